Source: an optimization exercise on an open RTL-to-GDS flow (aim: small area). Production flows keep margins and buffers that such runs may drop.
Where RTL was checked, it was by simulation tests only, not by an equivalence proof against the original.
The runs stand in the order in which they began. Some may have run side by side, so a run need not build on the results above it, and the first need not be the original design.
Some runs may be left out. An edit can pass the tests and still lose a function that they never use.
No functional check of the RTL was part of run 1.
No activity file was given, so power comes from the tool's default toggle rates.

===== design/flow/design.v =====
`timescale 1ns / 1ps
module synchronizer #
(
  parameter SIZE = 1,
  parameter DEPTH = 2
)
(
  input                   clk,
  input      [SIZE - 1:0] in,
  output reg [SIZE - 1:0] out
);
  reg  [SIZE - 1:0] sync [DEPTH - 2:0];
  genvar i;
  always @ (posedge clk)
    out <= sync[DEPTH - 2];
  always @ (posedge clk)
    sync[0] <= in;
  generate
    for (i = 0; i < (DEPTH - 2); i = i + 1)
    begin : flops
      always @ (posedge clk)
        sync[i + 1] <= sync[i];
    end
  endgenerate
endmodule
`timescale 1ns / 1ps
module spinn_receiver
(
  input                         clk,
  input                         rst,
  input                         enable,
  output reg                    err,
  input                   [6:0] data_2of7,
  output reg                    ack,
  output reg  [72 - 1:0] pkt_data,
  output reg                    pkt_vld,
  input                         pkt_rdy,
  output wire [2:0]             dbg_state
);
  localparam STATE_BITS = 3;
  localparam REST_ST    = 0;
  localparam IDLE_ST    = REST_ST + 1;
  localparam TRAN_ST    = IDLE_ST + 1;
  localparam WTRD_ST    = TRAN_ST + 1;
  localparam ERR0_ST    = WTRD_ST + 1;
  localparam EOP0_ST    = ERR0_ST + 1;
  localparam PARK_ST    = EOP0_ST + 1;              
  reg  [STATE_BITS - 1:0] state;
  reg                     busy;   
  reg                     nsb;    
  reg                     dat;    
  reg                     eop;    
  reg                     bad;    
  reg               [6:0] old_data_2of7;
  reg               [3:0] symbol;
  reg                     long_pkt;
  reg               [4:0] symbol_cnt;
  reg                     exp_eop;
  reg               [4:0] err_cnt;
  reg   [72 - 1:0] pkt_buf;
  reg   [72 - 1:0] nxt_data;
  reg                     nxt_vld;
  function [3:0] decode_2of7 ;
    input [6:0] data;
    input [6:0] old_data;
    case (data ^ old_data)
      7'b0010001: decode_2of7 = 0;     
      7'b0010010: decode_2of7 = 1;     
      7'b0010100: decode_2of7 = 2;     
      7'b0011000: decode_2of7 = 3;     
      7'b0100001: decode_2of7 = 4;     
      7'b0100010: decode_2of7 = 5;     
      7'b0100100: decode_2of7 = 6;     
      7'b0101000: decode_2of7 = 7;     
      7'b1000001: decode_2of7 = 8;     
      7'b1000010: decode_2of7 = 9;     
      7'b1000100: decode_2of7 = 10;    
      7'b1001000: decode_2of7 = 11;    
      7'b0000011: decode_2of7 = 12;    
      7'b0000110: decode_2of7 = 13;    
      7'b0001100: decode_2of7 = 14;    
      7'b0001001: decode_2of7 = 15;    
      default:    decode_2of7 = 4'hx;  
    endcase
  endfunction
  always @(posedge clk or posedge rst)
    if (rst)
    begin
        old_data_2of7 <= 7'd0;   
        ack           <= 1'b0;
    end
    else
        case (state)
            PARK_ST : 
                begin
                    old_data_2of7 <= old_data_2of7;   
                    ack           <= ack;             
                end
            REST_ST:    
                begin
                    old_data_2of7 <= data_2of7;   
	                ack           <= 1'b1;        
                end
            IDLE_ST: if (nsb)  
                begin
                    old_data_2of7 <= data_2of7;       
	                ack           <= ~ack;            
                end
             else
                begin
                    old_data_2of7 <= old_data_2of7;   
                    ack           <= ack;             
                end
            TRAN_ST: if (dat || bad)
                begin
                    old_data_2of7 <= data_2of7;   
                    ack           <= ~ack;        
                end
             else
                begin
                    old_data_2of7 <= old_data_2of7;   
                    ack           <= ack;             
	            end
	       EOP0_ST: if (!busy)  
                begin
                    old_data_2of7 <= data_2of7;       
                    ack           <= ~ack;            
                end
                else
                begin
                    old_data_2of7 <= old_data_2of7;   
                    ack           <= ack;             
                end
            WTRD_ST: if (!busy)  
                begin
                    old_data_2of7 <= data_2of7;       
                    ack           <= ~ack;            
                end
                else
                begin
                    old_data_2of7 <= old_data_2of7;   
                    ack           <= ack;             
                end
            ERR0_ST: if (nsb || (err_cnt == 0))  
                begin
                    old_data_2of7 <= data_2of7;       
                    ack           <= ~ack;            
                end
                else
                begin
                    old_data_2of7 <= old_data_2of7;   
                    ack           <= ack;             
                end
            default: 
                begin
                    old_data_2of7 <= old_data_2of7;   
                    ack           <= ack;             
                end
        endcase 
  always @(posedge clk or posedge rst)
    if (rst)
      pkt_vld <= 1'b0;   
    else
      if (nxt_vld || busy)
        pkt_vld <= 1'b1;
      else
        pkt_vld <= 1'b0;
  always @(posedge clk or posedge rst)
    if (rst)
      pkt_data <= 72'd0;   
    else
      case (state)
	EOP0_ST: if (exp_eop && !busy)
		   pkt_data <= nxt_data;
                 else
		   pkt_data <= pkt_data;   
	WTRD_ST: if (!busy)
		   pkt_data <= nxt_data;
                 else
		   pkt_data <= pkt_data;   
	default:   pkt_data <= pkt_data;   
      endcase 
  always @(*)
    if (long_pkt)
      nxt_data[40 +: 32] = pkt_buf[40 +: 32];   
    else
      nxt_data[40 +: 32] = 32'd0;               
  always @(*)
    if (long_pkt)
      nxt_data[0 +: 40] = pkt_buf[0 +: 40];
    else
      nxt_data[0 +: 40] = pkt_buf[32 +: 40];   
  always @(*)
    case (state)
    	EOP0_ST: if (exp_eop && !busy)
                   nxt_vld <= 1'b1;
                 else
                   nxt_vld <= 1'b0;
    	WTRD_ST: if (!busy)
    	           nxt_vld <= 1'b1;
                 else
    	           nxt_vld <= 1'b0;
    	default:   nxt_vld <= 1'b0;
    endcase 
  always @(posedge clk or posedge rst)
    if (rst)
      pkt_buf <= 72'd0;   
    else
      if (((state == IDLE_ST) || (state == TRAN_ST)) && dat)
        pkt_buf <= {symbol, pkt_buf[72 - 1:4]};
  always @(posedge clk or posedge rst)
    if (rst)
      symbol_cnt <= 5'd0;   
    else
      case (state)
	IDLE_ST: if (dat)
                   symbol_cnt <= 5'd1;   
                 else
                   symbol_cnt <= 5'd0;   
	TRAN_ST: if (dat)
		   symbol_cnt <= symbol_cnt + 1;   
                 else
		   symbol_cnt <= symbol_cnt;       
	default:   symbol_cnt <= symbol_cnt;       
      endcase 
  always @(posedge clk or posedge rst)
    if (rst)
      long_pkt <= 1'b0;   
    else
      case (state)
	IDLE_ST: if (dat)
                   long_pkt <= symbol[1];
        default:   long_pkt <= long_pkt;    
      endcase 
  always @(*)
    symbol = decode_2of7(data_2of7, old_data_2of7);
  always @(*)
    busy = pkt_vld && !pkt_rdy;
  always @(*)
    case (data_2of7 ^ old_data_2of7)
      7'b0010001: begin dat = 1; eop = 0; nsb = 1; bad = 0; end   
      7'b0010010: begin dat = 1; eop = 0; nsb = 1; bad = 0; end   
      7'b0010100: begin dat = 1; eop = 0; nsb = 1; bad = 0; end   
      7'b0011000: begin dat = 1; eop = 0; nsb = 1; bad = 0; end   
      7'b0100001: begin dat = 1; eop = 0; nsb = 1; bad = 0; end   
      7'b0100010: begin dat = 1; eop = 0; nsb = 1; bad = 0; end   
      7'b0100100: begin dat = 1; eop = 0; nsb = 1; bad = 0; end   
      7'b0101000: begin dat = 1; eop = 0; nsb = 1; bad = 0; end   
      7'b1000001: begin dat = 1; eop = 0; nsb = 1; bad = 0; end   
      7'b1000010: begin dat = 1; eop = 0; nsb = 1; bad = 0; end   
      7'b1000100: begin dat = 1; eop = 0; nsb = 1; bad = 0; end   
      7'b1001000: begin dat = 1; eop = 0; nsb = 1; bad = 0; end   
      7'b0000011: begin dat = 1; eop = 0; nsb = 1; bad = 0; end   
      7'b0000110: begin dat = 1; eop = 0; nsb = 1; bad = 0; end   
      7'b0001100: begin dat = 1; eop = 0; nsb = 1; bad = 0; end   
      7'b0001001: begin dat = 1; eop = 0; nsb = 1; bad = 0; end   
      7'b1100000: begin dat = 0; eop = 1; nsb = 1; bad = 0; end   
      0, 1, 2, 4,	  	   	  	  
      8, 16, 32,                                     
      64:         begin dat = 0; eop = 0; nsb = 0; bad = 0; end
      default:    begin dat = 0; eop = 0; nsb = 1; bad = 1; end
    endcase
  always @ (*)
    exp_eop = (!long_pkt && (symbol_cnt == 10)) || (symbol_cnt == 18);
  always @(posedge clk or posedge rst)
    if (rst)
      err <= 1'b0;
    else
      if (state == ERR0_ST)
        err <= 1'b1;
      else
        err <= 1'b0;   
  always @(posedge clk or posedge rst)
    if (rst)
      err_cnt <= 5'd31;
    else
      case (state)
	ERR0_ST: if (err_cnt != 0)
		   err_cnt <= err_cnt - 1;
                 else
		   err_cnt <= 5'd31;
	default:   err_cnt <= 5'd31;     
      endcase 
  always @(posedge clk or posedge rst)
    if (rst)
      state <= REST_ST;
    else
      case (state)
	REST_ST: if (enable)
	             state <= IDLE_ST;
             else
                 state <= PARK_ST;
    PARK_ST : if (enable)
                 state <= IDLE_ST;
              else
                 state <= PARK_ST;
	IDLE_ST: casex ({dat, bad})
                   2'b1x:   state <= TRAN_ST;   
                   2'bx1:   state <= ERR0_ST;   
                   default: state <= IDLE_ST;   
                 endcase
	TRAN_ST: casex ({bad, eop})
		           2'b1x:   
                     state <= ERR0_ST;
	               2'bx1:   
                     state <= EOP0_ST;
                   default:   
                     state <= TRAN_ST;
                 endcase
	EOP0_ST: casex ({exp_eop, busy})
		           2'b01:   
                     state <= EOP0_ST;
	               2'b11:   
                     state <= WTRD_ST;
                   default:   
                     if (enable)
                        state <= IDLE_ST;
                     else
                        state <= PARK_ST;
                 endcase
        WTRD_ST:  if (!busy)
                      if (enable)
                          state <= IDLE_ST;   
                      else 
                          state <= PARK_ST;
                 else
                   state <= WTRD_ST;   
        ERR0_ST:  if (eop)
                      if (enable)
                          state <= IDLE_ST;
                      else 
                          state <= PARK_ST;
                  else
                      state <= ERR0_ST;   
        default: state <= state;   
      endcase
  assign dbg_state = state;
endmodule
`timescale 1ns / 1ps
module spinn_driver
(
  input                        clk,
  input                        rst,
  input      [72 - 1:0] pkt_data,
  input                        pkt_vld,
  output reg                   pkt_rdy,
  output reg             [6:0] data_2of7,
  input                        ack,
  output wire [1:0]            dbg_state
);
  localparam STATE_BITS = 2;
  localparam IDLE_ST    = 0;
  localparam TRAN_ST    = IDLE_ST + 1;
  localparam EOP_ST     = TRAN_ST + 1;
  reg  [STATE_BITS - 1:0] state;
  reg                     eop;
  reg                     old_ack;
  reg   [72 - 5:0] pkt_buf;  
  reg                     long_pkt;
  reg               [4:0] symbol_cnt;
  function [6:0] encode_2of7 ;
    input [4:0] din;
    input [6:0] code_2of7;
    casex (din)
      5'b00000 : encode_2of7 = code_2of7 ^ 7'b0010001;  
      5'b00001 : encode_2of7 = code_2of7 ^ 7'b0010010;  
      5'b00010 : encode_2of7 = code_2of7 ^ 7'b0010100;  
      5'b00011 : encode_2of7 = code_2of7 ^ 7'b0011000;  
      5'b00100 : encode_2of7 = code_2of7 ^ 7'b0100001;  
      5'b00101 : encode_2of7 = code_2of7 ^ 7'b0100010;  
      5'b00110 : encode_2of7 = code_2of7 ^ 7'b0100100;  
      5'b00111 : encode_2of7 = code_2of7 ^ 7'b0101000;  
      5'b01000 : encode_2of7 = code_2of7 ^ 7'b1000001;  
      5'b01001 : encode_2of7 = code_2of7 ^ 7'b1000010;  
      5'b01010 : encode_2of7 = code_2of7 ^ 7'b1000100;  
      5'b01011 : encode_2of7 = code_2of7 ^ 7'b1001000;  
      5'b01100 : encode_2of7 = code_2of7 ^ 7'b0000011;  
      5'b01101 : encode_2of7 = code_2of7 ^ 7'b0000110;  
      5'b01110 : encode_2of7 = code_2of7 ^ 7'b0001100;  
      5'b01111 : encode_2of7 = code_2of7 ^ 7'b0001001;  
      5'b1xxxx : encode_2of7 = code_2of7 ^ 7'b1100000;  
      default  : encode_2of7 = 7'bxxxxxxx;
    endcase
  endfunction
  always @(posedge clk or posedge rst)
    if (rst)
    begin
      data_2of7 <= 7'd0;
      old_ack   <= 1'b0;   
    end
    else
      case (state)
        IDLE_ST: if (pkt_vld)
                 begin
                   data_2of7 <= encode_2of7({1'b0, pkt_data[3:0]},
                                             data_2of7
                                           );   
	           old_ack <= ack;              
	         end
                 else
                 begin
                   data_2of7 <= data_2of7;      
	           old_ack   <= old_ack;        
	         end
	TRAN_ST: if (old_ack != ack)
	         begin
                   if (eop)
                     data_2of7 <= encode_2of7({1'b1, pkt_buf[3:0]},
                                                 data_2of7
                                               );   
	           else
                     data_2of7 <= encode_2of7({1'b0, pkt_buf[3:0]},
                                                 data_2of7
                                               );   
	           old_ack <= ack;   
	         end
                 else
                 begin
                   data_2of7 <= data_2of7;   
	           old_ack   <= old_ack;     
	         end
        default: begin
                   data_2of7 <= data_2of7;   
	           old_ack   <= old_ack;     
	         end
      endcase 
  always @(posedge clk or posedge rst)
    if (rst)
      pkt_rdy <= 1'b1;
    else
      case (state)
        IDLE_ST: if (pkt_vld)
	           pkt_rdy <= 1'b0;
                 else
	           pkt_rdy <= 1'b1;
	EOP_ST:  if (old_ack != ack)
	           pkt_rdy <= 1'b1;      
                 else
	           pkt_rdy <= 1'b0;
        default:   pkt_rdy <= pkt_rdy;   
      endcase 
  always @(posedge clk or posedge rst)
    if (rst)
      pkt_buf <= {(72 - 4) {1'b0}};   
    else
      case (state)
        IDLE_ST: if (pkt_vld)
	           pkt_buf <= pkt_data[72 - 1:4];  
                 else
                   pkt_buf <= pkt_buf;                    
	TRAN_ST: if (old_ack != ack)
	           pkt_buf <= pkt_buf >> 4;   
                 else
                   pkt_buf <= pkt_buf;        
        default:   pkt_buf <= pkt_buf;        
      endcase 
  always @(posedge clk or posedge rst)
    if (rst)
      symbol_cnt <= 5'd0;   
    else
      case (state)
        IDLE_ST: if (pkt_vld)
                   symbol_cnt <= 5'd1;   
                 else
                   symbol_cnt <= 5'd0;
	TRAN_ST: if (old_ack != ack)
                   symbol_cnt <= symbol_cnt + 1;
                 else
                   symbol_cnt <= symbol_cnt;   
        default:   symbol_cnt <= symbol_cnt;   
      endcase 
  always @(posedge clk or posedge rst)
    if (rst)
      long_pkt <= 1'b0;   
    else
      case (state)
        IDLE_ST: if (pkt_vld)
                   long_pkt <= pkt_data[1];   
                 else
                   long_pkt <= long_pkt;      
        default:   long_pkt <= long_pkt;      
      endcase 
  always @ (*)
    eop = (!long_pkt && (symbol_cnt == 10)) || (symbol_cnt == 18);
  always @(posedge clk or posedge rst)
    if (rst)
      state <= IDLE_ST;
    else
      case (state)
        IDLE_ST: if (pkt_vld)
                   state <= TRAN_ST;
                 else
                   state <= IDLE_ST;   
	TRAN_ST: if ((old_ack != ack) && eop)
                   state <= EOP_ST;
                 else
                   state <= TRAN_ST;   
	EOP_ST:  if (old_ack != ack)
                   state <= IDLE_ST;
                 else
                   state <= EOP_ST;    
        default:   state <= state;     
      endcase 
  assign dbg_state = state;
endmodule
`timescale 1ns / 1ps
module in_mapper #
	(
		parameter AER_WIDTH = 32
	)
    (
        input  wire        			rst,
        input  wire        			clk,
        input  wire                 enable,
        output reg         			dump_mode,
        output reg                  offload,
        output reg                  link_timeout,
        input wire                  offload_on,
        input wire                  offload_off,
        input  wire [31:0]          tx_data_mask,
        input  wire                 link_timeout_dis,
        input  wire [AER_WIDTH-1:0] iaer_data,
        input  wire        			iaer_vld,
        output             			iaer_rdy,
        output      [71:0] 			ipkt_data,
        output             			ipkt_vld,
        input  wire        			ipkt_rdy
    );
    localparam FIFO_DEPTH  = 3;
    localparam FIFO_WIDTH  = 40;
    reg              [7:0] link_timeout_cnt;
    always @(posedge clk or posedge rst) begin
        if (rst) begin
            link_timeout_cnt <= 8'd128;
            link_timeout     <= 1'b0;
        end else begin
            link_timeout <= 1'b0;
            if (ipkt_rdy | link_timeout_dis) begin
                link_timeout_cnt <= 8'd128;   
            end else if (link_timeout_cnt != 8'd0) begin
                link_timeout_cnt <= link_timeout_cnt - 1;
            end else begin
                link_timeout_cnt <= link_timeout_cnt;   
                link_timeout <= 1'b1;
            end
        end
    end
    always @(posedge clk or posedge rst) begin
        if (rst) 
            offload <= 1'b1;
        else begin
            if (offload_off) 
                offload <= 1'b0;
            else if (offload_on) 
                offload <= 1'b1;
            end
        end
    always @(posedge clk or posedge rst) begin
        if (rst) 
            dump_mode <= 1'b1;
        else 
            dump_mode <= offload | link_timeout;
        end
    wire [38:0]  pkt_bits;
    wire         parity;
    assign pkt_bits = {{(32-AER_WIDTH){1'b0}}, (iaer_data & tx_data_mask), 7'd0};
    assign parity   = ~(^pkt_bits);
    reg [FIFO_WIDTH-1:0] data_fifo[0:FIFO_DEPTH-1];
    integer fifo_len;
    wire write;
    wire read;
    wire fifo_full;
    wire fifo_empty;
    integer i;
    assign write = ~fifo_full  & iaer_vld & enable;
    assign read  = ~fifo_empty & ipkt_rdy;
    always @(posedge clk or posedge rst) begin
        if (rst) begin
            fifo_len <= 0;
        end else begin
            case ({write, read})
                2'b01 :
                    begin
                        fifo_len <= fifo_len - 1;
                        for (i=0; i<FIFO_DEPTH-1; i=i+1)
                            data_fifo[i] <= data_fifo[i+1];
                    end
                2'b10 :
                    begin
                        fifo_len <= fifo_len + 1;
                        data_fifo[fifo_len] <= {pkt_bits, parity};
                    end
                2'b11 :
                    begin
                        for (i=0; i<FIFO_DEPTH-1; i=i+1)
                            data_fifo[i] <= data_fifo[i+1];
                        data_fifo[fifo_len-1] <= {pkt_bits, parity};
                    end
            endcase
        end
    end
    assign fifo_full  = (fifo_len == FIFO_DEPTH);
    assign fifo_empty = (fifo_len == 0);
    assign iaer_rdy   = (~fifo_full | dump_mode) & enable;
    assign ipkt_vld   = ~fifo_empty & ~dump_mode;
    assign ipkt_data  = {32'h0, data_fifo[0]};
endmodule
`timescale 1ns / 1ps
module out_mapper #
	(
		parameter AER_WIDTH = 32
	)
    (
        input              			rst,
        input           			clk,
        output reg         			parity_err,
        input  wire                 keys_enable,
        input  wire [31:0]          start_key,
        input  wire [31:0]          stop_key, 
        output reg                  cmd_start,
        output reg                  cmd_stop,
        input  wire [31:0]          rx_data_mask,
        input  wire [71:0] 			opkt_data,
        input  wire        			opkt_vld,
        output             			opkt_rdy,
        output      [AER_WIDTH-1:0] oaer_data,
        output             			oaer_vld,
        input  wire        			oaer_rdy
    );
    localparam FIFO_DEPTH  = 3;
    localparam FIFO_WIDTH  = 32;
    wire mc_pkt;
    wire parity_chk;
    wire fifo_full;
    wire fifo_empty;    
    assign mc_pkt = ~opkt_data[7] & ~opkt_data[6];
    assign parity_chk = ^opkt_data;
    always @(posedge clk or posedge rst) begin
        if (rst)
            parity_err <= 1'b0;
        else
            if (~fifo_full & opkt_vld & mc_pkt)
                parity_err <= ~parity_chk;
    end
    reg [FIFO_WIDTH-1:0] data_fifo[0:FIFO_DEPTH-1];
    integer fifo_len;
    wire write;
    wire read;
    wire cmd_vld, cmd_flag;    
    assign cmd_flag = (opkt_data[39:8] == start_key) | (opkt_data[39:8] == stop_key);
    assign cmd_vld = cmd_flag & opkt_vld & mc_pkt & parity_chk;     
    always @(posedge clk or posedge rst) begin
        if (rst) 
            begin
            cmd_start <= 0;
            cmd_stop  <= 0;
            end 
        else begin
            cmd_start <= (opkt_data[39:8] == start_key) & cmd_vld & keys_enable;
            cmd_stop  <= (opkt_data[39:8] == stop_key) & cmd_vld & keys_enable;
            end
        end
    integer i;
    assign write   = ~cmd_flag & ~fifo_full & opkt_vld & mc_pkt & parity_chk;
    assign read    = ~fifo_empty & oaer_rdy;
    always @(posedge clk or posedge rst) begin
        if (rst) begin
            fifo_len <= 0;
        end else begin
            case ({write, read})
                2'b01 :
                    begin
                        fifo_len <= fifo_len - 1;
                        for (i=0; i<FIFO_DEPTH-1; i=i+1)
                            data_fifo[i] <= data_fifo[i+1];
                    end
                2'b10 :
                    begin
                        fifo_len <= fifo_len + 1;
                        data_fifo[fifo_len] <= (rx_data_mask & opkt_data[39:8]);
                    end
                2'b11 :
                    begin
                        for (i=0; i<FIFO_DEPTH-1; i=i+1)
                            data_fifo[i] <= data_fifo[i+1];
                        data_fifo[fifo_len-1] <= (rx_data_mask & opkt_data[39:8]);
                    end
            endcase
        end
    end
    assign fifo_full  = (fifo_len == FIFO_DEPTH);
    assign fifo_empty = (fifo_len == 0);
    assign opkt_rdy   = ~fifo_full;
    assign oaer_vld   = ~fifo_empty;
    assign oaer_data  = data_fifo[0];
endmodule
`timescale 1ns / 1ps
module spinn_neu_if #
    (
    	parameter C_PSPNNLNK_WIDTH = 32,
    	parameter C_HAS_TX         = "true",
    	parameter C_HAS_RX         = "true"
    )
    (
        input wire         rst,
        input wire         clk_32,
        input wire         enable,
        output wire        dump_mode,
        output wire        parity_err,
        output wire        rx_err,
        output wire        offload,
        output wire        link_timeout,
        input  wire        link_timeout_dis,
        input  wire  [6:0] data_2of7_from_spinnaker,
        output wire        ack_to_spinnaker,
        output wire  [6:0] data_2of7_to_spinnaker,
        input  wire        ack_from_spinnaker,
        input  wire [31:0] iaer_addr,
        input  wire        iaer_vld,
        output wire        iaer_rdy,
        output wire [31:0] oaer_addr,
        output wire        oaer_vld,
        input  wire        oaer_rdy,
        input  wire        keys_enable,
        input  wire [31:0] start_key,
        input  wire [31:0] stop_key, 
        output wire        cmd_start,
        output wire        cmd_stop,
        input  wire [31:0] tx_data_mask,
        input  wire [31:0] rx_data_mask,
        input wire         offload_off,
        input wire         offload_on,
        output wire  [2:0] dbg_rxstate,
        output wire  [1:0] dbg_txstate,
        output wire        dbg_ipkt_vld,
        output wire        dbg_ipkt_rdy,
        output wire        dbg_opkt_vld,
        output wire        dbg_opkt_rdy
    );
    wire        clk_sync;
    wire        clk_mod;
    wire [31:0] i_iaer_addr;
    wire        i_iaer_rdy;
    wire        i_iaer_vld;
    wire        i_ispinn_ack;
    wire  [6:0] i_ispinn_data;
    wire  [6:0] s_ispinn_data;
    wire [31:0] i_oaer_addr;
    wire        i_oaer_rdy;
    wire        i_oaer_vld;
    wire        i_ospinn_ack;
    wire  [6:0] i_ospinn_data;
    wire        s_ospinn_ack;
    wire [71:0] i_ipkt_data;
    wire        i_ipkt_vld;
    wire        i_ipkt_rdy;
    wire [71:0] i_opkt_data;
    wire        i_opkt_vld;
    wire        i_opkt_rdy;
    wire        i_cmd_start;
    wire        i_cmd_stop;
    wire        i_offload_on;
    wire        i_offload_off;
    assign clk_sync = clk_32;
    assign clk_mod  = clk_32;
    assign i_ispinn_data    = data_2of7_from_spinnaker;
    assign ack_to_spinnaker = i_ispinn_ack;
    assign data_2of7_to_spinnaker = i_ospinn_data;
    assign i_ospinn_ack           = ack_from_spinnaker;
    assign i_iaer_addr = iaer_addr;
    assign i_iaer_vld  = iaer_vld;
    assign iaer_rdy    = i_iaer_rdy;
    assign oaer_addr   = i_oaer_addr;
    assign oaer_vld    = i_oaer_vld;
    assign i_oaer_rdy  = oaer_rdy;
generate
    if(C_HAS_RX == "true") 
    begin
    synchronizer
    #(
        .SIZE  (7),
        .DEPTH (2)
    ) sdat
    (
        .clk (clk_sync),
        .in  (i_ispinn_data),
        .out (s_ispinn_data)
    );
    spinn_receiver sr
    (
        .rst       (rst),
        .clk       (clk_mod),
        .enable    (enable),
        .err       (rx_err),
        .data_2of7 (s_ispinn_data),
        .ack       (i_ispinn_ack),
        .pkt_data  (i_opkt_data),
        .pkt_vld   (i_opkt_vld),
        .pkt_rdy   (i_opkt_rdy),
        .dbg_state (dbg_rxstate)
    );
    out_mapper     #(
        .AER_WIDTH     (C_PSPNNLNK_WIDTH)
    ) om
    (
        .rst           (rst),
        .clk           (clk_mod),
        .parity_err    (parity_err),
        .keys_enable   (keys_enable),       
        .start_key     (start_key),
        .stop_key      (stop_key),
        .cmd_start     (i_cmd_start),
        .cmd_stop      (i_cmd_stop),
        .rx_data_mask  (rx_data_mask),
        .opkt_data     (i_opkt_data),
        .opkt_vld      (i_opkt_vld),
        .opkt_rdy      (i_opkt_rdy),
        .oaer_data     (i_oaer_addr),
        .oaer_vld      (i_oaer_vld),
        .oaer_rdy      (i_oaer_rdy)
    );
    end  
endgenerate   
generate
    if(C_HAS_TX == "true")
    begin    
    synchronizer
    #(
        .SIZE  (1),
        .DEPTH (2)
    ) ssack
    (
        .clk (clk_sync),
        .in  (i_ospinn_ack),
        .out (s_ospinn_ack)
    );
    in_mapper     #(
        .AER_WIDTH (C_PSPNNLNK_WIDTH)
    ) im
    (
        .rst              (rst),
        .clk              (clk_mod),
        .enable           (enable),
        .dump_mode        (dump_mode),
        .offload          (offload),        
        .link_timeout     (link_timeout),
        .offload_on       (i_offload_on),
        .offload_off      (i_offload_off),  
        .tx_data_mask     (tx_data_mask),
        .link_timeout_dis (link_timeout_dis),
        .iaer_data        (i_iaer_addr),
        .iaer_vld         (i_iaer_vld),
        .iaer_rdy         (i_iaer_rdy),
        .ipkt_data        (i_ipkt_data),
        .ipkt_vld         (i_ipkt_vld),
        .ipkt_rdy         (i_ipkt_rdy)
    );
    spinn_driver sd
    (
        .rst       (rst),
        .clk       (clk_mod),
        .pkt_data  (i_ipkt_data),
        .pkt_vld   (i_ipkt_vld),
        .pkt_rdy   (i_ipkt_rdy),
        .data_2of7 (i_ospinn_data),
        .ack       (s_ospinn_ack),
        .dbg_state (dbg_txstate)
    );
    end
endgenerate
    assign dbg_ipkt_vld = i_ipkt_vld;
    assign dbg_ipkt_rdy = i_ipkt_rdy;
    assign dbg_opkt_vld = i_opkt_vld;
    assign dbg_opkt_rdy = i_opkt_rdy;
    assign i_offload_off = ((C_HAS_RX == "true") & i_cmd_start) | ((C_HAS_TX == "true") & offload_off);
    assign i_offload_on  = ((C_HAS_RX == "true") & i_cmd_stop)  | ((C_HAS_TX == "true") & offload_on );
    assign cmd_start     = (C_HAS_RX == "true") & i_cmd_start;
    assign cmd_stop      = (C_HAS_RX == "true") & i_cmd_stop;
endmodule

===== design/flow/run.sh =====
#!/bin/bash
# synth_recipe.tcl (not shown) runs the flow's synth.tcl, then flattens the netlist and writes it again
# the make line also repeats each setting of config.mk as NAME=value (left out here)
make -C /OpenROAD-flow-scripts/flow DESIGN_CONFIG=/design/flow/config.mk WORK_HOME=/design/flow/orfs CLKGATE_MAP_FILE= SYNTH_SCRIPT=/design/flow/synth_recipe.tcl finish

===== design/flow/constraint.sdc =====
create_clock -name core_clock -period 10.0 [get_ports {clk_32}]
set_input_delay 2.0000 -clock core_clock [delete_from_list [all_inputs] [get_ports {clk_32}]]
set_output_delay 2.0000 -clock core_clock [all_outputs]
set_load 0.01 [all_outputs]

===== design/flow/config.mk =====
export PLATFORM = sky130hd
export DESIGN_NAME = spinn_neu_if
export DESIGN_NICKNAME = spinn_neu_if
export VERILOG_FILES = /design/flow/design.v
export SDC_FILE = /design/flow/constraint.sdc
export NUM_CORES = 4
export LEC_CHECK = 0
export CAP_MARGIN = 20
export CORE_MARGIN = 2
export CORE_UTILIZATION = 40
export SLEW_MARGIN = 20

==> reports/qor.json, run 1 <==
{
  "status": {
    "outcome": "timing/DRC/antenna clean"
  },
  "global_routing": {
    "antenna_violations_before_repair": 3,
    "grt.met1_usage_pct": 26.50,
    "gr-usage-all-layers_pct": 19.00,
    "gr-max-usage-layer": "met2",
    "grt_pass1_wl_um": 100900,
    "grt_util_met2_pct": 30.57,
    "groute.layer.met3.usage_pct": 3.410,
    "first_global_vias": 17940,
    "grt.overflow.total": 0,
    "grt_start_max_net_pins": 148
  },
  "worst_setup_path": {
    "crit_path_max_fanout": 25,
    "worstPathArrival_ps": 6210,
    "worst_reg2reg_endpoint": "genblk1.om.fifo_len[19]",
    "worstSetupPathType": "in2reg",
    "timing.critical_path.required_ps": 10470,
    "r2r_start": "genblk1.sr.pkt_data[12]",
    "timing.critical_path.from_type": "input port",
    "crit_path_end_kind": "register",
    "ff2ff_path_depth": 17,
    "r2r_setup_slack_ps": 5040
  },
  "worst_hold_path": {
    "hold-path-cell-count": 0,
    "hold_start": "genblk1.sdat.sync[0][1]",
    "worstHoldEndpoint": "genblk1.sdat.out[1]",
    "timing.hold.worst.class": "reg2reg"
  },
  "timing": {
    "fin_crit_ps": 5745,
    "fin_skew_ps": 29.33,
    "worst_pin_slew_ps": 1010,
    "final-setup-viol-count": 0,
    "max_freq_ghz": 0.1741,
    "timing_max_transition_violations_final": 0,
    "timing.final.crit_share_pct": 57.45,
    "fin_setup_tns_ps": 0,
    "grt_setup_unrepaired": "no",
    "timing_hold_violations_final": 0,
    "max_slew_margin_pct": 32.67
  },
  "floorplanning": {
    "floorplan.die.height_um": 256.5,
    "start_util_pct": 40.44,
    "boundaryPins": 235,
    "placeable_core_area_sq_mm": 0.06308,
    "floorplan.die_area_sq_mm": 0.06582,
    "rows": 92,
    "die_w_um": 256.5
  },
  "placement": {
    "placed_instances": 3286,
    "gp_congestion": 0.8259,
    "place.port_buffers": 234,
    "place_area_sq_mm": 0.02859,
    "detailed_place_hpwl_um": 43330
  },
  "pwr": {
    "leakage_nw": 12.64,
    "power.density_mw_per_mm2": 217.4,
    "report.power.total_mw": 6.650,
    "vdd_drop_max_uv": 136.1
  },
  "logic_synthesis": {
    "largest_area_contributor_in_the_synthesized_netlist": "sky130_fd_sc_hd__dfrtp_1",
    "yosysUniqueCellTypes": 73,
    "synth_fp_nets": 2525,
    "post_synth_main_area_contributors": "sky130_fd_sc_hd__dfrtp_1 28%, sky130_fd_sc_hd__edfxtp_1 23%, sky130_fd_sc_hd__mux2i_1 4.9%",
    "synth_sequential_area_ratio_pct": 53.48,
    "synth_warnings": 10,
    "synth_top_area_share_pct": 28.35,
    "syn_inst": 2316,
    "yosys_register_bits": 509,
    "post_synth_instance_area_sq_mm": 0.02551,
    "syn-mean-instance-area_sq_um": 11.02,
    "most_frequently_used_cell_type_in_the_post_synthesis_netlist": "sky130_fd_sc_hd__dfrtp_1",
    "yosys-top-cells-count": "289 x sky130_fd_sc_hd__dfrtp_1, 228 x sky130_fd_sc_hd__nand2_1, 195 x sky130_fd_sc_hd__edfxtp_1",
    "synth_enable_flop_cells": 195,
    "synthArstFlopShare_pct": 58.55,
    "synthFlopType": "sky130_fd_sc_hd__dfrtp_1"
  },
  "clocking": {
    "cts_buf_count": 56,
    "cts_resized": 0,
    "cts_buffer_depth": 3,
    "cts_hold_repair.buffers": 0,
    "clock_tree_from_tritoncts": "yes",
    "cts-htree-levels": 2,
    "clk_transition_reported_paths_ps": 60,
    "ctsRootBufferMaster": "sky130_fd_sc_hd__clkbuf_16",
    "clkLatencyLatePin_ps": 620,
    "post_cts_buffers": 0,
    "numClockSinks": 509
  },
  "cells_and_area": {
    "final_util_pct": 48.48,
    "finish.cell_count_without_fillers": 3394,
    "final_cell_area_sq_mm": 0.03058,
    "syn2layout_area_growth_pct": 19.88,
    "post_route_cells_drive_above_1_share_pct": 9.658,
    "fin_nets": 2709
  },
  "routing": {
    "drt-wirelength-per-cell_um": 18.58,
    "vias_per_cell": 5.312,
    "dr.first_iter.drc_count": 1245,
    "detail_route.wirelength_um": 63050,
    "num_vias": 18030,
    "drc": 0,
    "drt_first_pass_iters": 5,
    "ant_nets": 0
  },
  "flow_run": {
    "drv.max_cap_violation_count": 0
  }
}
power by group:
| group | internal [mW] | switching [mW] | total, mW |
|---|---|---|---|
| combinational | 0.728 | 0.954 | 1.68 |
| clock | 1.30 | 0.856 | 2.15 |
| sequential | 2.51 | 0.301 | 2.82 |
| total | 4.54 | 2.11 | 6.65 |
final cells by class:
| class | count | area [sq um] |
|---|---|---|
| multi-input cells | 1632 | 11190 |
| clock buffers | 84 | 1692 |
| clock inverters | 21 | 244.0 |
| repair buffers | 260 | 2594 |
| flip-flops and latches | 509 | 13650 |
| diodes | 1 | 2.502 |
| fillers | 5757 | 32500 |
| well taps | 846 | 1059 |
| inverters | 41 | 157.7 |
how the worst max path moves through the flow:
stage                                      start                          end  slack, ps
after global routing               start_key[25]  genblk1.om.data_fifo[1][13]       4060
after detailed placement           start_key[25]   genblk1.om.data_fifo[1][1]       3770
final                              start_key[25]  genblk1.om.data_fifo[1][18]       4250
after floorplan                    start_key[10]   genblk1.om.data_fifo[0][0]       3610
after CTS                 genblk2.im.fifo_len[2]                     iaer_rdy       4320
after global placement             start_key[25]  genblk1.om.data_fifo[1][17]       3750
critical path: stages:
cell	delay [ps]
sky130_fd_sc_hd__clkdlybuf4s50_1	420
sky130_fd_sc_hd__xor2_1	160
sky130_fd_sc_hd__nor4_1	740
sky130_fd_sc_hd__nand4_1	230
sky130_fd_sc_hd__nor2_1	210
sky130_fd_sc_hd__nor2_1	100
sky130_fd_sc_hd__and3_1	230
sky130_fd_sc_hd__ha_1	520
sky130_fd_sc_hd__inv_1	390
sky130_fd_sc_hd__nor2_1	140
sky130_fd_sc_hd__a21oi_2	480
sky130_fd_sc_hd__buf_4	380
sky130_fd_sc_hd__a22o_1	180
cells by family after synthesis:
| kind of cell | count (synthesis) | synth area share [%] |
|---|---|---|
| mux | 215 | 8.877 |
| fa+ha+maj | 33 | 1.609 |
| simple gates | 683 | 13.17 |
| flops | 509 | 53.48 |
| buf+inv | 175 | 3.006 |
| xor+xnor | 258 | 8.887 |
| compound gates | 443 | 10.97 |
registers in the layout (all words and copies together), names as in the netlist, 2 cells and up:
name                         cells
genblk1.om.data_fifo            96
genblk1.om.fifo_len             32
genblk1.sdat.out                 7
genblk1.sdat.sync                7
genblk1.sr.err_cnt               5
genblk1.sr.old_data_2of7         7
genblk1.sr.pkt_buf              72
genblk1.sr.pkt_data             72
genblk1.sr.state                 3
genblk1.sr.symbol_cnt            5
genblk2.im.data_fifo            99
genblk2.im.fifo_len             32
genblk2.im.link_timeout_cnt      8
genblk2.sd.data_2of7             7
genblk2.sd.pkt_buf              36
genblk2.sd.state                 2
genblk2.sd.symbol_cnt            5
per-layer routing:
metal  part of all wire [%]  up-vias
met5                  0.022        -
met4                    2.2        2
met3                    4.9       88
met2                     47      442
met1                     46     8850
li1                       -     8647
cells in the final DEF (no fill, tap or decap), types with 63 or more instances in the layout:
master                            count
sky130_fd_sc_hd__nor2_1             109
sky130_fd_sc_hd__o21ai_0            159
sky130_fd_sc_hd__edfxtp_1           195
sky130_fd_sc_hd__mux2_2              89
sky130_fd_sc_hd__mux2i_1            125
sky130_fd_sc_hd__and2_1              63
sky130_fd_sc_hd__clkdlybuf4s50_1    234
sky130_fd_sc_hd__dfrtp_1            288
sky130_fd_sc_hd__a21oi_1            107
sky130_fd_sc_hd__xnor2_1            130
sky130_fd_sc_hd__xor2_1             127
sky130_fd_sc_hd__a22o_1              72
sky130_fd_sc_hd__nand2_1            228
sky130_fd_sc_hd__nand3_1             72
per-stage QoR:
| step | hold WS [ps] | setup WS (ps) |
|---|---|---|
| final | 326.1 | 4255 |
| after global routing | 328.9 | 4064 |
| after CTS | 327.4 | 4318 |
| after detailed placement | 312.8 | 3766 |
| after global placement | 314.3 | 3754 |
| after floorplan | 309.6 | 3615 |
==> run 2: changes to the inputs <==
==> design/flow/design.v (replaced) <==
`timescale 1ns / 1ps
module synchronizer #
(
  parameter SIZE = 1
)
(
  input                   clk,
  input      [SIZE - 1:0] in,
  output reg [SIZE - 1:0] out
);
  reg [SIZE - 1:0] sync;
  always @(posedge clk) begin
    sync <= in;
    out  <= sync;
  end
endmodule
`timescale 1ns / 1ps
module spinn_receiver
(
  input             clk,
  input             rst,
  input             enable,
  output reg        err,
  input       [6:0] data_2of7,
  output reg        ack,
  output reg [31:0] pkt_key,
  output reg        pkt_mc,
  output reg        pkt_par,
  output reg        pkt_vld,
  input             pkt_rdy,
  output      [2:0] dbg_state
);
  localparam REST_ST = 3'd0;
  localparam IDLE_ST = 3'd1;
  localparam TRAN_ST = 3'd2;
  localparam WTRD_ST = 3'd3;
  localparam ERR0_ST = 3'd4;
  localparam EOP0_ST = 3'd5;
  localparam PARK_ST = 3'd6;
  reg  [2:0] state;
  reg  [6:0] old_data_2of7;
  reg  [4:0] cnt;
  reg        long_pkt;
  reg [31:0] key;
  reg        mc2, mc10;      
  reg        par_a, par_b;   
  wire [6:0] d = data_2of7 ^ old_data_2of7;
  reg dat, eop, nsb;
  always @(*) begin
    dat = 1'b0;
    eop = 1'b0;
    nsb = 1'b1;
    case (d)
      7'b0010001, 7'b0010010, 7'b0010100, 7'b0011000,
      7'b0100001, 7'b0100010, 7'b0100100, 7'b0101000,
      7'b1000001, 7'b1000010, 7'b1000100, 7'b1001000,
      7'b0000011, 7'b0000110, 7'b0001100, 7'b0001001: dat = 1'b1;
      7'b1100000:                                     eop = 1'b1;
      7'd0, 7'd1, 7'd2, 7'd4, 7'd8, 7'd16, 7'd32, 7'd64: nsb = 1'b0;
      default: ;
    endcase
  end
  wire bad = nsb & ~dat & ~eop;
  wire       g3 = ~(d[4] | d[5] | d[6]);
  wire [3:0] symbol;
  assign symbol[3] = d[6] | g3;
  assign symbol[2] = d[5] | g3;
  assign symbol[1] = d[3] | (~g3 & d[2]);
  assign symbol[0] = g3 ? ((d[1] & d[2]) | (d[0] & d[3])) : (d[1] | d[3]);
  wire       sym_par = ^symbol;
  wire       sym_mc  = ~symbol[3] & ~symbol[2];
  wire busy    = pkt_vld & ~pkt_rdy;
  wire exp_eop = (~long_pkt & (cnt == 5'd10)) | (cnt == 5'd18);
  wire short18 = ~long_pkt & (cnt == 5'd18);
  wire st_idle = (state == IDLE_ST);
  wire st_tran = (state == TRAN_ST);
  wire st_err  = (state == ERR0_ST);
  wire st_eop  = (state == EOP0_ST);
  wire st_wtrd = (state == WTRD_ST);
  wire take = ((st_eop & exp_eop) | st_wtrd) & ~busy;
  wire adv = (st_idle & nsb) | (st_tran & (dat | bad)) |
             ((st_eop | st_wtrd) & ~busy) | (st_err & (nsb | (cnt == 5'd31)));
  always @(posedge clk or posedge rst)
    if (rst)
      ack <= 1'b0;
    else if (state == REST_ST)
      ack <= 1'b1;
    else if (adv)
      ack <= ~ack;
  always @(posedge clk)
    if ((state == REST_ST) | adv)
      old_data_2of7 <= data_2of7;
  wire [4:0] cnt_inc = cnt + 5'd1;
  always @(posedge clk)
    if (st_idle)
      cnt <= {4'd0, dat};
    else if (st_tran) begin
      if (dat)
        cnt <= cnt_inc;
      else if (bad)
        cnt <= 5'd0;
    end else if (st_err)
      cnt <= cnt_inc;
  wire       sym_in = dat & (st_idle | st_tran);
  wire [4:0] cnew   = st_idle ? 5'd1 : cnt_inc;
  wire [4:0] kidx   = cnew - 5'd3;
  wire       kwr    = sym_in & (cnew >= 5'd3) & (cnew <= 5'd18) &
                      (~long_pkt | (cnew <= 5'd10));
  always @(posedge clk)
    if (st_idle & dat)
      long_pkt <= symbol[1];
  genvar i;
  generate
    for (i = 0; i < 8; i = i + 1) begin : nib
      always @(posedge clk)
        if (kwr & (kidx[2:0] == i))
          key[4*i +: 4] <= symbol;
    end
  endgenerate
  always @(posedge clk)
    if (sym_in) begin
      if (cnew == 5'd2)  mc2  <= sym_mc;
      if (cnew == 5'd10) mc10 <= sym_mc;
      par_a <= (cnew == 5'd1) ? sym_par : (par_a ^ sym_par);
      par_b <= (cnew == 5'd9) ? sym_par : (par_b ^ sym_par);
    end
  always @(posedge clk)
    if (take) begin
      pkt_key <= key;
      pkt_mc  <= short18 ? mc10  : mc2;
      pkt_par <= short18 ? par_b : par_a;
    end
  always @(posedge clk or posedge rst)
    if (rst)
      pkt_vld <= 1'b0;
    else
      pkt_vld <= take | busy;
  always @(posedge clk or posedge rst)
    if (rst)
      err <= 1'b0;
    else
      err <= st_err;
  always @(posedge clk or posedge rst)
    if (rst)
      state <= REST_ST;
    else
      case (state)
        REST_ST, PARK_ST:
          state <= enable ? IDLE_ST : PARK_ST;
        IDLE_ST:
          if (dat)
            state <= TRAN_ST;
          else if (bad)
            state <= ERR0_ST;
        TRAN_ST:
          if (bad)
            state <= ERR0_ST;
          else if (eop)
            state <= EOP0_ST;
        EOP0_ST:
          if (busy)
            state <= exp_eop ? WTRD_ST : EOP0_ST;
          else
            state <= enable ? IDLE_ST : PARK_ST;
        WTRD_ST:
          if (~busy)
            state <= enable ? IDLE_ST : PARK_ST;
        ERR0_ST:
          if (eop)
            state <= enable ? IDLE_ST : PARK_ST;
        default: ;
      endcase
  assign dbg_state = state;
endmodule
`timescale 1ns / 1ps
module spinn_driver
(
  input             clk,
  input             rst,
  input      [31:0] pkt_data,
  input             pkt_par,
  input             pkt_vld,
  output reg        pkt_rdy,
  output reg  [6:0] data_2of7,
  input             ack,
  output      [1:0] dbg_state
);
  localparam IDLE_ST = 2'd0;
  localparam TRAN_ST = 2'd1;
  localparam EOP_ST  = 2'd2;
  function [6:0] code_2of7;
    input [3:0] n;
    case (n)
      4'd0:  code_2of7 = 7'b0010001;
      4'd1:  code_2of7 = 7'b0010010;
      4'd2:  code_2of7 = 7'b0010100;
      4'd3:  code_2of7 = 7'b0011000;
      4'd4:  code_2of7 = 7'b0100001;
      4'd5:  code_2of7 = 7'b0100010;
      4'd6:  code_2of7 = 7'b0100100;
      4'd7:  code_2of7 = 7'b0101000;
      4'd8:  code_2of7 = 7'b1000001;
      4'd9:  code_2of7 = 7'b1000010;
      4'd10: code_2of7 = 7'b1000100;
      4'd11: code_2of7 = 7'b1001000;
      4'd12: code_2of7 = 7'b0000011;
      4'd13: code_2of7 = 7'b0000110;
      4'd14: code_2of7 = 7'b0001100;
      default: code_2of7 = 7'b0001001;
    endcase
  endfunction
  reg  [1:0] state;
  reg        old_ack;
  reg [31:0] buf_data;
  reg  [3:0] cnt;
  wire toggle = old_ack ^ ack;
  wire eop    = (cnt == 4'd10);
  wire first  = (cnt == 4'd1);
  wire st_idle = (state == IDLE_ST);
  wire st_tran = (state == TRAN_ST);
  wire st_eop  = (state == EOP_ST);
  wire       send_first = st_idle & pkt_vld;
  wire       send_next  = st_tran & toggle;
  wire [3:0] nib = send_first ? {3'b000, pkt_par} :
                   first      ? 4'd0 : buf_data[3:0];
  wire [6:0] sym = (send_next & eop) ? 7'b1100000 : code_2of7(nib);
  always @(posedge clk or posedge rst)
    if (rst)
      data_2of7 <= 7'd0;
    else if (send_first | send_next)
      data_2of7 <= data_2of7 ^ sym;
  always @(posedge clk)
    if (send_first | send_next)
      old_ack <= ack;
  always @(posedge clk)
    if (send_first)
      buf_data <= pkt_data;
    else if (send_next & ~first)
      buf_data <= {buf_data[31:28], buf_data[31:4]};
  always @(posedge clk)
    if (send_first)
      cnt <= 4'd1;
    else if (send_next)
      cnt <= cnt + 4'd1;
  always @(posedge clk or posedge rst)
    if (rst)
      pkt_rdy <= 1'b1;
    else if (st_idle)
      pkt_rdy <= ~pkt_vld;
    else if (st_eop)
      pkt_rdy <= toggle;
  always @(posedge clk or posedge rst)
    if (rst)
      state <= IDLE_ST;
    else
      case (state)
        IDLE_ST: if (pkt_vld)           state <= TRAN_ST;
        TRAN_ST: if (toggle & eop)      state <= EOP_ST;
        EOP_ST:  if (toggle)            state <= IDLE_ST;
        default: ;
      endcase
  assign dbg_state = state;
endmodule
`timescale 1ns / 1ps
module fifo3
(
  input             clk,
  input             rst,
  input             wr,
  input             rd,
  input      [31:0] din,
  output     [31:0] dout,
  output            empty,
  output            full
);
  reg  [1:0] len;
  reg [31:0] f0, f1, f2;
  always @(posedge clk or posedge rst)
    if (rst)
      len <= 2'd0;
    else
      len <= len + {1'b0, wr} - {1'b0, rd};
  always @(posedge clk) begin
    if ((len == 2'd0) | ((len == 2'd1) & rd))
      f0 <= din;
    else if (rd)
      f0 <= f1;
    if ((len[1] == 1'b0) | ((len == 2'd2) & rd))
      f1 <= din;
    else if (rd)
      f1 <= f2;
    if (len != 2'd3)
      f2 <= din;
  end
  assign dout  = f0;
  assign empty = (len == 2'd0);
  assign full  = (len == 2'd3);
endmodule
module in_mapper
(
  input             rst,
  input             clk,
  input             enable,
  output reg        dump_mode,
  output reg        offload,
  output            link_timeout,
  input             offload_on,
  input             offload_off,
  input      [31:0] tx_data_mask,
  input             link_timeout_dis,
  input      [31:0] iaer_data,
  input             iaer_vld,
  output            iaer_rdy,
  output     [31:0] ipkt_data,
  output            ipkt_par,
  output            ipkt_vld,
  input             ipkt_rdy
);
  reg [7:0] tcnt;
  always @(posedge clk or posedge rst)
    if (rst)
      tcnt <= 8'd129;
    else if (ipkt_rdy | link_timeout_dis)
      tcnt <= 8'd129;
    else if (tcnt != 8'd0)
      tcnt <= tcnt - 8'd1;
  assign link_timeout = (tcnt == 8'd0);
  always @(posedge clk or posedge rst)
    if (rst)
      offload <= 1'b1;
    else if (offload_off)
      offload <= 1'b0;
    else if (offload_on)
      offload <= 1'b1;
  always @(posedge clk or posedge rst)
    if (rst)
      dump_mode <= 1'b1;
    else
      dump_mode <= offload | link_timeout;
  wire fifo_full;
  wire fifo_empty;
  wire write = ~fifo_full & iaer_vld & enable;
  wire read  = ~fifo_empty & ipkt_rdy;
  fifo3 fifo
  (
    .clk   (clk),
    .rst   (rst),
    .wr    (write),
    .rd    (read),
    .din   (iaer_data & tx_data_mask),
    .dout  (ipkt_data),
    .empty (fifo_empty),
    .full  (fifo_full)
  );
  assign ipkt_par = ~(^ipkt_data);
  assign iaer_rdy = (~fifo_full | dump_mode) & enable;
  assign ipkt_vld = ~fifo_empty & ~dump_mode;
endmodule
`timescale 1ns / 1ps
module out_mapper
(
  input             rst,
  input             clk,
  output reg        parity_err,
  input             keys_enable,
  input      [31:0] start_key,
  input      [31:0] stop_key,
  output reg        cmd_start,
  output reg        cmd_stop,
  input      [31:0] rx_data_mask,
  input      [31:0] pkt_key,
  input             pkt_mc,
  input             pkt_par,
  input             pkt_vld,
  output            pkt_rdy,
  output     [31:0] oaer_data,
  output            oaer_vld,
  input             oaer_rdy
);
  wire fifo_full;
  wire fifo_empty;
  wire mc_ok    = pkt_vld & pkt_mc;
  wire is_start = (pkt_key == start_key);
  wire is_stop  = (pkt_key == stop_key);
  wire good     = mc_ok & pkt_par;
  always @(posedge clk or posedge rst)
    if (rst)
      parity_err <= 1'b0;
    else if (~fifo_full & mc_ok)
      parity_err <= ~pkt_par;
  always @(posedge clk or posedge rst)
    if (rst) begin
      cmd_start <= 1'b0;
      cmd_stop  <= 1'b0;
    end else begin
      cmd_start <= is_start & good & keys_enable;
      cmd_stop  <= is_stop  & good & keys_enable;
    end
  wire write = ~is_start & ~is_stop & ~fifo_full & good;
  wire read  = ~fifo_empty & oaer_rdy;
  fifo3 fifo
  (
    .clk   (clk),
    .rst   (rst),
    .wr    (write),
    .rd    (read),
    .din   (rx_data_mask & pkt_key),
    .dout  (oaer_data),
    .empty (fifo_empty),
    .full  (fifo_full)
  );
  assign pkt_rdy  = ~fifo_full;
  assign oaer_vld = ~fifo_empty;
endmodule
`timescale 1ns / 1ps
module spinn_neu_if #
    (
        parameter C_PSPNNLNK_WIDTH = 32,
        parameter C_HAS_TX         = "true",
        parameter C_HAS_RX         = "true"
    )
    (
        input wire         rst,
        input wire         clk_32,
        input wire         enable,
        output wire        dump_mode,
        output wire        parity_err,
        output wire        rx_err,
        output wire        offload,
        output wire        link_timeout,
        input  wire        link_timeout_dis,
        input  wire  [6:0] data_2of7_from_spinnaker,
        output wire        ack_to_spinnaker,
        output wire  [6:0] data_2of7_to_spinnaker,
        input  wire        ack_from_spinnaker,
        input  wire [31:0] iaer_addr,
        input  wire        iaer_vld,
        output wire        iaer_rdy,
        output wire [31:0] oaer_addr,
        output wire        oaer_vld,
        input  wire        oaer_rdy,
        input  wire        keys_enable,
        input  wire [31:0] start_key,
        input  wire [31:0] stop_key,
        output wire        cmd_start,
        output wire        cmd_stop,
        input  wire [31:0] tx_data_mask,
        input  wire [31:0] rx_data_mask,
        input wire         offload_off,
        input wire         offload_on,
        output wire  [2:0] dbg_rxstate,
        output wire  [1:0] dbg_txstate,
        output wire        dbg_ipkt_vld,
        output wire        dbg_ipkt_rdy,
        output wire        dbg_opkt_vld,
        output wire        dbg_opkt_rdy
    );
    wire  [6:0] s_ispinn_data;
    wire        s_ospinn_ack;
    wire [31:0] opkt_key;
    wire        opkt_mc;
    wire        opkt_par;
    wire        opkt_vld;
    wire        opkt_rdy;
    wire [31:0] ipkt_data;
    wire        ipkt_par;
    wire        ipkt_vld;
    wire        ipkt_rdy;
    synchronizer #(.SIZE(7)) sdat
    (
        .clk (clk_32),
        .in  (data_2of7_from_spinnaker),
        .out (s_ispinn_data)
    );
    spinn_receiver sr
    (
        .rst       (rst),
        .clk       (clk_32),
        .enable    (enable),
        .err       (rx_err),
        .data_2of7 (s_ispinn_data),
        .ack       (ack_to_spinnaker),
        .pkt_key   (opkt_key),
        .pkt_mc    (opkt_mc),
        .pkt_par   (opkt_par),
        .pkt_vld   (opkt_vld),
        .pkt_rdy   (opkt_rdy),
        .dbg_state (dbg_rxstate)
    );
    out_mapper om
    (
        .rst          (rst),
        .clk          (clk_32),
        .parity_err   (parity_err),
        .keys_enable  (keys_enable),
        .start_key    (start_key),
        .stop_key     (stop_key),
        .cmd_start    (cmd_start),
        .cmd_stop     (cmd_stop),
        .rx_data_mask (rx_data_mask),
        .pkt_key      (opkt_key),
        .pkt_mc       (opkt_mc),
        .pkt_par      (opkt_par),
        .pkt_vld      (opkt_vld),
        .pkt_rdy      (opkt_rdy),
        .oaer_data    (oaer_addr),
        .oaer_vld     (oaer_vld),
        .oaer_rdy     (oaer_rdy)
    );
    synchronizer #(.SIZE(1)) ssack
    (
        .clk (clk_32),
        .in  (ack_from_spinnaker),
        .out (s_ospinn_ack)
    );
    in_mapper im
    (
        .rst              (rst),
        .clk              (clk_32),
        .enable           (enable),
        .dump_mode        (dump_mode),
        .offload          (offload),
        .link_timeout     (link_timeout),
        .offload_on       (cmd_stop | offload_on),
        .offload_off      (cmd_start | offload_off),
        .tx_data_mask     (tx_data_mask),
        .link_timeout_dis (link_timeout_dis),
        .iaer_data        (iaer_addr),
        .iaer_vld         (iaer_vld),
        .iaer_rdy         (iaer_rdy),
        .ipkt_data        (ipkt_data),
        .ipkt_par         (ipkt_par),
        .ipkt_vld         (ipkt_vld),
        .ipkt_rdy         (ipkt_rdy)
    );
    spinn_driver sd
    (
        .rst       (rst),
        .clk       (clk_32),
        .pkt_data  (ipkt_data),
        .pkt_par   (ipkt_par),
        .pkt_vld   (ipkt_vld),
        .pkt_rdy   (ipkt_rdy),
        .data_2of7 (data_2of7_to_spinnaker),
        .ack       (s_ospinn_ack),
        .dbg_state (dbg_txstate)
    );
    assign dbg_ipkt_vld = ipkt_vld;
    assign dbg_ipkt_rdy = ipkt_rdy;
    assign dbg_opkt_vld = opkt_vld;
    assign dbg_opkt_rdy = opkt_rdy;
endmodule
==> run 2 against run 1 <==
Non-clock buffer count down 10; hold slack worse by 11 ps; area after synthesis down 38%; die area down 37%; largest cell class unchanged.
==> reports/qor.json, run 2 <==
{
  "clocking": {
    "clkLatencyLatePin_ps": 550,
    "cts_buffer_depth": 3,
    "clk_transition_reported_paths_ps": 60,
    "cts_hold_repair.buffers": 0,
    "ctsRootBufferMaster": "sky130_fd_sc_hd__clkbuf_16",
    "numClockSinks": 361,
    "cts_buf_count": 40,
    "post_cts_buffers": 0,
    "clock_tree_from_tritoncts": "yes",
    "cts-htree-levels": 2,
    "cts_resized": 0
  },
  "pwr": {
    "vdd_drop_max_uv": 154.9,
    "leakage_nw": 8.008,
    "power.density_mw_per_mm2": 324.1
  },
  "logic_synthesis": {
    "synthesized_area_fraction_occupied_by_ao_oa_aoi_and_oai_cells_pct": 7.835,
    "synthesized_area_fraction_occupied_by_xor_and_xnor_cells_pct": 7.686,
    "synthArstFlopShare_pct": 9.141,
    "synth_top_area_share_pct": 57.51,
    "post_synth_main_area_contributors": "sky130_fd_sc_hd__edfxtp_1 58%, sky130_fd_sc_hd__nand2_1 7.4%, sky130_fd_sc_hd__o21ai_0 4.7%",
    "post_synth_and_or_nand_nor_area_fraction_pct": 13.44,
    "synth_warnings": 7,
    "syn-mean-instance-area_sq_um": 11.76,
    "yosys_register_bits": 361,
    "synth_enable_flop_cells": 304,
    "yosys-top-cells-count": "311 x sky130_fd_sc_hd__nand2_1, 304 x sky130_fd_sc_hd__edfxtp_1, 150 x sky130_fd_sc_hd__o21ai_0",
    "synth_top_family_by_area": "simple AND/OR/NAND/NOR gates",
    "synthFlopType": "sky130_fd_sc_hd__edfxtp_1",
    "synth_fp_nets": 1548,
    "post_synth_fa_ha_maj_area_fraction_pct": 1.781,
    "post_synth_instance_area_sq_mm": 0.01587,
    "yosysUniqueCellTypes": 71,
    "largest_area_contributor_in_the_synthesized_netlist": "sky130_fd_sc_hd__edfxtp_1",
    "synth.mux.area_fraction_pct": 0.3074,
    "syn_inst": 1350,
    "synth_sequential_area_ratio_pct": 65.78,
    "most_frequently_used_cell_type_in_the_post_synthesis_netlist": "sky130_fd_sc_hd__nand2_1"
  },
  "timing": {
    "grt_setup_unrepaired": "no",
    "max_slew_margin_pct": 36.82,
    "fin_crit_ps": 5484,
    "fin_skew_ps": 20.37,
    "timing_max_transition_violations_final": 0,
    "max_freq_ghz": 0.1823,
    "worst_pin_slew_ps": 939.0,
    "final-setup-viol-count": 0,
    "timing.final.crit_share_pct": 54.84,
    "timing_hold_violations_final": 0,
    "fin_setup_tns_ps": 0
  },
  "routing": {
    "drc": 0,
    "num_vias": 10460,
    "drt_first_pass_iters": 5,
    "vias_per_cell": 4.871,
    "dr.first_iter.drc_count": 512,
    "detail_route.wirelength_um": 36420,
    "ant_nets": 0,
    "drt-wirelength-per-cell_um": 16.96
  },
  "worst_setup_path": {
    "crit_path_frequent_cell": "sky130_fd_sc_hd__clkdlybuf4s50_1",
    "worst_path_max_delay_cell": "sky130_fd_sc_hd__clkdlybuf4s50_1",
    "crit_path_cell_chain": "clkdlybuf4s50_1 -> o21a_1 -> clkdlybuf4s50_1",
    "slowest_delay_ps": 720,
    "worstPathArrival_ps": 3480,
    "critical_path.top_delay_family": "buffers and inverters",
    "timing.critical_path.from_type": "input port",
    "crit_path_max_fanout": 8,
    "worstSetupPathType": "in2out",
    "timing.critical_path.required_ps": 8000,
    "crit_path_end_kind": "primary output",
    "timing.critical_path.buf_inv": 2
  },
  "placement": {
    "gp_congestion": 0.8188,
    "placed_instances": 2073,
    "place.port_buffers": 234,
    "detailed_place_hpwl_um": 25730
  },
  "cells_and_area": {
    "antenna_cells": 0,
    "finish.cell_count_without_fillers": 2147,
    "layout_common_cells": "311 x sky130_fd_sc_hd__nand2_1, 304 x sky130_fd_sc_hd__edfxtp_1, 234 x sky130_fd_sc_hd__clkdlybuf4s50_1",
    "fin_nets": 1795,
    "syn2layout_area_growth_pct": 27.28,
    "post_route_cells_drive_above_1_share_pct": 7.244,
    "layout_commonest_cell": "sky130_fd_sc_hd__nand2_1"
  },
  "floorplanning": {
    "start_util_pct": 40.79,
    "placeable_core_area_sq_mm": 0.03892,
    "floorplan.die.height_um": 203.2,
    "die_w_um": 203.2,
    "boundaryPins": 235,
    "rows": 72,
    "floorplan.die_area_sq_mm": 0.04129
  },
  "flow_run": {
    "drv.max_cap_violation_count": 0
  },
  "global_routing": {
    "grt.overflow.total": 0,
    "antenna_violations_before_repair": 1,
    "first_global_vias": 10050,
    "grt_pass1_wl_um": 56640,
    "gr-usage-all-layers_pct": 17.70,
    "grt_start_max_net_pins": 65
  },
  "status": {
    "outcome": "timing/DRC/antenna clean"
  },
  "worst_hold_path": {
    "timing.hold.worst.class": "reg2reg"
  }
}
[run 2: area by class of cell]
class,count,area (sq um)
flip-flops and latches,361,10440
well taps,518,648.1
clock buffers,51,1104
inverters,89,334.1
clock inverters,23,279.0
multi-input cells,855,4935
fillers,3422,18710
repair buffers,250,2462
[run 2: report_power, final]
group          total [mW]  switching [mW]  leakage [nW]  internal (mW)
logic                2.28            1.34          3.65          0.938
clock network        1.54           0.597         0.674          0.939
registers            2.73           0.286          3.68           2.45
[run 2: layer usage]
metal	GRT usage, %	vias up	share of wire [%]
li1	-	5183	-
met1	25.33	4937	47
met2	27.46	279	45
met3	3.228	56	5.5
met4	5.527	2	2.2
met5	0	-	0.025
[run 2: path summary, 6_finish.rpt]
| path | start | end | slack [ps] | cells after the start |
|---|---|---|---|---|
| max reg2reg | sr.cnt[0] | sr.key[3] | 6530 | 9 |
| min in group asynchronous | rst | im.tcnt[6] | 1870 | 3 |
| min reg2reg | sdat.sync[1] | sdat.out[1] | 320 | 0 |
| min | sdat.sync[1] | sdat.out[1] | 320 | 0 |
| max in group asynchronous | rst | sd.pkt_rdy | 7740 | 3 |
| max | enable | iaer_rdy | 4520 | 3 |
[run 2: logic make-up (layout without fill, tap and decap cells)]
kind of cell | after synthesis | after routing
compound gates | 215 | 215
flops | 361 | 361
fa+ha+maj | 23 | 23
xor+xnor | 135 | 135
simple gates | 478 | 478
buf+inv | 134 | 413
mux | 4 | 4
[run 2: stage by stage]
stage                     utilization (%)  instance area, sq um  hold slack, ps  setup WS [ps]  power [mW]
after global routing                51.91                 20200           325.8           4469       7.006
after floorplan                         -                 15870           309.6           5859       4.263
after detailed placement            48.36                 18820           312.1           4537       5.076
after global placement              48.36                 18820           310.7           4520       5.015
after CTS                           51.91                 20200           316.1           4524       6.634
final                               51.91                 20200           315.3           4516       6.548
==> run 3: changes to the inputs <==
==> design/flow/flow/run.sh (new file) <==
#!/bin/bash
# Standard ORFS layout (standard.sh, standard synthesis unchanged) with
# smaller port buffers and a clock tree of small buffers without dummy loads.
set -euo pipefail
export BUFFER_PORTS_ARGS="-buffer_cell sky130_fd_sc_hd__buf_1"
export CTS_ARGS="-sink_clustering_enable -repair_clock_nets -dont_use_dummy_load -buf_list sky130_fd_sc_hd__clkbuf_4"
bash standard.sh > standard.log 2>&1
==> design/flow/standard.sh (new file) <==
#!/bin/bash
# synth_recipe.tcl (not shown) runs the flow's synth.tcl, then flattens the netlist and writes it again
# the make line also repeats each setting of config.mk as NAME=value (left out here)
make -C /OpenROAD-flow-scripts/flow DESIGN_CONFIG=/design/flow/config.mk WORK_HOME=/design/flow/orfs CLKGATE_MAP_FILE= SYNTH_SCRIPT=/design/flow/synth_recipe.tcl "${@:-finish}"
--- a/design/flow/config.mk
+++ b/design/flow/config.mk
@@ -7,2 +7,3 @@
 export LEC_CHECK = 0
+export ABC_AREA = 1
 export CAP_MARGIN = 20
removed: design/flow/run.sh
==> run 3 against run 2 <==
Final cell count increased by 8.1%; clock power decreased by 38%; critical endpoint unchanged; design area decreased by 10%; flip-flop and latch count unchanged; register-to-register slack improved by 740 ps; largest power group unchanged; first-iteration DRC count increased by 41%; hold slack improved by 5.5 ps; critical path depth increased by 1; clock skew increased by 69 ps.
==> reports/qor.json, run 3 <==
{
  "status": {
    "outcome": "timing/DRC/antenna clean"
  },
  "routing": {
    "vias_per_cell": 4.769,
    "ant_nets": 0,
    "drc": 0,
    "drt_first_pass_iters": 5,
    "drt-wirelength-per-cell_um": 15.07,
    "num_vias": 11070,
    "dr.first_iter.drc_count": 723,
    "detail_route.wirelength_um": 34990
  },
  "clocking": {
    "numClockSinks": 361,
    "post_cts_buffers": 0,
    "ctsRootBufferMaster": "sky130_fd_sc_hd__clkbuf_4",
    "cts_buf_count": 98,
    "clkLatencyLatePin_ps": 800,
    "cts-htree-levels": 3,
    "cts_resized": 0,
    "cts_buffer_depth": 3,
    "cts_hold_repair.buffers": 0,
    "clk_transition_reported_paths_ps": 50,
    "clock_tree_from_tritoncts": "yes"
  },
  "global_routing": {
    "grt_start_max_net_pins": 65,
    "grt.overflow.total": 0,
    "gr-usage-all-layers_pct": 17.17,
    "first_global_vias": 10780,
    "antenna_violations_before_repair": 3,
    "grt_pass1_wl_um": 54940
  },
  "placement": {
    "gp_congestion": 0.8605,
    "place.port_buffers": 234,
    "detailed_place_hpwl_um": 24630,
    "place_area_sq_mm": 0.01744
  },
  "worst_setup_path": {
    "crit_path_frequent_cell": "sky130_fd_sc_hd__buf_1",
    "timing.critical_path.required_ps": 8000,
    "worstSetupPathType": "in2out",
    "ff2ff_path_depth": 12,
    "crit_path_cell_chain": "buf_1 -> inv_1 -> nor2_1 -> buf_1",
    "worstPathArrival_ps": 2680,
    "r2r_setup_slack_ps": 7270,
    "worst_reg2reg_endpoint": "sr.key[10]",
    "worst_path_max_delay_cell": "sky130_fd_sc_hd__nor2_1",
    "timing.critical_path.from_type": "input port",
    "crit_path_max_fanout": 4,
    "r2r_start": "sr.state[1]",
    "slowest_delay_ps": 220,
    "crit_path_end_kind": "primary output"
  },
  "timing": {
    "timing_hold_violations_final": 0,
    "fin_skew_ps": 89.84,
    "worst_pin_slew_ps": 1096,
    "grt_setup_unrepaired": "no",
    "final-setup-viol-count": 0,
    "fin_setup_tns_ps": 0,
    "timing_max_transition_violations_final": 0,
    "max_slew_margin_pct": 26.92,
    "fin_crit_ps": 4676,
    "timing.final.crit_share_pct": 46.76,
    "max_freq_ghz": 0.2139
  },
  "logic_synthesis": {
    "synth_sequential_area_ratio_pct": 65.70,
    "post_synth_instance_area_sq_mm": 0.01589,
    "synth_enable_flop_cells": 304,
    "yosysUniqueCellTypes": 42,
    "yosys_register_bits": 361,
    "synth_warnings": 7,
    "post_synth_main_area_contributors": "sky130_fd_sc_hd__edfxtp_1 57%, sky130_fd_sc_hd__nand2_1 8.8%, sky130_fd_sc_hd__dfrtp_1 4.4%",
    "most_frequently_used_cell_type_in_the_post_synthesis_netlist": "sky130_fd_sc_hd__nand2_1",
    "synth_fp_nets": 1676,
    "synthArstFlopShare_pct": 9.141,
    "largest_area_contributor_in_the_synthesized_netlist": "sky130_fd_sc_hd__edfxtp_1",
    "synthFlopType": "sky130_fd_sc_hd__edfxtp_1",
    "yosys-top-cells-count": "374 x sky130_fd_sc_hd__nand2_1, 304 x sky130_fd_sc_hd__edfxtp_1, 153 x sky130_fd_sc_hd__inv_1",
    "syn_inst": 1478,
    "syn-mean-instance-area_sq_um": 10.75,
    "synth_top_area_share_pct": 57.44
  },
  "pwr": {
    "leakage_nw": 7.467,
    "power.density_mw_per_mm2": 285.2,
    "vdd_drop_max_uv": 128.7,
    "report.power.total_mw": 5.186
  },
  "cells_and_area": {
    "layout_commonest_cell": "sky130_fd_sc_hd__nand2_1",
    "register_area_sq_mm": 0.01044,
    "syn2layout_area_growth_pct": 14.42,
    "final_util_pct": 46.08,
    "post_route_cells_drive_above_1_share_pct": 10.10,
    "multiInputGateArea_sq_mm": 0.004722,
    "layout_common_cells": "374 x sky130_fd_sc_hd__nand2_1, 304 x sky130_fd_sc_hd__edfxtp_1, 234 x sky130_fd_sc_hd__buf_1",
    "fill_cells": 3774,
    "fin_nets": 1992,
    "final_cell_area_sq_mm": 0.01818
  },
  "flow_run": {
    "drv.max_cap_violation_count": 0
  },
  "floorplanning": {
    "boundaryPins": 235,
    "rows": 73,
    "die_w_um": 203.3,
    "placeable_core_area_sq_mm": 0.03946,
    "floorplan.die_area_sq_mm": 0.04134,
    "floorplan.die.height_um": 203.3,
    "start_util_pct": 40.28
  },
  "worst_hold_path": {
    "hold-path-cell-count": 0,
    "worstHoldEndpoint": "sdat.out[2]",
    "timing.hold.worst.class": "reg2reg",
    "hold_start": "sdat.sync[2]"
  }
}
run 3: cell count changes after synthesis, sizes merged, moves of 16 or more:
cell,before,now
nor2,48,137
xnor2,48,71
nand3,14,37
nand2,313,385
a21oi,16,85
xor2,87,20
o21ai,152,91
nor4,27,11
inv,89,167
run 3: final cells by class:
class                   count  area share, %
diodes                      4        0.05505
clock buffers              98          4.046
inverters                 167          3.447
multi-input cells         917          25.97
flip-flops and latches    361          57.42
well taps                 525          3.612
repair buffers            249          5.450
run 3: per-layer routing:
metal	wire length [um]	up-vias	GRT usage (%)
met2	15560	347	26.08
met3	2675	78	5.081
li1	-	5559	-
met5	0	-	0
met1	15740	5086	22.88
met4	1020	0	7.508
run 3: cells by family (layout without fill, tap and decap cells):
kind of cell	Yosys count	after routing	synth area share [%]
and+or+nand+nor	610	610	16.23
DFF	361	361	65.70
buffers and inverters	200	514	4.779
AOI/OAI and AO/OA	193	193	6.440
xor gates and xnor gates	91	91	5.062
adders and majority gates	21	21	1.653
muxes	2	2	0.1417
other	0	4	0
run 3: worst max path at each step:
stage	cells after the start	startpoint	to	slack, ps
4_1_cts	4	enable	iaer_rdy	5290
2_1_floorplan	2	enable	iaer_rdy	5790
6_report	4	enable	iaer_rdy	5320
3_5_place_dp	4	enable	iaer_rdy	5290
5_1_grt	4	enable	iaer_rdy	5270
3_3_place_gp	4	enable	iaer_rdy	5280
run 3: worst max-delay path: cells and delay by family:
kind                   cells  cell delay, ps
buffers and inverters      3             450
and+or+nand+nor            1             220
run 3: report_power, final:
part	total, mW	switching, mW	leakage, nW	internal, mW
Clock	0.956	0.516	0.451	0.440
Combinational	1.66	1.09	3.40	0.566
Sequential	2.57	0.208	3.62	2.36
Total	5.19	1.82	7.47	3.37
run 3: metrics by stage:
step | hold slack, ps | worst slack (ps) | std cells
CTS | 320.8 | 5287 | 2317
floorplan | 309.6 | 5786 | 1478
detailed placement | 315.4 | 5292 | 2219
finish | 320.8 | 5325 | 2321
global placement | 313.1 | 5280 | 2219
global route | 322.2 | 5271 | 2321
==> run 4: changes to the inputs <==
--- a/design/flow/design.v
+++ b/design/flow/design.v
@@ -43,4 +43,4 @@
   reg        long_pkt;
-  reg [31:0] key;
-  reg        mc2, mc10;      
+  reg [31:0] key;            
+  reg        key_mc;         
   reg        par_a, par_b;   
@@ -70,3 +70,2 @@
   wire       sym_par = ^symbol;
-  wire       sym_mc  = ~symbol[3] & ~symbol[2];
   wire busy    = pkt_vld & ~pkt_rdy;
@@ -105,5 +104,3 @@
   wire [4:0] cnew   = st_idle ? 5'd1 : cnt_inc;
-  wire [4:0] kidx   = cnew - 5'd3;
-  wire       kwr    = sym_in & (cnew >= 5'd3) & (cnew <= 5'd18) &
-                      (~long_pkt | (cnew <= 5'd10));
+  wire       kshift = sym_in & (~long_pkt | (cnew <= 5'd10));
   always @(posedge clk)
@@ -111,14 +108,9 @@
       long_pkt <= symbol[1];
-  genvar i;
-  generate
-    for (i = 0; i < 8; i = i + 1) begin : nib
-      always @(posedge clk)
-        if (kwr & (kidx[2:0] == i))
-          key[4*i +: 4] <= symbol;
+  always @(posedge clk)
+    if (kshift) begin
+      key    <= {symbol, key[31:4]};
+      key_mc <= ~key[3] & ~key[2];
     end
-  endgenerate
   always @(posedge clk)
     if (sym_in) begin
-      if (cnew == 5'd2)  mc2  <= sym_mc;
-      if (cnew == 5'd10) mc10 <= sym_mc;
       par_a <= (cnew == 5'd1) ? sym_par : (par_a ^ sym_par);
@@ -129,3 +121,3 @@
       pkt_key <= key;
-      pkt_mc  <= short18 ? mc10  : mc2;
+      pkt_mc  <= key_mc;
       pkt_par <= short18 ? par_b : par_a;
@@ -182,3 +174,3 @@
   input             pkt_vld,
-  output reg        pkt_rdy,
+  output            pkt_rdy,
   output reg  [6:0] data_2of7,
@@ -244,9 +236,3 @@
       cnt <= cnt + 4'd1;
-  always @(posedge clk or posedge rst)
-    if (rst)
-      pkt_rdy <= 1'b1;
-    else if (st_idle)
-      pkt_rdy <= ~pkt_vld;
-    else if (st_eop)
-      pkt_rdy <= toggle;
+  assign pkt_rdy = st_idle;
   always @(posedge clk or posedge rst)
@@ -318,11 +304,14 @@
 );
-  reg [7:0] tcnt;
+  localparam [7:0] T_START = 8'h01;
+  localparam [7:0] T_END   = 8'h16;
+  reg  [7:0] tcnt;
+  wire [7:0] tnext = {tcnt[6:0], tcnt[7] ^ tcnt[5] ^ tcnt[4] ^ tcnt[3]};
+  assign link_timeout = (tcnt == T_END);
   always @(posedge clk or posedge rst)
     if (rst)
-      tcnt <= 8'd129;
+      tcnt <= T_START;
     else if (ipkt_rdy | link_timeout_dis)
-      tcnt <= 8'd129;
-    else if (tcnt != 8'd0)
-      tcnt <= tcnt - 8'd1;
-  assign link_timeout = (tcnt == 8'd0);
+      tcnt <= T_START;
+    else if (~link_timeout)
+      tcnt <= tnext;
   always @(posedge clk or posedge rst)
==> design/flow/flow/run.sh (replaced) <==
#!/bin/bash
# Layout flow: the standard ORFS flow (standard.sh) with
#  - an area-only abc script for the standard synthesis's logic mapping
#    (registers are mapped by the standard dfflibmap step, untouched by abc),
#  - buf_1 port buffers,
#  - a clock tree of clkbuf_4 with small sink clusters and no dummy loads.
set -euo pipefail
HERE=$(pwd)
rm -rf "$HERE/orfs_scripts"
cp -r "$FLOW_HOME/scripts" "$HERE/orfs_scripts"
cp "$HERE/flow/abc_area.script" "$HERE/orfs_scripts/abc_area.script"
export BUFFER_PORTS_ARGS="-buffer_cell sky130_fd_sc_hd__buf_1"
export CTS_ARGS="-sink_clustering_enable -repair_clock_nets -dont_use_dummy_load -buf_list sky130_fd_sc_hd__clkbuf_4 -sink_clustering_size 10 -sink_clustering_max_diameter 40"
bash standard.sh SCRIPTS_DIR="$HERE/orfs_scripts" finish > "$HERE/standard.log" 2>&1
==> design/flow/flow/abc_area.script (new file) <==
strash
dch -f
amap -F 2 -A 8
topo
==> run 4 against run 3 <==
Combinational power is 24% higher; setup slack improved by 84 ps; critical path depth unchanged; fmax is 1.8% higher; still clean on timing, DRC and antenna; largest cell class unchanged; hold slack worse by 8.7 ps; register-to-register slack lost 720 ps.
==> reports/qor.json, run 4 <==
{
  "logic_synthesis": {
    "synthArstFlopShare_pct": 8.914,
    "most_frequently_used_cell_type_in_the_post_synthesis_netlist": "sky130_fd_sc_hd__edfxtp_1",
    "synth.mux.area_fraction_pct": 0,
    "largest_area_contributor_in_the_synthesized_netlist": "sky130_fd_sc_hd__edfxtp_1",
    "synth_top_family_by_area": "compound AO/OA/AOI/OAI gates",
    "synth_sequential_area_ratio_pct": 69.60,
    "post_synth_fa_ha_maj_area_fraction_pct": 1.510,
    "synth_enable_flop_cells": 303,
    "synth_top_area_share_pct": 60.99,
    "syn_inst": 1128,
    "post_synth_main_area_contributors": "sky130_fd_sc_hd__edfxtp_1 61%, sky130_fd_sc_hd__o22a_1 9.2%, sky130_fd_sc_hd__dfrtp_1 4.9%",
    "post_synth_instance_area_sq_mm": 0.01492,
    "syn-mean-instance-area_sq_um": 13.23,
    "yosysUniqueCellTypes": 42,
    "synthFlopType": "sky130_fd_sc_hd__edfxtp_1",
    "synth_warnings": 7,
    "post_synth_and_or_nand_nor_area_fraction_pct": 9.359,
    "synthesized_area_fraction_occupied_by_xor_and_xnor_cells_pct": 0.1174,
    "yosys-top-cells-count": "303 x sky130_fd_sc_hd__edfxtp_1, 156 x sky130_fd_sc_hd__o22a_1, 125 x sky130_fd_sc_hd__nor2_1",
    "synthesized_area_fraction_occupied_by_ao_oa_aoi_and_oai_cells_pct": 16.70,
    "yosys_register_bits": 359,
    "synth_fp_nets": 1323
  },
  "cells_and_area": {
    "layout_commonest_cell": "sky130_fd_sc_hd__edfxtp_1",
    "final_util_pct": 46.22,
    "layout_common_cells": "303 x sky130_fd_sc_hd__edfxtp_1, 234 x sky130_fd_sc_hd__buf_1, 156 x sky130_fd_sc_hd__o22a_1",
    "post_route_cells_drive_above_1_share_pct": 5.326,
    "fill_cells": 3389,
    "finish.cell_count_without_fillers": 1896,
    "syn2layout_area_growth_pct": 13.69,
    "fin_nets": 1624
  },
  "worst_setup_path": {
    "slowest_delay_ps": 180,
    "timing.critical_path.from_type": "input port",
    "crit_path_cell_chain": "buf_1 -> clkinv_1 -> nor2_1 -> buf_1",
    "crit_path_end_kind": "primary output",
    "worst_path_max_delay_cell": "sky130_fd_sc_hd__buf_1",
    "r2r_start": "sr.old_data_2of7[1]",
    "cp-startpoint": "enable",
    "worstSetupEndpoint": "iaer_rdy",
    "worstPathArrival_ps": 2590,
    "worst_reg2reg_endpoint": "sr.state[1]",
    "r2r_setup_slack_ps": 6550,
    "crit_path_frequent_cell": "sky130_fd_sc_hd__buf_1",
    "crit_path_max_fanout": 5,
    "timing.critical_path.required_ps": 8000,
    "worstSetupPathType": "in2out",
    "ff2ff_path_depth": 12
  },
  "worst_hold_path": {
    "timing.hold.worst.class": "reg2reg"
  },
  "placement": {
    "place.port_buffers": 234,
    "detailed_place_hpwl_um": 24870,
    "placed_instances": 1846,
    "worst_setup_timing_slack_at_the_placement_stage_ps": 5088,
    "gp_congestion": 0.8578
  },
  "timing": {
    "timing_hold_violations_final": 0,
    "fin_skew_ps": 104.2,
    "timing.final.crit_share_pct": 45.91,
    "worst_pin_slew_ps": 1036,
    "grt_setup_unrepaired": "no",
    "final-setup-viol-count": 0,
    "layout_setup_ws_ps": 5409,
    "max_freq_ghz": 0.2178,
    "fin_setup_tns_ps": 0,
    "timing_max_transition_violations_final": 0,
    "fin_crit_ps": 4591,
    "max_slew_margin_pct": 30.80
  },
  "global_routing": {
    "grt.overflow.total": 0,
    "first_global_vias": 9466,
    "grt_start_max_net_pins": 38,
    "gr-usage-all-layers_pct": 17.65,
    "grt_pass1_wl_um": 52520,
    "antenna_violations_before_repair": 1
  },
  "routing": {
    "dr.first_iter.drc_count": 635,
    "drt-wirelength-per-cell_um": 18.37,
    "ant_nets": 0,
    "num_vias": 10030,
    "drt_first_pass_iters": 5,
    "drc": 0,
    "detail_route.wirelength_um": 34830,
    "vias_per_cell": 5.289
  },
  "floorplanning": {
    "rows": 70,
    "floorplan.die_area_sq_mm": 0.03886,
    "die_w_um": 197.1,
    "placeable_core_area_sq_mm": 0.03670,
    "floorplan.die.height_um": 197.1,
    "boundaryPins": 235,
    "start_util_pct": 40.65
  },
  "clocking": {
    "cts_buffer_depth": 3,
    "post_cts_buffers": 0,
    "clock_tree_from_tritoncts": "yes",
    "ctsRootBufferMaster": "sky130_fd_sc_hd__clkbuf_4",
    "cts_hold_repair.buffers": 0,
    "cts_resized": 0,
    "clk_transition_reported_paths_ps": 100,
    "cts-htree-levels": 2,
    "clkLatencyLatePin_ps": 720,
    "numClockSinks": 359,
    "cts_buf_count": 48
  },
  "status": {
    "outcome": "timing/DRC/antenna clean"
  },
  "pwr": {
    "vdd_drop_max_uv": 153.6,
    "leakage_nw": 5.848,
    "report.power.total_mw": 5.524,
    "power.density_mw_per_mm2": 325.7
  },
  "flow_run": {
    "drv.max_cap_violation_count": 0
  }
}
-- run 4: worst max-delay path: cells and delay by family --
| kind | cells | cell delay, ps |
|---|---|---|
| AND/OR/NAND/NOR | 1 | 110 |
| buffers and inverters | 3 | 480 |
-- run 4: final cells by class --
class                   count  area (sq um)  share of cell area [%]
repair buffers            251          1046                   6.167
diodes                      1         2.502                 0.01475
well taps                 468         585.6                   3.452
inverters                 108         405.4                   2.390
clock buffers              48         360.3                   2.125
multi-input cells         661          4178                   24.63
flip-flops and latches    359         10380                   61.22
-- run 4: power by group --
part | internal [mW] | switching, mW
logic | 0.768 | 1.29
clock network | 0.220 | 0.447
registers | 2.52 | 0.282
total | 3.51 | 2.02
-- run 4: layer usage --
| metal | wire length, um | global-route usage [%] |
|---|---|---|
| met1 | 16260 | 25.17 |
| met2 | 15620 | 27.48 |
| met3 | 2068 | 3.176 |
| met4 | 886 | 5.737 |
| met5 | 0 | 0 |
-- run 4: through the flow --
step	area, sq um	hold WS (ps)
floorplan	14920	309.6
global placement	16540	310.0
detailed placement	16570	313.2
CTS	16930	318.1
global route	16960	339.3
finish	16960	312.2
-- run 4: cell families (layout without fill, tap and decap cells) --
kind of cell / count (synthesis) / after routing
and+or+nand+nor: 299 / 299
other: 0 / 1
DFF: 359 / 359
xor gates and xnor gates: 2 / 2
adders and majority gates: 18 / 18
AOI/OAI and AO/OA: 342 / 342
buffers and inverters: 108 / 407
-- run 4: worst min-delay path by stage --
stage	startpoint	endpoint	cells after the start
after floorplan	sdat.sync[0]	sdat.out[0]	0
after global placement	sdat.sync[3]	sdat.out[3]	0
after detailed placement	sdat.sync[3]	sdat.out[3]	0
after CTS	sdat.sync[5]	sdat.out[5]	0
after global routing	sdat.sync[5]	sdat.out[5]	0
final	sdat.sync[5]	sdat.out[5]	0
==> run 5: changes to the inputs <==
--- a/design/flow/design.v
+++ b/design/flow/design.v
@@ -215,4 +215,5 @@
   wire       send_next  = st_tran & toggle;
+  wire [2:0] nidx = cnt[2:0] - 3'd2;   
   wire [3:0] nib = send_first ? {3'b000, pkt_par} :
-                   first      ? 4'd0 : buf_data[3:0];
+                   first      ? 4'd0 : buf_data[4 * nidx +: 4];
   wire [6:0] sym = (send_next & eop) ? 7'b1100000 : code_2of7(nib);
@@ -229,4 +230,2 @@
       buf_data <= pkt_data;
-    else if (send_next & ~first)
-      buf_data <= {buf_data[31:28], buf_data[31:4]};
   always @(posedge clk)
@@ -268,11 +267,11 @@
       len <= len + {1'b0, wr} - {1'b0, rd};
+  wire f0_din  = (len == 2'd0) | ((len == 2'd1) & rd);
+  wire f0_nxt  = len[1] & rd;
+  wire f0_keep = ~(f0_din | f0_nxt);
+  wire f1_din  = ~len[1] | ((len == 2'd2) & rd);
+  wire f1_nxt  = (len == 2'd3) & rd;
+  wire f1_keep = ~(f1_din | f1_nxt);
   always @(posedge clk) begin
-    if ((len == 2'd0) | ((len == 2'd1) & rd))
-      f0 <= din;
-    else if (rd)
-      f0 <= f1;
-    if ((len[1] == 1'b0) | ((len == 2'd2) & rd))
-      f1 <= din;
-    else if (rd)
-      f1 <= f2;
+    f0 <= ({32{f0_din}} & din) | ({32{f0_nxt}} & f1) | ({32{f0_keep}} & f0);
+    f1 <= ({32{f1_din}} & din) | ({32{f1_nxt}} & f2) | ({32{f1_keep}} & f1);
     if (len != 2'd3)
==> run 5 against run 4 <==
Setup slack gained 27 ps; wire length increased by 4.6%; critical path depth stayed put; global-route usage rose by 1.9 points; area after synthesis shrank 5.1%; utilization increased by 0.39 points; hold slack better by 13 ps; flip-flop and latch count is the same; combinational power shrank 8%; die area is 5.0% lower.
==> reports/qor.json, run 5 <==
{
  "routing": {
    "top_layer_used": "met5",
    "drt_first_pass_iters": 9,
    "detail_route.wirelength_um": 36430,
    "vias_per_cell": 5.501,
    "dr_wl_met3_um": 2802,
    "wl_met2_um": 15980,
    "drt-wirelength-per-cell_um": 18.25,
    "num_vias": 10980,
    "ant_nets": 0,
    "met1Wirelength_um": 16770,
    "dr.first_iter.drc_count": 1298,
    "drc": 0
  },
  "floorplanning": {
    "die_w_um": 192.1,
    "placeable_core_area_sq_mm": 0.03471,
    "floorplan.die_area_sq_mm": 0.03692,
    "boundaryPins": 235,
    "rows": 68,
    "start_util_pct": 40.79,
    "floorplan.die.height_um": 192.1
  },
  "worst_setup_path": {
    "r2r_setup_slack_ps": 6390,
    "crit_path_frequent_cell": "sky130_fd_sc_hd__buf_1",
    "r2r_start": "sd.cnt[0]",
    "worstPathArrival_ps": 2560,
    "timing.critical_path.from_type": "input port",
    "timing.critical_path.required_ps": 8000,
    "worstSetupPathType": "in2out",
    "slowest_delay_ps": 160,
    "timing.critical_path.buf_inv": 3,
    "crit_path_end_kind": "primary output",
    "worst_path_max_delay_cell": "sky130_fd_sc_hd__buf_1",
    "critical_path.top_delay_family": "buffers and inverters",
    "crit_path_max_fanout": 4,
    "worst_reg2reg_endpoint": "sd.data_2of7[0]",
    "crit_path_cell_chain": "buf_1 -> clkinv_1 -> nor2_1 -> buf_1",
    "ff2ff_path_depth": 10
  },
  "clocking": {
    "clock_tree_from_tritoncts": "yes",
    "ctsRootBufferMaster": "sky130_fd_sc_hd__clkbuf_4",
    "cts_resized": 0,
    "cts-htree-levels": 2,
    "cts_buffer_depth": 3,
    "cts_hold_repair.buffers": 0,
    "numClockSinks": 359,
    "clkLatencyLatePin_ps": 780,
    "cts_buf_count": 52,
    "clk_transition_reported_paths_ps": 50,
    "post_cts_buffers": 0
  },
  "logic_synthesis": {
    "synth_sequential_area_ratio_pct": 64.28,
    "yosys-top-cells-count": "222 x sky130_fd_sc_hd__clkinv_1, 175 x sky130_fd_sc_hd__edfxtp_1, 152 x sky130_fd_sc_hd__dfxtp_1",
    "synth_warnings": 7,
    "synthArstFlopShare_pct": 8.914,
    "synth_fp_nets": 1436,
    "synthFlopType": "sky130_fd_sc_hd__edfxtp_1",
    "syn-mean-instance-area_sq_um": 11.42,
    "synth_top_area_share_pct": 37.11,
    "largest_area_contributor_in_the_synthesized_netlist": "sky130_fd_sc_hd__edfxtp_1",
    "post_synth_instance_area_sq_mm": 0.01416,
    "syn_inst": 1240,
    "yosys_register_bits": 359,
    "post_synth_main_area_contributors": "sky130_fd_sc_hd__edfxtp_1 37%, sky130_fd_sc_hd__dfxtp_1 21%, sky130_fd_sc_hd__a222oi_1 9.0%",
    "most_frequently_used_cell_type_in_the_post_synthesis_netlist": "sky130_fd_sc_hd__clkinv_1",
    "synth_enable_flop_cells": 175,
    "yosysUniqueCellTypes": 41
  },
  "pwr": {
    "combPwrFrac_pct": 37.4,
    "power_switching_mw": 2.044,
    "vdd_drop_max_uv": 164.6,
    "p_int_mw": 3.004,
    "share_clk_of_total_power_pct": 13.9,
    "power_frac_seq_pct": 48.7,
    "leakage_nw": 5.649,
    "switching_share_pct": 40.49,
    "power.density_mw_per_mm2": 312.0
  },
  "global_routing": {
    "grt.overflow.total": 0,
    "antenna_violations_before_repair": 2,
    "grt_pass1_wl_um": 55700,
    "gr-usage-all-layers_pct": 19.53,
    "first_global_vias": 10010,
    "grt_start_max_net_pins": 38
  },
  "timing": {
    "max_slew_margin_pct": 31.37,
    "final-setup-viol-count": 0,
    "timing_max_transition_violations_final": 0,
    "fin_crit_ps": 4565,
    "worst_pin_slew_ps": 1027,
    "fin_setup_tns_ps": 0,
    "max_freq_ghz": 0.2191,
    "grt_setup_unrepaired": "no",
    "finalHoldWorstSlack_ps": 324.8,
    "timing.final.crit_share_pct": 45.65,
    "fin_skew_ps": 129.7,
    "timing_hold_violations_final": 0,
    "layout_setup_ws_ps": 5435
  },
  "cells_and_area": {
    "layout_common_cells": "234 x sky130_fd_sc_hd__buf_1, 222 x sky130_fd_sc_hd__clkinv_1, 175 x sky130_fd_sc_hd__edfxtp_1",
    "post_route_cells_drive_above_1_share_pct": 5.328,
    "fill_cells": 3281,
    "layout_commonest_cell": "sky130_fd_sc_hd__buf_1",
    "syn2layout_area_growth_pct": 14.25,
    "fin_nets": 1737,
    "register_area_sq_mm": 0.009102,
    "multiInputGateArea_sq_mm": 0.004302
  },
  "flow_run": {
    "drv.max_cap_violation_count": 0
  },
  "worst_hold_path": {
    "timing.hold.worst.class": "reg2reg",
    "hold-path-cell-count": 0,
    "hold_start": "sdat.sync[3]",
    "worstHoldEndpoint": "sdat.out[3]"
  },
  "placement": {
    "place.port_buffers": 234,
    "gp_congestion": 0.8577,
    "worst_setup_timing_slack_at_the_placement_stage_ps": 5438,
    "detailed_place_hpwl_um": 24720
  },
  "status": {
    "outcome": "timing/DRC/antenna clean"
  }
}
-- run 5: cell count changes after synthesis, moves of 4 or more --
cell and change:
sky130_fd_sc_hd__dfxtp_1 +128, sky130_fd_sc_hd__o22a_1 -154, sky130_fd_sc_hd__o21ai_0 +22, sky130_fd_sc_hd__nand2_1 +14, sky130_fd_sc_hd__edfxtp_1 -128, sky130_fd_sc_hd__a21oi_1 -17, sky130_fd_sc_hd__a222oi_1 +127, sky130_fd_sc_hd__clkinv_1 +114
sky130_fd_sc_hd__nor2_1 -7, sky130_fd_sc_hd__nor2b_1 -4
-- run 5: through the flow --
stage | util (%) | power (mW) | instance area (sq um) | cells
final | 46.60 | 5.048 | 16180 | 1996
after global routing | 46.60 | 5.432 | 16180 | 1996
after CTS | 46.59 | 5.094 | 16170 | 1994
after detailed placement | 45.47 | 4.380 | 15780 | 1942
after global placement | 45.47 | 4.309 | 15780 | 1942
after floorplan | - | 3.673 | 14160 | 1240
-- run 5: layout make-up --
cell class	count	area share [%]
flip-flops and latches	359	56.26
multi-input cells	659	26.59
repair buffers	247	6.032
inverters	222	5.151
well taps	455	3.519
clock buffers	52	2.413
diodes	2	0.03094
-- run 5: kinds of logic after synthesis --
| kind of cell | count (synthesis) | synth area share [%] |
|---|---|---|
| AOI/OAI and AO/OA | 336 | 18.07 |
| xor gates and xnor gates | 4 | 0.2474 |
| adders and majority gates | 19 | 1.679 |
| buffers and inverters | 222 | 5.885 |
| DFF | 359 | 64.28 |
| and+or+nand+nor | 300 | 9.835 |
-- run 5: power groups by stage --
stage	Sequential [mW]	Clock [mW]	Combinational [mW]
2_1_floorplan	2.43	0	1.24
3_3_place_gp	2.47	0	1.84
3_5_place_dp	2.49	0	1.89
4_1_cts	2.46	0.739	1.90
5_1_grt	2.51	0.798	2.12
6_report	2.46	0.702	1.89
-- run 5: how the worst max path moves through the flow --
stage | from | end | cells past startpoint
5_1_grt | im.fifo.len[1] | iaer_rdy | 7
4_1_cts | im.fifo.len[1] | iaer_rdy | 7
6_report | enable | iaer_rdy | 4
3_5_place_dp | enable | iaer_rdy | 4
2_1_floorplan | oaer_rdy | om.fifo.f0[0] | 5
3_3_place_gp | enable | iaer_rdy | 4
-- run 5: metal layers --
metal,up-vias,global-route usage [%]
met4,2,6.723
met2,447,29.15
met1,5194,28.48
met5,-,0
li1,5277,-
met3,59,3.599
==> run 6: changes to the inputs <==
==> design/flow/flow/run.sh (replaced) <==
#!/bin/bash
# Layout flow: the standard ORFS flow (standard.sh) with
#  - its synthesis script unchanged except for an area-only abc script
#    (abc_area.script) and no adder extraction (ADDER_MAP_FILE empty), so
#    the registers are mapped by the same dfflibmap step as the standard
#    synthesis and abc only maps the logic between them,
#  - buf_1 port buffers,
#  - a clock tree of clkbuf_4 with small sink clusters and no dummy loads.
set -euo pipefail
HERE=$(pwd)
rm -rf "$HERE/orfs_scripts"
cp -r "$FLOW_HOME/scripts" "$HERE/orfs_scripts"
cp "$HERE/flow/abc_area.script" "$HERE/orfs_scripts/abc_area.script"
export BUFFER_PORTS_ARGS="-buffer_cell sky130_fd_sc_hd__buf_1"
export CTS_ARGS="-sink_clustering_enable -repair_clock_nets -dont_use_dummy_load -buf_list sky130_fd_sc_hd__clkbuf_4 -sink_clustering_size 10 -sink_clustering_max_diameter 40"
bash standard.sh SCRIPTS_DIR="$HERE/orfs_scripts" ADDER_MAP_FILE= finish > "$HERE/standard.log" 2>&1
==> design/flow/flow/abc_area.script (replaced) <==
strash
dch -f
amap -F 2 -A 8
topo
strash
dch -f
amap -F 2 -A 8
topo
==> run 6 against run 5 <==
Combinational power fell by 17%; count of clock-buffer cells in the layout rose by 1; power fell by 8.8%; non-clock buffer count fell by 2; sequential power fell by 5%; still clean; flip-flop and latch count did not move; fmax fell by 0.97%; critical endpoint unchanged; global-route usage fell by 0.14 points; sequential share of layout area rose by 1.0 points; area after synthesis fell by 2.1%.
==> reports/qor.json, run 6 <==
{
  "worst_setup_path": {
    "worstPathArrival_ps": 2610,
    "worst_reg2reg_endpoint": "sr.state[1]",
    "worstSetupPathType": "in2out",
    "timing.critical_path.required_ps": 8000,
    "ff2ff_path_depth": 12,
    "crit_path_max_fanout": 4,
    "crit_path_end_kind": "primary output",
    "slowest_delay_ps": 170,
    "worst_path_max_delay_cell": "sky130_fd_sc_hd__buf_1",
    "crit_path_cell_chain": "buf_1 -> clkinv_1 -> nor2_1 -> buf_1",
    "r2r_setup_slack_ps": 6510,
    "crit_path_frequent_cell": "sky130_fd_sc_hd__buf_1",
    "timing.critical_path.buf_inv": 3,
    "timing.critical_path.from_type": "input port",
    "r2r_start": "sr.old_data_2of7[2]",
    "critical_path.top_delay_family": "buffers and inverters"
  },
  "logic_synthesis": {
    "syn-mean-instance-area_sq_um": 11.55,
    "synth_top_area_share_pct": 37.90,
    "synthArstFlopShare_pct": 8.914,
    "synth_sequential_area_ratio_pct": 65.65,
    "synth_warnings": 7,
    "largest_area_contributor_in_the_synthesized_netlist": "sky130_fd_sc_hd__edfxtp_1",
    "synth_enable_flop_cells": 175,
    "yosys_register_bits": 359,
    "yosys-top-cells-count": "213 x sky130_fd_sc_hd__clkinv_1, 175 x sky130_fd_sc_hd__edfxtp_1, 152 x sky130_fd_sc_hd__dfxtp_1",
    "post_synth_instance_area_sq_mm": 0.01387,
    "yosysUniqueCellTypes": 43,
    "syn_inst": 1201,
    "most_frequently_used_cell_type_in_the_post_synthesis_netlist": "sky130_fd_sc_hd__clkinv_1",
    "synth_fp_nets": 1378,
    "synthFlopType": "sky130_fd_sc_hd__edfxtp_1",
    "post_synth_main_area_contributors": "sky130_fd_sc_hd__edfxtp_1 38%, sky130_fd_sc_hd__dfxtp_1 22%, sky130_fd_sc_hd__a222oi_1 9.3%"
  },
  "timing": {
    "timing_max_transition_violations_final": 0,
    "fin_crit_ps": 4610,
    "timing_hold_violations_final": 0,
    "fin_skew_ps": 101.5,
    "grt_setup_unrepaired": "no",
    "fin_setup_tns_ps": 0,
    "worst_pin_slew_ps": 1033,
    "final-setup-viol-count": 0,
    "max_slew_margin_pct": 30.99,
    "max_freq_ghz": 0.2169,
    "timing.final.crit_share_pct": 46.10
  },
  "clocking": {
    "cts_hold_repair.buffers": 0,
    "ctsRootBufferMaster": "sky130_fd_sc_hd__clkbuf_4",
    "cts-htree-levels": 2,
    "cts_buf_count": 53,
    "numClockSinks": 359,
    "clock_tree_from_tritoncts": "yes",
    "cts_buffer_depth": 3,
    "clkLatencyLatePin_ps": 750,
    "clk_transition_reported_paths_ps": 40,
    "post_cts_buffers": 0,
    "cts_resized": 0
  },
  "cells_and_area": {
    "post_route_cells_drive_above_1_share_pct": 5.470,
    "fin_nets": 1678,
    "register_area_sq_mm": 0.009102,
    "final_cell_area_sq_mm": 0.01589,
    "layout_commonest_cell": "sky130_fd_sc_hd__buf_1",
    "fill_cells": 3263,
    "multiInputGateArea_sq_mm": 0.004049,
    "layout_common_cells": "234 x sky130_fd_sc_hd__buf_1, 213 x sky130_fd_sc_hd__clkinv_1, 175 x sky130_fd_sc_hd__edfxtp_1",
    "syn2layout_area_growth_pct": 14.57
  },
  "worst_hold_path": {
    "worstHoldEndpoint": "sdat.out[1]",
    "timing.hold.worst.class": "reg2reg",
    "hold_start": "sdat.sync[1]",
    "hold-path-cell-count": 0
  },
  "floorplanning": {
    "rows": 68,
    "placeable_core_area_sq_mm": 0.03437,
    "floorplan.die_area_sq_mm": 0.03617,
    "start_util_pct": 40.34,
    "boundaryPins": 235,
    "floorplan.die.height_um": 190.2,
    "die_w_um": 190.2
  },
  "global_routing": {
    "antenna_violations_before_repair": 3,
    "grt_pass1_wl_um": 54740,
    "first_global_vias": 10150,
    "grt.overflow.total": 0,
    "gr-usage-all-layers_pct": 19.39,
    "grt_start_max_net_pins": 37
  },
  "routing": {
    "drt-wirelength-per-cell_um": 18.08,
    "dr.first_iter.drc_count": 1337,
    "drc": 0,
    "ant_nets": 0,
    "vias_per_cell": 5.500,
    "num_vias": 10760,
    "detail_route.wirelength_um": 35380,
    "drt_first_pass_iters": 7
  },
  "placement": {
    "place.port_buffers": 234,
    "detailed_place_hpwl_um": 23550,
    "gp_congestion": 0.8987,
    "place_area_sq_mm": 0.01548
  },
  "pwr": {
    "combPwrFrac_pct": 34.2,
    "vdd_drop_max_uv": 273.1,
    "p_int_mw": 2.821,
    "share_clk_of_total_power_pct": 15.2,
    "power.density_mw_per_mm2": 289.7,
    "power_switching_mw": 1.782,
    "power_frac_seq_pct": 50.6,
    "leakage_nw": 5.516,
    "switching_share_pct": 38.72
  },
  "flow_run": {
    "drv.max_cap_violation_count": 0
  },
  "status": {
    "outcome": "timing/DRC/antenna clean"
  }
}
run 6: cell count changes after synthesis, moves of 3 or more:
cell,previous run,this run
sky130_fd_sc_hd__o22ai_1,11,24
sky130_fd_sc_hd__o2111ai_1,5,1
sky130_fd_sc_hd__o221ai_1,22,10
sky130_fd_sc_hd__a311oi_1,3,6
sky130_fd_sc_hd__ha_1,19,0
sky130_fd_sc_hd__a221oi_1,5,8
sky130_fd_sc_hd__a22oi_1,6,2
sky130_fd_sc_hd__a21oi_1,59,79
sky130_fd_sc_hd__nand4_1,10,6
sky130_fd_sc_hd__nand2_1,67,34
sky130_fd_sc_hd__xor2_1,4,8
sky130_fd_sc_hd__clkinv_1,222,213
sky130_fd_sc_hd__o21ai_0,69,47
sky130_fd_sc_hd__nor2_1,118,133
run 6: power groups by stage:
stage / combinational [mW] / sequential [mW] / clock [mW]
final: 1.57 / 2.33 / 0.700
after global routing: 1.76 / 2.38 / 0.795
after CTS: 1.58 / 2.32 / 0.741
after detailed placement: 1.57 / 2.35 / 0
after global placement: 1.55 / 2.34 / 0
after floorplan: 1.04 / 2.31 / 0
run 6: worst register-to-register path, stage by stage (launching register included):
cell,delay [ps]
sky130_fd_sc_hd__edfxtp_1,400
sky130_fd_sc_hd__a21oi_1,370
sky130_fd_sc_hd__nor2_1,140
sky130_fd_sc_hd__o22ai_1,220
sky130_fd_sc_hd__nor3_1,70
sky130_fd_sc_hd__a31oi_1,540
sky130_fd_sc_hd__clkinv_1,290
sky130_fd_sc_hd__o21ai_0,410
sky130_fd_sc_hd__a21oi_1,140
sky130_fd_sc_hd__a21oi_1,130
sky130_fd_sc_hd__o21ai_0,200
sky130_fd_sc_hd__a2111oi_0,340
sky130_fd_sc_hd__a21oi_1,90
run 6: worst max path at each step:
stage / cells past startpoint / end / start / slack, ps
6_report: 4 / iaer_rdy / enable / 5390
3_3_place_gp: 4 / iaer_rdy / enable / 5430
2_1_floorplan: 5 / om.fifo.f1[0] / oaer_rdy / 4420
3_5_place_dp: 4 / iaer_rdy / enable / 5400
5_1_grt: 4 / iaer_rdy / enable / 5330
4_1_cts: 4 / iaer_rdy / enable / 5390
run 6: final cells by class:
cell class	count	area share (%)
Antenna cell	3	0.04726
Clock buffer	53	2.505
Inverter	213	5.033
Multi-Input combinational cell	629	25.49
Sequential cell	359	57.30
Tap cell	455	3.584
Timing Repair Buffer	245	6.049
run 6: logic make-up (layout without fill, tap and decap cells):
| logic type | after synthesis | after routing | share of synthesized area, % |
|---|---|---|---|
| compound gates | 337 | 337 | 18.42 |
| xor+xnor | 10 | 10 | 0.6317 |
| buf+inv | 213 | 511 | 5.766 |
| flops | 359 | 359 | 65.65 |
| other cells | 0 | 3 | 0 |
| simple gates | 282 | 282 | 9.538 |
run 6: through the flow:
step	setup slack [ps]	hold slack (ps)	cells	util, %	total power [mW]
after detailed placement	5397	314.3	1901	45.04	3.926
after global routing	5327	345.0	1956	46.21	4.935
after CTS	5394	325.6	1954	46.20	4.643
after floorplan	4417	309.6	1201	-	3.357
final	5390	324.6	1957	46.22	4.603
after global placement	5427	314.5	1901	45.04	3.886
run 6: layer usage:
metal / vias up / wire (um) / global-route usage, %
met5: - / 0 / 0
met4: 0 / 1163 / 8.140
met3: 80 / 3159 / 3.855
met2: 484 / 15680 / 30.11
met1: 5051 / 15380 / 26.56
li1: 5149 / - / -
==> run 7: changes to the inputs <==
--- a/design/flow/design.v
+++ b/design/flow/design.v
@@ -215,5 +215,4 @@
   wire       send_next  = st_tran & toggle;
-  wire [2:0] nidx = cnt[2:0] - 3'd2;   
   wire [3:0] nib = send_first ? {3'b000, pkt_par} :
-                   first      ? 4'd0 : buf_data[4 * nidx +: 4];
+                   first      ? 4'd0 : buf_data[3:0];
   wire [6:0] sym = (send_next & eop) ? 7'b1100000 : code_2of7(nib);
@@ -227,5 +226,11 @@
       old_ack <= ack;
-  always @(posedge clk)
+  wire buf_shift = send_next & ~first;
+  wire buf_keep  = ~(send_first | buf_shift);
+  always @(posedge clk) begin
+    buf_data[27:0]  <= ({28{send_first}} & pkt_data[27:0]) |
+                       ({28{buf_shift}} & buf_data[31:4]) |
+                       ({28{buf_keep}} & buf_data[27:0]);
     if (send_first)
-      buf_data <= pkt_data;
+      buf_data[31:28] <= pkt_data[31:28];
+  end
   always @(posedge clk)
==> run 7 against run 6 <==
Still clean on timing, DRC and antenna; final cell count grew 1.1%; non-clock buffer count up 2; global-route usage decreased by 0.075 points; combinational power increased by 3%; critical endpoint unchanged; largest cell class unchanged; largest power group unchanged.
==> reports/qor.json, run 7 <==
{
  "cells_and_area": {
    "finish.cell_count_without_fillers": 1979,
    "layout_common_cells": "234 x sky130_fd_sc_hd__buf_1, 222 x sky130_fd_sc_hd__clkinv_1, 180 x sky130_fd_sc_hd__dfxtp_1",
    "fin_nets": 1708,
    "layout_commonest_cell": "sky130_fd_sc_hd__buf_1",
    "fill_cells": 3222,
    "syn2layout_area_growth_pct": 14.71,
    "final_cell_area_sq_mm": 0.01575,
    "post_route_cells_drive_above_1_share_pct": 5.232,
    "final_util_pct": 46.73
  },
  "routing": {
    "vias_per_cell": 5.417,
    "drt_first_pass_iters": 8,
    "drc": 0,
    "num_vias": 10720,
    "dr.first_iter.drc_count": 1334,
    "detail_route.wirelength_um": 35630,
    "ant_nets": 0,
    "drt-wirelength-per-cell_um": 18.00
  },
  "logic_synthesis": {
    "post_synth_main_area_contributors": "sky130_fd_sc_hd__edfxtp_1 32%, sky130_fd_sc_hd__dfxtp_1 26%, sky130_fd_sc_hd__a222oi_1 11%",
    "synth_enable_flop_cells": 147,
    "synth_sequential_area_ratio_pct": 64.26,
    "post_synth_instance_area_sq_mm": 0.01373,
    "yosys_register_bits": 359,
    "synthFlopType": "sky130_fd_sc_hd__dfxtp_1",
    "synth_top_area_share_pct": 32.15,
    "yosys-top-cells-count": "222 x sky130_fd_sc_hd__clkinv_1, 180 x sky130_fd_sc_hd__dfxtp_1, 157 x sky130_fd_sc_hd__a222oi_1",
    "synth_fp_nets": 1409,
    "yosysUniqueCellTypes": 36,
    "syn-mean-instance-area_sq_um": 11.14,
    "synthArstFlopShare_pct": 8.914,
    "largest_area_contributor_in_the_synthesized_netlist": "sky130_fd_sc_hd__edfxtp_1",
    "syn_inst": 1232,
    "synth_warnings": 7,
    "most_frequently_used_cell_type_in_the_post_synthesis_netlist": "sky130_fd_sc_hd__clkinv_1"
  },
  "placement": {
    "placed_instances": 1926,
    "worst_setup_timing_slack_at_the_placement_stage_ps": 5247,
    "gp_congestion": 0.8999,
    "place.port_buffers": 234,
    "detailed_place_hpwl_um": 23680,
    "place_area_sq_mm": 0.01534
  },
  "pwr": {
    "report.power.total_mw": 4.642,
    "vdd_drop_max_uv": 231.8,
    "power.density_mw_per_mm2": 294.8,
    "leakage_nw": 5.559
  },
  "floorplanning": {
    "placeable_core_area_sq_mm": 0.03370,
    "die_w_um": 189.3,
    "start_util_pct": 40.74,
    "floorplan.die.height_um": 189.3,
    "rows": 67,
    "boundaryPins": 235,
    "floorplan.die_area_sq_mm": 0.03582
  },
  "clocking": {
    "clock_tree_from_tritoncts": "yes",
    "cts_buffer_depth": 3,
    "post_cts_buffers": 0,
    "clkLatencyLatePin_ps": 710,
    "cts_buf_count": 50,
    "cts_hold_repair.buffers": 0,
    "numClockSinks": 359,
    "ctsRootBufferMaster": "sky130_fd_sc_hd__clkbuf_4",
    "cts-htree-levels": 2,
    "cts_resized": 0,
    "clk_transition_reported_paths_ps": 100
  },
  "status": {
    "outcome": "timing/DRC/antenna clean"
  },
  "timing": {
    "fin_setup_tns_ps": 0,
    "max_slew_margin_pct": 33.39,
    "worst_pin_slew_ps": 996.8,
    "fin_skew_ps": 102.9,
    "finalHoldWorstSlack_ps": 279.9,
    "timing_hold_violations_final": 0,
    "layout_setup_ws_ps": 5240,
    "fin_crit_ps": 4760,
    "timing_max_transition_violations_final": 0,
    "max_freq_ghz": 0.2101,
    "grt_setup_unrepaired": "no",
    "timing.final.crit_share_pct": 47.60,
    "final-setup-viol-count": 0
  },
  "worst_setup_path": {
    "crit_path_frequent_cell": "sky130_fd_sc_hd__buf_1",
    "crit_path_max_fanout": 5,
    "worstSetupPathType": "in2out",
    "crit_path_end_kind": "primary output",
    "crit_path_cell_chain": "buf_1 -> clkinv_1 -> nor2_1 -> buf_1",
    "timing.critical_path.from_type": "input port",
    "timing.critical_path.required_ps": 8000,
    "worstPathArrival_ps": 2760,
    "slowest_delay_ps": 230,
    "worst_path_max_delay_cell": "sky130_fd_sc_hd__buf_1"
  },
  "worst_hold_path": {
    "timing.hold.worst.class": "reg2reg"
  },
  "global_routing": {
    "grt_start_max_net_pins": 38,
    "grt_pass1_wl_um": 55210,
    "grt.overflow.total": 0,
    "antenna_violations_before_repair": 2,
    "gr-usage-all-layers_pct": 19.32,
    "first_global_vias": 10290
  },
  "flow_run": {
    "drv.max_cap_violation_count": 0
  }
}
[run 7: changes by cell type in the layout (fill, tap and decap cells not counted), sizes merged, moves of 6 or more]
cell    before  now
a222oi     129  157
a311oi       6    0
and2        40   46
clkinv     213  222
dfxtp      152  180
edfxtp     175  147
nand2       34   57
nor4         6   15
o21ai       47   55
o221ai      10    3
o22ai       24   12
[run 7: final timing paths]
check | start | endpoint | slack, ps | cells after the start
max | enable | iaer_rdy | 5240 | 4
min | sdat.sync[0] | sdat.out[0] | 280 | 0
max reg2reg | sr.old_data_2of7[2] | sr.state[1] | 6370 | 13
min reg2reg | sdat.sync[0] | sdat.out[0] | 280 | 0
max in group asynchronous | rst | im.tcnt[0] | 8200 | 3
min in group asynchronous | rst | sd.state[0] | 1340 | 3
[run 7: cell type report]
class	count	area (sq um)	area share, %
Sequential cell	359	8822	56.02
Multi-Input combinational cell	651	4155	26.39
Timing Repair Buffer	247	996.0	6.324
Inverter	222	833.3	5.292
Tap cell	448	560.5	3.560
Clock buffer	50	375.4	2.384
Antenna cell	2	5.005	0.03178
[run 7: kinds of logic (layout without fill, tap and decap cells)]
logic type / Yosys count / count (layout) / synth area share (%)
other cells: 0 / 2 / 0
simple gates: 308 / 308 / 10.47
compound gates: 337 / 337 / 18.81
xor+xnor: 6 / 6 / 0.3828
buf+inv: 222 / 519 / 6.070
flops: 359 / 359 / 64.26
[run 7: where the power goes]
group,switching (mW),internal (mW)
Combinational,1.06,0.551
Clock,0.452,0.229
Sequential,0.289,2.06
Total,1.80,2.84
[run 7: critical path, delay by kind of cell]
family / cells / cell delay (ps)
buffers and inverters: 3 / 610
AND/OR/NAND/NOR: 1 / 150
[run 7: layer usage]
metal	routed length, um	part of all wire, %	GRT usage (%)
met1	15900	45	26.55
met3	2634	7.4	3.540
met2	16450	46	31.63
met5	0	0	0
met4	635	1.8	4.919
==> run 8: changes to the inputs <==
--- a/design/flow/design.v
+++ b/design/flow/design.v
@@ -119,4 +119,5 @@
   always @(posedge clk)
+    pkt_key <= ({32{take}} & key) | ({32{busy}} & pkt_key);
+  always @(posedge clk)
     if (take) begin
-      pkt_key <= key;
       pkt_mc  <= key_mc;
@@ -281,4 +282,3 @@
     f1 <= ({32{f1_din}} & din) | ({32{f1_nxt}} & f2) | ({32{f1_keep}} & f1);
-    if (len != 2'd3)
-      f2 <= din;
+    f2 <= ({32{~full}} & din) | ({32{full & ~rd}} & f2);
   end
==> run 8 against run 7 <==
Still clean; flip-flop and latch count did not move; hold slack improved by 17 ps; power fell by 0.23%; die area fell by 0.45%; clock skew fell by 0.83 ps; combinational power rose by 7%; count of clock-buffer cells in the layout rose by 6; global-route usage rose by 1.8 points; wire length rose by 7.5%; design area barely moved; first-iteration DRC count fell by 15%; area after synthesis fell by 0.46%; critical path type is now reg2out; critical endpoint unchanged; largest power group unchanged; highest routed layer unchanged.
==> reports/qor.json, run 8 <==
{
  "floorplanning": {
    "boundaryPins": 235,
    "placeable_core_area_sq_mm": 0.03362,
    "start_util_pct": 40.65,
    "floorplan.die.height_um": 188.8,
    "floorplan.die_area_sq_mm": 0.03565,
    "die_w_um": 188.8,
    "rows": 67
  },
  "logic_synthesis": {
    "syn_inst": 1447,
    "synth_fp_nets": 1624,
    "synth_enable_flop_cells": 51,
    "largest_area_contributor_in_the_synthesized_netlist": "sky130_fd_sc_hd__dfxtp_1",
    "syn-mean-instance-area_sq_um": 9.443,
    "synth_top_area_share_pct": 40.44,
    "post_synth_main_area_contributors": "sky130_fd_sc_hd__dfxtp_1 40%, sky130_fd_sc_hd__edfxtp_1 11%, sky130_fd_sc_hd__clkinv_1 7.1%",
    "most_frequently_used_cell_type_in_the_post_synthesis_netlist": "sky130_fd_sc_hd__dfxtp_1",
    "yosysUniqueCellTypes": 41,
    "yosys_register_bits": 359,
    "post_synth_instance_area_sq_mm": 0.01366,
    "yosys-top-cells-count": "276 x sky130_fd_sc_hd__dfxtp_1, 258 x sky130_fd_sc_hd__clkinv_1, 142 x sky130_fd_sc_hd__nand2_1",
    "synth_warnings": 7,
    "synthFlopType": "sky130_fd_sc_hd__dfxtp_1",
    "synthArstFlopShare_pct": 8.914,
    "synth_sequential_area_ratio_pct": 57.53
  },
  "cells_and_area": {
    "final_cell_area_sq_mm": 0.01574,
    "fin_nets": 1932,
    "final_util_pct": 46.82,
    "post_route_cells_drive_above_1_share_pct": 5.191,
    "syn2layout_area_growth_pct": 15.19,
    "layout_commonest_cell": "sky130_fd_sc_hd__dfxtp_1",
    "layout_common_cells": "276 x sky130_fd_sc_hd__dfxtp_1, 258 x sky130_fd_sc_hd__clkinv_1, 234 x sky130_fd_sc_hd__buf_1"
  },
  "pwr": {
    "leakage_nw": 5.501,
    "power_frac_seq_pct": 47.1,
    "p_int_mw": 2.729,
    "power.density_mw_per_mm2": 294.3,
    "share_clk_of_total_power_pct": 15.7,
    "switching_share_pct": 41.08,
    "vdd_drop_max_uv": 147.1,
    "power_switching_mw": 1.903,
    "combPwrFrac_pct": 37.1
  },
  "clocking": {
    "post_cts_buffers": 0,
    "cts_hold_repair.buffers": 0,
    "cts-htree-levels": 2,
    "cts_buffer_depth": 3,
    "clkLatencyLatePin_ps": 750,
    "ctsRootBufferMaster": "sky130_fd_sc_hd__clkbuf_4",
    "cts_buf_count": 56,
    "cts_resized": 0,
    "numClockSinks": 359,
    "clock_tree_from_tritoncts": "yes",
    "clk_transition_reported_paths_ps": 100
  },
  "timing": {
    "max_slew_margin_pct": 32.20,
    "timing_hold_violations_final": 0,
    "final-setup-viol-count": 0,
    "layout_setup_ws_ps": 5146,
    "max_freq_ghz": 0.2060,
    "fin_skew_ps": 102.1,
    "fin_crit_ps": 4854,
    "timing_max_transition_violations_final": 0,
    "grt_setup_unrepaired": "no",
    "timing.final.crit_share_pct": 48.54,
    "worst_pin_slew_ps": 1016,
    "fin_setup_tns_ps": 0
  },
  "worst_setup_path": {
    "crit_path_end_kind": "primary output",
    "crit_path_max_fanout": 34,
    "timing.critical_path.required_ps": 8000,
    "worstPathArrival_ps": 2850,
    "worstSetupPathType": "reg2out",
    "timing.critical_path.from_type": "register"
  },
  "routing": {
    "drt-wirelength-per-cell_um": 17.36,
    "dr.first_iter.drc_count": 1131,
    "ant_nets": 0,
    "num_vias": 11890,
    "drt_first_pass_iters": 7,
    "drc": 0,
    "vias_per_cell": 5.394,
    "detail_route.wirelength_um": 38290
  },
  "global_routing": {
    "first_global_vias": 11210,
    "grt_start_max_net_pins": 35,
    "grt.overflow.total": 0,
    "gr-usage-all-layers_pct": 21.15,
    "grt_pass1_wl_um": 59880,
    "antenna_violations_before_repair": 2
  },
  "status": {
    "outcome": "timing/DRC/antenna clean"
  },
  "placement": {
    "worst_setup_timing_slack_at_the_placement_stage_ps": 5302,
    "place.port_buffers": 234,
    "gp_congestion": 0.8705,
    "detailed_place_hpwl_um": 26010,
    "place_area_sq_mm": 0.01531
  },
  "flow_run": {
    "drv.max_cap_violation_count": 0
  },
  "worst_hold_path": {
    "timing.hold.worst.class": "reg2reg"
  }
}
## run 8: changes by cell type after synthesis, moves of 10 or more
cell	before	now
sky130_fd_sc_hd__edfxtp_1	147	51
sky130_fd_sc_hd__nand2_1	57	142
sky130_fd_sc_hd__clkinv_1	222	258
sky130_fd_sc_hd__nor3_1	18	49
sky130_fd_sc_hd__a221o_1	0	33
sky130_fd_sc_hd__dfxtp_1	180	276
sky130_fd_sc_hd__o21ai_0	55	111
sky130_fd_sc_hd__nor2b_1	23	6
sky130_fd_sc_hd__a22oi_1	1	33
sky130_fd_sc_hd__a22o_1	0	10
sky130_fd_sc_hd__and2_0	46	0
sky130_fd_sc_hd__a222oi_1	157	93
sky130_fd_sc_hd__o22ai_1	12	70
## run 8: kinds of logic (layout without fill, tap and decap cells)
logic type                Yosys count  count (layout)  synth area share, %
AOI/OAI and AO/OA                 467             467                24.13
DFF                               359             359                57.53
and+or+nand+nor                   357             357                10.87
buffers and inverters             258             564                7.087
xor gates and xnor gates            6               6               0.3846
other                               0               4                    0
## run 8: path summary, 6_finish.rpt
kind,depth (start not counted),slack [ps],to,start
worst max-delay path,5,5150,iaer_rdy,im.fifo.len[1]
worst min-delay path,0,300,sdat.out[6],sdat.sync[6]
worst max register to register,8,6060,sr.old_data_2of7[0],om.fifo.len[0]
worst min register to register,0,300,sdat.out[6],sdat.sync[6]
max in group asynchronous,3,8210,sd.data_2of7[3],rst
min in group asynchronous,3,1340,sr.err,rst
## run 8: critical path, cell delays in order, from the launching register on
cell	delay (ps)
sky130_fd_sc_hd__dfrtp_1	360
sky130_fd_sc_hd__clkinv_1	270
sky130_fd_sc_hd__nor2_4	810
sky130_fd_sc_hd__clkinv_1	330
sky130_fd_sc_hd__o21a_1	260
sky130_fd_sc_hd__buf_1	120
## run 8: area by class of cell
type	instances	area (sq um)
Multi-Input combinational cell	830	4921
Inverter	258	968.4
Fill cell	3269	17880
Antenna cell	4	10.01
Sequential cell	359	7861
Clock buffer	56	420.4
Timing Repair Buffer	250	998.5
Tap cell	448	560.5
## run 8: through the flow
stage	hold slack (ps)	power [mW]	std cells
after global placement	313.8	3.884	2145
after floorplan	309.6	3.299	1447
after global routing	305.1	4.987	2203
after detailed placement	314.4	3.928	2145
after CTS	299.7	4.662	2201
final	296.7	4.632	2205
## run 8: power groups by stage
stage / logic [mW] / clock network (mW) / registers (mW)
after floorplan: 1.14 / 0 / 2.16
after global placement: 1.68 / 0 / 2.20
after detailed placement: 1.72 / 0 / 2.21
after CTS: 1.72 / 0.760 / 2.18
after global routing: 1.93 / 0.818 / 2.24
final: 1.72 / 0.729 / 2.18
## run 8: metal layers
layer / GRT usage, % / part of all wire, % / routed length, um
met4: 7.091 / 2.6 / 991
met1: 29.04 / 45 / 17320
met3: 3.893 / 6.9 / 2634
met5: 0 / 0 / 0
met2: 33.65 / 45 / 17340
==> run 9: changes to the inputs <==
--- a/design/flow/config.mk
+++ b/design/flow/config.mk
@@ -10,3 +10,3 @@
 export CORE_MARGIN = 2
-export CORE_UTILIZATION = 40
+export CORE_UTILIZATION = 60
 export SLEW_MARGIN = 20
==> run 9 against run 8 <==
Global-route usage up 8.3 points; utilization up 22 points; register-to-register slack better by 490 ps; area after synthesis is the same; clock skew decreased by 49 ps.
==> reports/qor.json, run 9 <==
{
  "floorplanning": {
    "start_util_pct": 60.72,
    "die_w_um": 154.9,
    "boundaryPins": 235,
    "floorplan.die.height_um": 154.9,
    "rows": 55,
    "placeable_core_area_sq_mm": 0.02250,
    "floorplan.die_area_sq_mm": 0.02400
  },
  "timing": {
    "max_slew_margin_pct": 33.24,
    "max_freq_ghz": 0.2221,
    "final-setup-viol-count": 0,
    "fin_setup_tns_ps": 0,
    "layout_setup_ws_ps": 5497,
    "fin_crit_ps": 4503,
    "fin_skew_ps": 53.27,
    "timing_hold_violations_final": 0,
    "worst_pin_slew_ps": 999.1,
    "grt_setup_unrepaired": "no",
    "timing.final.crit_share_pct": 45.03,
    "timing_max_transition_violations_final": 0
  },
  "routing": {
    "detail_route.wirelength_um": 36160,
    "drt-wirelength-per-cell_um": 17.76,
    "drt_first_pass_iters": 6,
    "drc": 0,
    "num_vias": 12100,
    "ant_nets": 0,
    "vias_per_cell": 5.945,
    "dr.first_iter.drc_count": 1415
  },
  "logic_synthesis": {
    "yosys-top-cells-count": "276 x sky130_fd_sc_hd__dfxtp_1, 258 x sky130_fd_sc_hd__clkinv_1, 142 x sky130_fd_sc_hd__nand2_1",
    "synth_fp_nets": 1624,
    "syn_inst": 1447,
    "synth_warnings": 7,
    "synth_top_area_share_pct": 40.44,
    "synth_sequential_area_ratio_pct": 57.53,
    "largest_area_contributor_in_the_synthesized_netlist": "sky130_fd_sc_hd__dfxtp_1",
    "synth_enable_flop_cells": 51,
    "syn-mean-instance-area_sq_um": 9.443,
    "post_synth_instance_area_sq_mm": 0.01366,
    "synthFlopType": "sky130_fd_sc_hd__dfxtp_1",
    "most_frequently_used_cell_type_in_the_post_synthesis_netlist": "sky130_fd_sc_hd__dfxtp_1",
    "yosysUniqueCellTypes": 41,
    "synthArstFlopShare_pct": 8.914,
    "post_synth_main_area_contributors": "sky130_fd_sc_hd__dfxtp_1 40%, sky130_fd_sc_hd__edfxtp_1 11%, sky130_fd_sc_hd__clkinv_1 7.1%",
    "yosys_register_bits": 359
  },
  "status": {
    "outcome": "timing/DRC/antenna clean"
  },
  "cells_and_area": {
    "fin_nets": 1927,
    "post_route_cells_drive_above_1_share_pct": 4.863,
    "layout_commonest_cell": "sky130_fd_sc_hd__dfxtp_1",
    "layout_common_cells": "276 x sky130_fd_sc_hd__dfxtp_1, 258 x sky130_fd_sc_hd__clkinv_1, 234 x sky130_fd_sc_hd__buf_1",
    "final_util_pct": 68.81,
    "syn2layout_area_growth_pct": 13.31
  },
  "worst_setup_path": {
    "slowest_delay_ps": 400,
    "timing.critical_path.from_type": "register",
    "crit_path_cell_chain": "buf_4 -> clkinv_1 -> nor2_2 -> clkinv_1 -> o21a_1 -> buf_1",
    "crit_path_max_fanout": 35,
    "timing.critical_path.required_ps": 8000,
    "worst_path_max_delay_cell": "sky130_fd_sc_hd__buf_4",
    "crit_path_end_kind": "primary output",
    "worstSetupPathType": "reg2out",
    "worstPathArrival_ps": 2500,
    "crit_path_frequent_cell": "sky130_fd_sc_hd__clkinv_1"
  },
  "global_routing": {
    "first_global_vias": 11070,
    "grt_start_max_net_pins": 38,
    "grt.overflow.total": 0,
    "grt_pass1_wl_um": 56480,
    "antenna_violations_before_repair": 4,
    "gr-usage-all-layers_pct": 29.44
  },
  "placement": {
    "detailed_place_hpwl_um": 24330,
    "gp_congestion": 0.8864,
    "worst_setup_timing_slack_at_the_placement_stage_ps": 5526,
    "place.port_buffers": 234
  },
  "clocking": {
    "cts-htree-levels": 2,
    "clkLatencyLatePin_ps": 690,
    "ctsRootBufferMaster": "sky130_fd_sc_hd__clkbuf_4",
    "clk_transition_reported_paths_ps": 100,
    "clock_tree_from_tritoncts": "yes",
    "cts_buf_count": 47,
    "post_cts_buffers": 0,
    "cts_resized": 0,
    "cts_buffer_depth": 3,
    "cts_hold_repair.buffers": 0,
    "numClockSinks": 359
  },
  "flow_run": {
    "drv.max_cap_violation_count": 0
  },
  "worst_hold_path": {
    "timing.hold.worst.class": "reg2reg"
  },
  "pwr": {
    "power.density_mw_per_mm2": 295.3,
    "vdd_drop_max_uv": 177.4,
    "report.power.total_mw": 4.573,
    "leakage_nw": 5.478
  }
}
[run 9: power breakdown]
part	total [mW]	leakage, nW	switching (mW)	internal, mW
clock	0.667	0.216	0.451	0.216
combinational	1.72	2.14	1.14	0.584
sequential	2.18	3.12	0.290	1.90
[run 9: final timing paths]
| check | slack [ps] | end | cells past startpoint | from |
|---|---|---|---|---|
| max in group asynchronous | 8230 | im.dump_mode | 3 | rst |
| min | 310 | sdat.out[6] | 0 | sdat.sync[6] |
| max reg2reg | 6550 | sd.buf_data[21] | 10 | im.fifo.len[1] |
| min in group asynchronous | 1360 | sd.data_2of7[3] | 3 | rst |
| max | 5500 | iaer_rdy | 6 | im.fifo.len[1] |
| min reg2reg | 310 | sdat.out[6] | 0 | sdat.sync[6] |
[run 9: critical path, delay by kind of cell, from the launching register on]
family                 cells  cell delay (ps)
AOI/OAI and AO/OA          1              200
and+or+nand+nor            1              200
DFF                        1              340
buffers and inverters      4             1080
[run 9: area by class of cell]
class                           instances  area (sq um)
Sequential cell                       359          7861
Multi-Input combinational cell        830          4908
Timing Repair Buffer                  254          1028
Fill cell                            1875          7019
Antenna cell                            3         7.507
Tap cell                              285         356.6
Clock buffer                           47         352.8
Inverter                              258         968.4
[run 9: logic make-up (layout without fill, tap and decap cells)]
group                     after synthesis  in the layout  share of synthesized area (%)
other                                   0              3                              0
and+or+nand+nor                       357            357                          10.87
xor gates and xnor gates                6              6                         0.3846
buffers and inverters                 258            559                          7.087
AOI/OAI and AO/OA                     467            467                          24.13
DFF                                   359            359                          57.53
[run 9: routing by layer]
| metal | part of all wire (%) | vias to the layer above | global-route usage [%] |
|---|---|---|---|
| met2 | 44 | 519 | 45.61 |
| met1 | 43 | 5587 | 41.35 |
| met5 | 0.030 | - | 0 |
| met4 | 2.5 | 2 | 10.05 |
| met3 | 9.7 | 70 | 6.295 |
| li1 | - | 5926 | - |
[run 9: metrics by stage]
stage / instances / hold slack, ps / instance area, sq um
2_1_floorplan: 1447 / 309.6 / 13660
3_3_place_gp: 1986 / 310.8 / 15120
3_5_place_dp: 1986 / 314.4 / 15120
4_1_cts: 2033 / 316.6 / 15480
5_1_grt: 2036 / 322.8 / 15480
6_report: 2036 / 306.7 / 15480
==> run 10: changes to the inputs <==
--- a/design/flow/config.mk
+++ b/design/flow/config.mk
@@ -10,3 +10,3 @@
 export CORE_MARGIN = 2
-export CORE_UTILIZATION = 60
+export CORE_UTILIZATION = 75
 export SLEW_MARGIN = 20
==> run 10 against run 9 <==
Still clean; clock power is 2% lower; largest cell class unchanged; critical path depth is 3 lower; wire length grew 5.0%; via count increased by 5.6%; count of clock-buffer cells in the layout down 2; largest power group unchanged.
==> reports/qor.json, run 10 <==
{
  "worst_setup_path": {
    "worstSetupPathDepth": 3,
    "timing.critical_path.buf_inv": 2,
    "cp-startpoint": "enable",
    "crit_path_end_kind": "primary output",
    "worst_reg2reg_endpoint": "om.fifo.f1[0]",
    "critical_path.top_delay_family": "buffers and inverters",
    "crit_path_frequent_cell": "sky130_fd_sc_hd__buf_1",
    "timing.critical_path.from_type": "input port",
    "r2r_setup_slack_ps": 6210,
    "crit_path_cell_chain": "buf_1 -> o21a_1 -> buf_1",
    "crit_path_max_fanout": 5,
    "r2r_start": "om.fifo.len[1]",
    "worstSetupPathType": "in2out",
    "worstPathArrival_ps": 2470,
    "ff2ff_path_depth": 9,
    "worstSetupEndpoint": "iaer_rdy",
    "timing.critical_path.required_ps": 8000,
    "worst_path_max_delay_cell": "sky130_fd_sc_hd__buf_1",
    "slowest_delay_ps": 170
  },
  "logic_synthesis": {
    "synthFlopType": "sky130_fd_sc_hd__dfxtp_1",
    "yosysUniqueCellTypes": 41,
    "synth_fp_nets": 1624,
    "synth_top_area_share_pct": 40.44,
    "post_synth_instance_area_sq_mm": 0.01366,
    "post_synth_main_area_contributors": "sky130_fd_sc_hd__dfxtp_1 40%, sky130_fd_sc_hd__edfxtp_1 11%, sky130_fd_sc_hd__clkinv_1 7.1%",
    "synth_enable_flop_cells": 51,
    "yosys_register_bits": 359,
    "yosys-top-cells-count": "276 x sky130_fd_sc_hd__dfxtp_1, 258 x sky130_fd_sc_hd__clkinv_1, 142 x sky130_fd_sc_hd__nand2_1",
    "syn-mean-instance-area_sq_um": 9.443,
    "most_frequently_used_cell_type_in_the_post_synthesis_netlist": "sky130_fd_sc_hd__dfxtp_1",
    "synth_sequential_area_ratio_pct": 57.53,
    "syn_inst": 1447,
    "synth_warnings": 7,
    "synthArstFlopShare_pct": 8.914,
    "largest_area_contributor_in_the_synthesized_netlist": "sky130_fd_sc_hd__dfxtp_1"
  },
  "clocking": {
    "clk_transition_reported_paths_ps": 90,
    "post_cts_buffers": 0,
    "cts_resized": 0,
    "cts_buf_count": 45,
    "cts_buffer_depth": 3,
    "clock_tree_from_tritoncts": "yes",
    "cts-htree-levels": 2,
    "clkLatencyLatePin_ps": 700,
    "numClockSinks": 359,
    "cts_hold_repair.buffers": 0,
    "ctsRootBufferMaster": "sky130_fd_sc_hd__clkbuf_4"
  },
  "timing": {
    "timing_max_transition_violations_final": 0,
    "worst_pin_slew_ps": 1086,
    "fin_crit_ps": 4467,
    "max_slew_margin_pct": 27.44,
    "layout_setup_ws_ps": 5534,
    "final-setup-viol-count": 0,
    "fin_skew_ps": 101.8,
    "fin_setup_tns_ps": 0,
    "max_freq_ghz": 0.2239,
    "grt_setup_unrepaired": "no",
    "timing_hold_violations_final": 0,
    "timing.final.crit_share_pct": 44.67
  },
  "pwr": {
    "report.power.total_mw": 4.615,
    "leakage_nw": 5.464,
    "share_clk_of_total_power_pct": 14.1,
    "vdd_drop_max_uv": 293.0,
    "combPwrFrac_pct": 38.2,
    "power.density_mw_per_mm2": 300.0,
    "switching_share_pct": 41.85,
    "p_int_mw": 2.683,
    "power_frac_seq_pct": 47.7,
    "power_switching_mw": 1.932
  },
  "cells_and_area": {
    "fill_cells": 995,
    "post_route_cells_drive_above_1_share_pct": 4.814,
    "layout_commonest_cell": "sky130_fd_sc_hd__dfxtp_1",
    "layout_common_cells": "276 x sky130_fd_sc_hd__dfxtp_1, 257 x sky130_fd_sc_hd__clkinv_1, 234 x sky130_fd_sc_hd__buf_1",
    "fin_nets": 1924,
    "syn2layout_area_growth_pct": 12.58,
    "finish.cell_count_without_fillers": 1977
  },
  "global_routing": {
    "first_global_vias": 12440,
    "gr-usage-all-layers_pct": 37.95,
    "grt_pass1_wl_um": 59650,
    "grt_start_max_net_pins": 38,
    "antenna_violations_before_repair": 5,
    "grt.overflow.total": 0
  },
  "floorplanning": {
    "placeable_core_area_sq_mm": 0.01790,
    "floorplan.die_area_sq_mm": 0.01932,
    "floorplan.die.height_um": 139.0,
    "die_w_um": 139.0,
    "rows": 49,
    "start_util_pct": 76.33,
    "boundaryPins": 235
  },
  "routing": {
    "drt-wirelength-per-cell_um": 19.20,
    "dr.first_iter.drc_count": 1749,
    "detail_route.wirelength_um": 37960,
    "ant_nets": 0,
    "drt_first_pass_iters": 12,
    "num_vias": 12780,
    "vias_per_cell": 6.463,
    "drc": 0
  },
  "status": {
    "outcome": "timing/DRC/antenna clean"
  },
  "placement": {
    "place.port_buffers": 234,
    "detailed_place_hpwl_um": 25870,
    "gp_congestion": 0.9509,
    "placed_instances": 1929,
    "worst_setup_timing_slack_at_the_placement_stage_ps": 5542
  },
  "worst_hold_path": {
    "timing.hold.worst.class": "reg2reg",
    "hold_start": "sdat.sync[1]"
  },
  "flow_run": {
    "drv.max_cap_violation_count": 0
  }
}
## run 10: cell counts after synthesis
No cell type changed its count.
## run 10: kinds of logic after synthesis
family | Yosys count | synth area share, %
AND/OR/NAND/NOR | 357 | 10.87
XOR/XNOR | 6 | 0.3846
flip-flops | 359 | 57.53
buffers and inverters | 258 | 7.087
AO/OA/AOI/OAI | 467 | 24.13
## run 10: per-stage QoR
step	utilization (%)	area (sq um)	hold WS (ps)
floorplan	-	13660	309.6
global placement	83.99	15040	309.9
detailed placement	84.00	15040	312.1
CTS	85.89	15380	285.4
global route	85.90	15380	291.4
finish	85.93	15380	283.3
## run 10: worst min path at each step
stage                        to  slack [ps]  depth (start not counted)
global placement    sdat.out[3]         310                          0
floorplan           sdat.out[0]         310                          0
global route        sdat.out[1]         290                          0
finish              sdat.out[1]         280                          0
detailed placement  sdat.out[2]         310                          0
CTS                 sdat.out[1]         290                          0
## run 10: worst register-to-register path: cells and delay by family, from the launching register on
| kind | cells | cell delay, ps |
|---|---|---|
| flip-flops | 1 | 420 |
| buffers and inverters | 5 | 1450 |
| AND/OR/NAND/NOR | 3 | 1360 |
| AO/OA/AOI/OAI | 1 | 420 |
## run 10: layer usage
| metal | wire length, um | vias to the layer above | global-route usage (%) |
|---|---|---|---|
| li1 | - | 5913 | - |
| met1 | 13980 | 5871 | 47.43 |
| met2 | 18050 | 865 | 63.60 |
| met3 | 4785 | 125 | 9.807 |
| met4 | 1115 | 4 | 15.05 |
| met5 | 27 | - | 0 |
## run 10: power groups by stage
stage                     clock network, mW  registers (mW)  logic (mW)
after floorplan                           0            2.16        1.14
after global placement                    0            2.19        1.61
after detailed placement                  0            2.22        1.71
after CTS                             0.650            2.19        1.72
after global routing                  0.699            2.24        1.93
final                                 0.652            2.20        1.76
## run 10: cell type report
cell class	instances	area (sq um)	area share (%)
sequential	359	7861	51.10
multi-input combinational	830	4901	31.86
antenna	3	7.507	0.04880
timing repair buffer	253	1021	6.637
tap	229	286.5	1.863
inverter	258	968.4	6.295
clock buffer	45	337.8	2.196

what the ideal ports hide:
No port has a modelled driver above. Below, the same layouts with a new extraction and two added sets of constraints.
Step 1, drivers: a clkbuf_16 drives clk_32 and a buf_2 each remaining input, both assumed.
Step 2 times the ports against the registers' clock, not the clock port: input delays grow and output delays shrink by t, the midpoint of the rising clock arrivals with the driver on.
Slacks: ideal ports / drivers / drivers and shift; pairs: ideal ports / drivers.
run	t (ns)	setup WS [ns]	worst setup path at the end
run 1	0.661	4.255 / 4.287 / 3.626	input to register
run 2	0.597	4.516 / 4.474 / 4.474	input to output
run 3	0.804	5.324 / 5.267 / 5.267	input to output
run 4	0.712	5.409 / 5.386 / 5.108	input to register
run 5	0.762	5.435 / 5.412 / 5.412	input to output
run 6	0.756	5.390 / 5.365 / 5.365	input to output
run 7	0.693	5.240 / 5.197 / 5.197	input to output
run 8	0.750	5.146 / 5.095 / 5.280	input to output
run 9	0.702	5.497 / 5.453 / 5.494	input to output
run 10	0.697	5.533 / 5.511 / 5.469	input to register
After both steps every run listed still meets setup and hold. For run 1, which loses most, drivers alone change the setup slack by +0.032 ns; drivers and shift together by -0.629 ns.
